From an optimization exercise on the open Yosys and OpenROAD flow, aimed at small area; shortcuts taken in it are not production practice.
Only simulation tests tie the RTL to the original design; equivalence was not proved.
Order is by start time. A run may have started before the one above it ended, and the first run may already hold edits.
The series may have gaps, and a smaller design here may also do less where the tests do not look.
No driver is modelled on the clock port, so clocking that relies on it looks cheaper here than on a real chip.
Power is estimated from default activity; no workload was simulated.

$ cat run.sh
#!/bin/bash
# synth_recipe.tcl (not shown) runs the flow's synth.tcl, then flattens the netlist and writes it again
# the make line also repeats each setting of config.mk as NAME=value (left out here)
make -C /OpenROAD-flow-scripts/flow DESIGN_CONFIG=/design/flow/config.mk WORK_HOME=/design/flow/orfs CLKGATE_MAP_FILE= SYNTH_SCRIPT=/design/flow/synth_recipe.tcl finish
$ cat config.mk
export PLATFORM = sky130hd
export DESIGN_NAME = elevator_top
export DESIGN_NICKNAME = elevator_top
export VERILOG_FILES = /design/flow/design.v
export SDC_FILE = /design/flow/constraint.sdc
export NUM_CORES = 4
export LEC_CHECK = 0
export CAP_MARGIN = 20
export CORE_MARGIN = 2
export CORE_UTILIZATION = 40
export PLACE_DENSITY = 0.6
export SLEW_MARGIN = 20
$ cat constraint.sdc
create_clock -name core_clock -period 8.0 [get_ports {clks}]
set_input_delay 1.6000 -clock core_clock [delete_from_list [all_inputs] [get_ports {clks}]]
set_output_delay 1.6000 -clock core_clock [all_outputs]
set_load 0.01 [all_outputs]
$ cat design.v
module button_debouncer(clock, reset_n, key_in, enable_out);
    input                                           clock;
    input                                           reset_n;    
    input                                           key_in;
	output                                          enable_out;
	reg                     [1:0]                   key_current_state;
    reg                     [1:0]                   key_next_state;
	reg                                             enable_out;
	parameter UNPRESSED = 2'b00, 
              PRESSED = 2'b01, 
              RELEASED = 2'b10;
always@(posedge clock, negedge reset_n) begin
    if(reset_n == 1'b0)
        key_current_state <= UNPRESSED;
    else
        key_current_state <= key_next_state;
end 
always@(key_current_state, key_in) begin
    case(key_current_state)
        UNPRESSED: begin
            if(key_in == 1'b0)
                key_next_state = PRESSED;
            else
                key_next_state = UNPRESSED;
        end
        PRESSED: begin
            if(key_in == 1'b1)
                key_next_state = RELEASED;
            else
                key_next_state = PRESSED;
        end
        RELEASED: begin
            key_next_state = UNPRESSED;
        end
        default: key_next_state = 2'bxx;
    endcase
end 
always@(key_current_state) begin
    case(key_current_state)
        UNPRESSED: enable_out = 1'b0;
        PRESSED:   enable_out = 1'b0;
        RELEASED:  enable_out = 1'b1;
    default:       enable_out = 1'bx;
    endcase
end 
endmodule
module elevator_fsm(clock, reset_n, elevator_floor_selector, emergency_stop, activate_elevator, weight_sensor, power_switch, direction_selector, counter_state, control_output);
    input                                                     clock;     
	input                                                     reset_n; 
    input                       [3:0]                         elevator_floor_selector;  
    input                                                     emergency_stop;
    input                                                     activate_elevator;
    input                                                     weight_sensor;
    input                                                     power_switch;
    input                                                     direction_selector;  
	output                      [10:0]                        control_output;    
    output                      [4:0]                         counter_state;         
	reg                         [4:0]                         counter_state;
    reg                         [4:0]                         next_counter_state;
    reg                         [10:0]                        control_output;      
    parameter                   STOP_FL1                      = 5'h00,      
                                STOP_FL2                      = 5'h01,      
                                STOP_FL3                      = 5'h02,     
                                STOP_FL4                      = 5'h03,
                                STOP_FL5                      = 5'h04,
                                STOP_FL6                      = 5'h05,
                                STOP_FL7                      = 5'h06, 
                                STOP_FL8                      = 5'h07,
                                STOP_FL9                      = 5'h08,      
                                STOP_FL10                     = 5'h09,
                                STOP_FL11                     = 5'h0A, 
                                UP_F1_F2                      = 5'h0B,
                                UP_F2_F3                      = 5'h0C,
                                UP_F3_F4                      = 5'h0D,
                                UP_F4_F5                      = 5'h0E,
                                UP_F5_F6                      = 5'h0F,
                                UP_F6_F7                      = 5'h10,
                                UP_F7_F8                      = 5'h11,
                                UP_F8_F9                      = 5'h12,
                                UP_F9_F10                     = 5'h13,
                                UP_F10_F11                    = 5'h14,
                                DOWN_F11_F10                  = 5'h15,
                                DOWN_F10_F9                   = 5'h16,
                                DOWN_F9_F8                    = 5'h17,
                                DOWN_F8_F7                    = 5'h18,
                                DOWN_F7_F6                    = 5'h19,
                                DOWN_F6_F5                    = 5'h1A,
                                DOWN_F5_F4                    = 5'h1B,
                                DOWN_F4_F3                    = 5'h1C,
                                DOWN_F3_F2                    = 5'h1D,
                                DOWN_F2_F1                    = 5'h1E,
                                EMERGENCY                     = 5'h1F;
    parameter                   FLOOR_1                       = 4'h0,
                                FLOOR_2                       = 4'h1,
                                FLOOR_3                       = 4'h2,
                                FLOOR_4                       = 4'h3,
                                FLOOR_5                       = 4'h4,
                                FLOOR_6                       = 4'h5,
                                FLOOR_7                       = 4'h6,
                                FLOOR_8                       = 4'h7,
                                FLOOR_9                       = 4'h8,
                                FLOOR_10                      = 4'h9,
                                FLOOR_11                      = 4'hA;
    always @(posedge clock or negedge reset_n) begin
		if (!reset_n) begin
			counter_state <= STOP_FL1;  
        end
		else begin
            counter_state <= next_counter_state;  
        end
    end
    always @(*) begin
        case(counter_state)
            STOP_FL1:         next_counter_state = ((activate_elevator) & (power_switch) & (!emergency_stop) & (direction_selector) & (!weight_sensor) ) ? UP_F1_F2                                                                                                                           : (emergency_stop) ? EMERGENCY : STOP_FL1;
            UP_F1_F2:         next_counter_state = ((elevator_floor_selector == FLOOR_2) & (direction_selector)                                        ) ? STOP_FL2     : ((direction_selector)                                                                               ) ? UP_F2_F3    : (emergency_stop) ? EMERGENCY : UP_F1_F2;
            DOWN_F2_F1:       next_counter_state = ((elevator_floor_selector == FLOOR_1) & (!direction_selector)                                       ) ? STOP_FL1                                                                                                                           : (emergency_stop) ? EMERGENCY : DOWN_F2_F1;
            STOP_FL2:         next_counter_state = ((activate_elevator) & (power_switch) & (!emergency_stop) & (direction_selector) & (!weight_sensor) ) ? UP_F2_F3     : ((activate_elevator) & (power_switch) & (!emergency_stop) & (!direction_selector) & (!weight_sensor)) ? DOWN_F2_F1  : (emergency_stop) ? EMERGENCY : STOP_FL2;
            UP_F2_F3:         next_counter_state = ((elevator_floor_selector == FLOOR_3) & (direction_selector)                                        ) ? STOP_FL3     : ((direction_selector)                                                                               ) ? UP_F3_F4    : (emergency_stop) ? EMERGENCY : UP_F2_F3;
            DOWN_F3_F2:       next_counter_state = ((elevator_floor_selector == FLOOR_2) & (!direction_selector)                                       ) ? STOP_FL2     : ((!direction_selector)                                                                              ) ? DOWN_F2_F1  : (emergency_stop) ? EMERGENCY : DOWN_F3_F2;
            STOP_FL3:         next_counter_state = ((activate_elevator) & (power_switch) & (!emergency_stop) & (direction_selector) & (!weight_sensor) ) ? UP_F3_F4     : ((activate_elevator) & (power_switch) & (!emergency_stop) & (!direction_selector) & (!weight_sensor)) ? DOWN_F3_F2  : (emergency_stop) ? EMERGENCY : STOP_FL3;
            UP_F3_F4:         next_counter_state = ((elevator_floor_selector == FLOOR_4) & (direction_selector)                                        ) ? STOP_FL4     : ((direction_selector)                                                                               ) ? UP_F4_F5    : (emergency_stop) ? EMERGENCY : UP_F3_F4;
            DOWN_F4_F3:       next_counter_state = ((elevator_floor_selector == FLOOR_3) & (!direction_selector)                                       ) ? STOP_FL3     : ((!direction_selector)                                                                              ) ? DOWN_F3_F2  : (emergency_stop) ? EMERGENCY : DOWN_F4_F3;
            STOP_FL4:         next_counter_state = ((activate_elevator) & (power_switch) & (!emergency_stop) & (direction_selector) & (!weight_sensor) ) ? UP_F4_F5     : ((activate_elevator) & (power_switch) & (!emergency_stop) & (!direction_selector) & (!weight_sensor)) ? DOWN_F4_F3  : (emergency_stop) ? EMERGENCY : STOP_FL4;
            UP_F4_F5:         next_counter_state = ((elevator_floor_selector == FLOOR_5) & (direction_selector)                                        ) ? STOP_FL5     : ((direction_selector)                                                                               ) ? UP_F5_F6    : (emergency_stop) ? EMERGENCY : UP_F4_F5;
            DOWN_F5_F4:       next_counter_state = ((elevator_floor_selector == FLOOR_4) & (!direction_selector)                                       ) ? STOP_FL4     : ((!direction_selector)                                                                              ) ? DOWN_F4_F3  : (emergency_stop) ? EMERGENCY : DOWN_F5_F4;
            STOP_FL5:         next_counter_state = ((activate_elevator) & (power_switch) & (!emergency_stop) & (direction_selector) & (!weight_sensor) ) ? UP_F5_F6     : ((activate_elevator) & (power_switch) & (!emergency_stop) & (!direction_selector) & (!weight_sensor)) ? DOWN_F5_F4  : (emergency_stop) ? EMERGENCY : STOP_FL5;
            UP_F5_F6:         next_counter_state = ((elevator_floor_selector == FLOOR_6) & (direction_selector)                                        ) ? STOP_FL6     : ((direction_selector)                                                                               ) ? UP_F6_F7    : (emergency_stop) ? EMERGENCY : UP_F5_F6;
            DOWN_F6_F5:       next_counter_state = ((elevator_floor_selector == FLOOR_5) & (!direction_selector)                                       ) ? STOP_FL5     : ((!direction_selector)                                                                              ) ? DOWN_F5_F4  : (emergency_stop) ? EMERGENCY : DOWN_F6_F5;
            STOP_FL6:         next_counter_state = ((activate_elevator) & (power_switch) & (!emergency_stop) & (direction_selector) & (!weight_sensor) ) ? UP_F6_F7     : ((activate_elevator) & (power_switch) & (!emergency_stop) & (!direction_selector) & (!weight_sensor)) ? DOWN_F6_F5  : (emergency_stop) ? EMERGENCY : STOP_FL6;
            UP_F6_F7:         next_counter_state = ((elevator_floor_selector == FLOOR_7) & (direction_selector)                                        ) ? STOP_FL7     : ((direction_selector)                                                                               ) ? UP_F7_F8    : (emergency_stop) ? EMERGENCY : UP_F6_F7;
            DOWN_F7_F6:       next_counter_state = ((elevator_floor_selector == FLOOR_6) & (!direction_selector)                                       ) ? STOP_FL6     : ((!direction_selector)                                                                              ) ? DOWN_F6_F5  : (emergency_stop) ? EMERGENCY : DOWN_F7_F6;
            STOP_FL7:         next_counter_state = ((activate_elevator) & (power_switch) & (!emergency_stop) & (direction_selector) & (!weight_sensor) ) ? UP_F7_F8     : ((activate_elevator) & (power_switch) & (!emergency_stop) & (!direction_selector) & (!weight_sensor)) ? DOWN_F7_F6  : (emergency_stop) ? EMERGENCY : STOP_FL7;
            UP_F7_F8:         next_counter_state = ((elevator_floor_selector == FLOOR_8) & (direction_selector)                                        ) ? STOP_FL8     : ((direction_selector)                                                                               ) ? UP_F8_F9    : (emergency_stop) ? EMERGENCY : UP_F7_F8;
            DOWN_F8_F7:       next_counter_state = ((elevator_floor_selector == FLOOR_7) & (!direction_selector)                                       ) ? STOP_FL7     : ((!direction_selector)                                                                              ) ? DOWN_F7_F6  : (emergency_stop) ? EMERGENCY : DOWN_F8_F7;
            STOP_FL8:         next_counter_state = ((activate_elevator) & (power_switch) & (!emergency_stop) & (direction_selector) & (!weight_sensor) ) ? UP_F8_F9     : ((activate_elevator) & (power_switch) & (!emergency_stop) & (!direction_selector) & (!weight_sensor)) ? DOWN_F8_F7  : (emergency_stop) ? EMERGENCY : STOP_FL8;
            UP_F8_F9:         next_counter_state = ((elevator_floor_selector == FLOOR_9) & (direction_selector)                                        ) ? STOP_FL9     : ((direction_selector)                                                                               ) ? UP_F9_F10   : (emergency_stop) ? EMERGENCY : UP_F8_F9;
            DOWN_F9_F8:       next_counter_state = ((elevator_floor_selector == FLOOR_8) & (!direction_selector)                                       ) ? STOP_FL8     : ((!direction_selector)                                                                              ) ? DOWN_F8_F7  : (emergency_stop) ? EMERGENCY : DOWN_F9_F8;
            STOP_FL9:         next_counter_state = ((activate_elevator) & (power_switch) & (!emergency_stop) & (direction_selector) & (!weight_sensor) ) ? UP_F9_F10    : ((activate_elevator) & (power_switch) & (!emergency_stop) & (!direction_selector) & (!weight_sensor)) ? DOWN_F9_F8  : (emergency_stop) ? EMERGENCY : STOP_FL9;
            UP_F9_F10:        next_counter_state = ((elevator_floor_selector == FLOOR_10) & (direction_selector)                                       ) ? STOP_FL10    : ((direction_selector)                                                                               ) ? UP_F10_F11  : (emergency_stop) ? EMERGENCY : UP_F9_F10;
            DOWN_F10_F9:      next_counter_state = ((elevator_floor_selector == FLOOR_9) & (!direction_selector)                                       ) ? STOP_FL9     : ((!direction_selector)                                                                              ) ? DOWN_F9_F8  : (emergency_stop) ? EMERGENCY : DOWN_F10_F9;
            STOP_FL10:        next_counter_state = ((activate_elevator) & (power_switch) & (!emergency_stop) & (direction_selector) & (!weight_sensor) ) ? UP_F10_F11   : ((activate_elevator) & (power_switch) & (!emergency_stop) & (!direction_selector) & (!weight_sensor)) ? DOWN_F10_F9 : (emergency_stop) ? EMERGENCY : STOP_FL10;
            UP_F10_F11:       next_counter_state = ((elevator_floor_selector == FLOOR_11) & (direction_selector)                                       ) ? STOP_FL11    : ((direction_selector)                                                                               ) ? UP_F10_F11  : (emergency_stop) ? EMERGENCY : UP_F10_F11;
            DOWN_F11_F10:     next_counter_state = ((elevator_floor_selector == FLOOR_10) & (!direction_selector)                                      ) ? STOP_FL10    : ((!direction_selector)                                                                              ) ? DOWN_F10_F9 : (emergency_stop) ? EMERGENCY : DOWN_F11_F10;
            STOP_FL11:        next_counter_state = ((activate_elevator) & (power_switch) & (!emergency_stop) & (!direction_selector) & (!weight_sensor)) ? DOWN_F11_F10                                                                                                                       : (emergency_stop) ? EMERGENCY : STOP_FL11;
            EMERGENCY:        next_counter_state = ((!power_switch) & (!emergency_stop)                                                                ) ? STOP_FL1                                                                                                                           : (emergency_stop) ? EMERGENCY : EMERGENCY;  
            default:          next_counter_state = 5'hxx;  
        endcase     
    end
	always @(counter_state) begin
        case(counter_state)
            STOP_FL1:           control_output = 11'b00000010001;
            UP_F1_F2:           control_output = 11'b00010100110;
            DOWN_F2_F1:         control_output = 11'b00000101010;
            STOP_FL2:           control_output = 11'b00010010001;
            UP_F2_F3:           control_output = 11'b00100100110;
            DOWN_F3_F2:         control_output = 11'b00010101010;
            STOP_FL3:           control_output = 11'b00100010001;
            UP_F3_F4:           control_output = 11'b00110100110;
            DOWN_F4_F3:         control_output = 11'b00100101010;
            STOP_FL4:           control_output = 11'b00110010001;
            UP_F4_F5:           control_output = 11'b01000100110;
            DOWN_F5_F4:         control_output = 11'b00110101010;
            STOP_FL5:           control_output = 11'b01000010001;
            UP_F5_F6:           control_output = 11'b01010100110;
            DOWN_F6_F5:         control_output = 11'b01000101010;
            STOP_FL6:           control_output = 11'b01010010001;
            UP_F6_F7:           control_output = 11'b01100100110;
            DOWN_F7_F6:         control_output = 11'b01010101010;
            STOP_FL7:           control_output = 11'b01100010001;
            UP_F7_F8:           control_output = 11'b01110100110;
            DOWN_F8_F7:         control_output = 11'b01100101010;
            STOP_FL8:           control_output = 11'b01110010001;
            UP_F8_F9:           control_output = 11'b10000100110;
            DOWN_F9_F8:         control_output = 11'b01110101010;
            STOP_FL9:           control_output = 11'b10000010001;
            UP_F9_F10:          control_output = 11'b10010100110;
            DOWN_F10_F9:        control_output = 11'b10000101010;
            STOP_FL10:          control_output = 11'b10010010001;
            UP_F10_F11:         control_output = 11'b10100100110;
            DOWN_F11_F10:       control_output = 11'b10010101010;
            STOP_FL11:          control_output = 11'b10100010001;
            EMERGENCY:          control_output = 11'b11111010001;  
            default:            control_output = 11'bxxxxxxxxxxx;
        endcase
    end
endmodule
module floor_logic_control_unit(clock, reset_n, floor_call_buttons, panel_buttons, door_open_btn, door_close_btn, emergency_btn, power_switch, current_floor_state, elevator_state, elevator_moving, elevator_direction, elevator_floor_selector, direction_selector, activate_elevator, call_button_lights, panel_button_lights, door_open_allowed, door_close_allowed);
    input                                                       clock;
    input                                                       reset_n;
    input                       [10:0]                          floor_call_buttons;       
    input                       [10:0]                          panel_buttons;            
    input                                                       door_open_btn;
    input                                                       door_close_btn;
    input                                                       emergency_btn;
    input                                                       power_switch;                    
    input                       [3:0]                           current_floor_state;       
    input                       [4:0]                           elevator_state;            
    input                                                       elevator_moving;                 
    input                                                       elevator_direction;              
    output                      [3:0]                           elevator_floor_selector;
    output                                                      direction_selector;
    output                                                      activate_elevator;
    output                                                      door_open_allowed;
    output                                                      door_close_allowed;
    output                      [10:0]                          call_button_lights;
    output                      [10:0]                          panel_button_lights;
    reg                         [3:0]                           elevator_floor_selector;
    reg                                                         door_open_allowed;
    reg                                                         door_close_allowed;
    reg                                                         direction_selector;
    reg                                                         activate_elevator;
    reg                         [10:0]                          call_button_lights;
    reg                         [10:0]                          panel_button_lights;
    reg                         [3:0]                           next_floor;
    reg                         [3:0]                           floor_selector_held;
    reg                                                         direction_held;
    reg                                                         door_open_held;
    reg                                                         door_close_held;
    parameter                   FLOOR_1                       = 4'h0,
                                FLOOR_2                       = 4'h1,
                                FLOOR_3                       = 4'h2,
                                FLOOR_4                       = 4'h3,
                                FLOOR_5                       = 4'h4,
                                FLOOR_6                       = 4'h5,
                                FLOOR_7                       = 4'h6,
                                FLOOR_8                       = 4'h7,
                                FLOOR_9                       = 4'h8,
                                FLOOR_10                      = 4'h9,
                                FLOOR_11                      = 4'hA,
                                EMERGENCY_STATE               = 4'hF;                               
always @(posedge clock or negedge reset_n) begin
    if (!reset_n) begin
        call_button_lights = 11'b0;
        panel_button_lights = 11'b0;
    end
    else if (power_switch && !emergency_btn) begin   
        case (1'b1)
            panel_buttons[0] && current_floor_state != FLOOR_1 && !panel_button_lights[0]: panel_button_lights[0] = 1'b1;
            panel_buttons[1] && current_floor_state != FLOOR_2 && !panel_button_lights[1]: panel_button_lights[1] = 1'b1;
            panel_buttons[2] && current_floor_state != FLOOR_3 && !panel_button_lights[2]: panel_button_lights[2] = 1'b1;
            panel_buttons[3] && current_floor_state != FLOOR_4 && !panel_button_lights[3]: panel_button_lights[3] = 1'b1;
            panel_buttons[4] && current_floor_state != FLOOR_5 && !panel_button_lights[4]: panel_button_lights[4] = 1'b1;
            panel_buttons[5] && current_floor_state != FLOOR_6 && !panel_button_lights[5]: panel_button_lights[5] = 1'b1;
            panel_buttons[6] && current_floor_state != FLOOR_7 && !panel_button_lights[6]: panel_button_lights[6] = 1'b1;
            panel_buttons[7] && current_floor_state != FLOOR_8 && !panel_button_lights[7]: panel_button_lights[7] = 1'b1;
            panel_buttons[8] && current_floor_state != FLOOR_9 && !panel_button_lights[8]: panel_button_lights[8] = 1'b1;
            panel_buttons[9] && current_floor_state != FLOOR_10 && !panel_button_lights[9]: panel_button_lights[9] = 1'b1;
            panel_buttons[10] && current_floor_state != FLOOR_11 && !panel_button_lights[10]: panel_button_lights[10] = 1'b1;
        endcase
        case (1'b1)
            floor_call_buttons[0] && current_floor_state != FLOOR_1 && !call_button_lights[0]: call_button_lights[0] = 1'b1;
            floor_call_buttons[1] && current_floor_state != FLOOR_2 && !call_button_lights[1]: call_button_lights[1] = 1'b1;
            floor_call_buttons[2] && current_floor_state != FLOOR_3 && !call_button_lights[2]: call_button_lights[2] = 1'b1;
            floor_call_buttons[3] && current_floor_state != FLOOR_4 && !call_button_lights[3]: call_button_lights[3] = 1'b1;
            floor_call_buttons[4] && current_floor_state != FLOOR_5 && !call_button_lights[4]: call_button_lights[4] = 1'b1;
            floor_call_buttons[5] && current_floor_state != FLOOR_6 && !call_button_lights[5]: call_button_lights[5] = 1'b1;
            floor_call_buttons[6] && current_floor_state != FLOOR_7 && !call_button_lights[6]: call_button_lights[6] = 1'b1;
            floor_call_buttons[7] && current_floor_state != FLOOR_8 && !call_button_lights[7]: call_button_lights[7] = 1'b1;
            floor_call_buttons[8] && current_floor_state != FLOOR_9 && !call_button_lights[8]: call_button_lights[8] = 1'b1;
            floor_call_buttons[9] && current_floor_state != FLOOR_10 && !call_button_lights[9]: call_button_lights[9] = 1'b1;
            floor_call_buttons[10] && current_floor_state != FLOOR_11 && !call_button_lights[10]: call_button_lights[10] = 1'b1;
        endcase
        if (power_switch && !elevator_moving) begin
            case (1'b1)
                (activate_elevator) && current_floor_state == FLOOR_1: begin
                    panel_button_lights[0] = 1'b0;
                    call_button_lights[0] = 1'b0;
                end
                (activate_elevator) && current_floor_state == FLOOR_2: begin
                    panel_button_lights[1] = 1'b0;
                    call_button_lights[1] = 1'b0;
                end
                (activate_elevator) && current_floor_state == FLOOR_3: begin
                    panel_button_lights[2] = 1'b0;
                    call_button_lights[2] = 1'b0;
                end
                (activate_elevator) && current_floor_state == FLOOR_4: begin
                    panel_button_lights[3] = 1'b0;
                    call_button_lights[3] = 1'b0;
                end
                (activate_elevator) && current_floor_state == FLOOR_5: begin
                    panel_button_lights[4] = 1'b0;
                    call_button_lights[4] = 1'b0;
                end
                (activate_elevator) && current_floor_state == FLOOR_6: begin
                    panel_button_lights[5] = 1'b0;
                    call_button_lights[5] = 1'b0;
                end
                (activate_elevator) && current_floor_state == FLOOR_7: begin
                    panel_button_lights[6] = 1'b0;
                    call_button_lights[6] = 1'b0;
                end
                (activate_elevator) && current_floor_state == FLOOR_8: begin
                    panel_button_lights[7] = 1'b0;
                    call_button_lights[7] = 1'b0;
                end
                (activate_elevator) && current_floor_state == FLOOR_9: begin
                    panel_button_lights[8] = 1'b0;
                    call_button_lights[8] = 1'b0;
                end
                (activate_elevator) && current_floor_state == FLOOR_10: begin
                    panel_button_lights[9] = 1'b0;
                    call_button_lights[9] = 1'b0;
                end
                (activate_elevator) && current_floor_state == FLOOR_11: begin
                    panel_button_lights[10] = 1'b0;
                    call_button_lights[10] = 1'b0;
                end
            endcase
        end
    end
end
always @(posedge clock or negedge reset_n) begin
    if (!reset_n) begin
        floor_selector_held <= 4'b0;
        direction_held <= 1'b1;
        door_open_held <= 1'b0;
        door_close_held <= 1'b0;
    end
    else begin
        floor_selector_held <= elevator_floor_selector;
        direction_held <= direction_selector;
        door_open_held <= door_open_allowed;
        door_close_held <= door_close_allowed;
    end
end
always @(*) begin
    elevator_floor_selector = floor_selector_held;
    if (!reset_n) begin
        elevator_floor_selector = 4'b0;
    end
    else begin
        if (!elevator_moving && (floor_selector_held == current_floor_state)) begin
            if (elevator_direction) begin  
                case (1'b1)
                    (current_floor_state > FLOOR_1) && (call_button_lights[0] || panel_button_lights[0]): elevator_floor_selector = FLOOR_1;
                    (current_floor_state > FLOOR_2) && (call_button_lights[1] || panel_button_lights[1]): elevator_floor_selector = FLOOR_2;
                    (current_floor_state > FLOOR_3) && (call_button_lights[2] || panel_button_lights[2]): elevator_floor_selector = FLOOR_3;
                    (current_floor_state > FLOOR_4) && (call_button_lights[3] || panel_button_lights[3]): elevator_floor_selector = FLOOR_4;
                    (current_floor_state > FLOOR_5) && (call_button_lights[4] || panel_button_lights[4]): elevator_floor_selector = FLOOR_5;
                    (current_floor_state > FLOOR_6) && (call_button_lights[5] || panel_button_lights[5]): elevator_floor_selector = FLOOR_6;
                    (current_floor_state > FLOOR_7) && (call_button_lights[6] || panel_button_lights[6]): elevator_floor_selector = FLOOR_7;
                    (current_floor_state > FLOOR_8) && (call_button_lights[7] || panel_button_lights[7]): elevator_floor_selector = FLOOR_8;
                    (current_floor_state > FLOOR_9) && (call_button_lights[8] || panel_button_lights[8]): elevator_floor_selector = FLOOR_9;
                    (current_floor_state > FLOOR_10) && (call_button_lights[9] || panel_button_lights[9]): elevator_floor_selector = FLOOR_10;
                    (current_floor_state > FLOOR_11) && (call_button_lights[10] || panel_button_lights[10]): elevator_floor_selector = FLOOR_11;
                    default: begin
                        case (1'b1)
                            (call_button_lights[0] || panel_button_lights[0]): elevator_floor_selector = FLOOR_1;
                            (call_button_lights[1] || panel_button_lights[1]): elevator_floor_selector = FLOOR_2;
                            (call_button_lights[2] || panel_button_lights[2]): elevator_floor_selector = FLOOR_3;
                            (call_button_lights[3] || panel_button_lights[3]): elevator_floor_selector = FLOOR_4;
                            (call_button_lights[4] || panel_button_lights[4]): elevator_floor_selector = FLOOR_5;
                            (call_button_lights[5] || panel_button_lights[5]): elevator_floor_selector = FLOOR_6;
                            (call_button_lights[6] || panel_button_lights[6]): elevator_floor_selector = FLOOR_7;
                            (call_button_lights[7] || panel_button_lights[7]): elevator_floor_selector = FLOOR_8;
                            (call_button_lights[8] || panel_button_lights[8]): elevator_floor_selector = FLOOR_9;
                            (call_button_lights[9] || panel_button_lights[9]): elevator_floor_selector = FLOOR_10;
                            (call_button_lights[10] || panel_button_lights[10]): elevator_floor_selector = FLOOR_11;
                            default: elevator_floor_selector = current_floor_state;  
                        endcase
                    end
                endcase
            end
            else begin  
                case (1'b1)
                    (current_floor_state < FLOOR_1) && (call_button_lights[0] || panel_button_lights[0]): elevator_floor_selector = FLOOR_1;
                    (current_floor_state < FLOOR_2) && (call_button_lights[1] || panel_button_lights[1]): elevator_floor_selector = FLOOR_2;
                    (current_floor_state < FLOOR_3) && (call_button_lights[2] || panel_button_lights[2]): elevator_floor_selector = FLOOR_3;
                    (current_floor_state < FLOOR_4) && (call_button_lights[3] || panel_button_lights[3]): elevator_floor_selector = FLOOR_4;
                    (current_floor_state < FLOOR_5) && (call_button_lights[4] || panel_button_lights[4]): elevator_floor_selector = FLOOR_5;
                    (current_floor_state < FLOOR_6) && (call_button_lights[5] || panel_button_lights[5]): elevator_floor_selector = FLOOR_6;
                    (current_floor_state < FLOOR_7) && (call_button_lights[6] || panel_button_lights[6]): elevator_floor_selector = FLOOR_7;
                    (current_floor_state < FLOOR_8) && (call_button_lights[7] || panel_button_lights[7]): elevator_floor_selector = FLOOR_8;
                    (current_floor_state < FLOOR_9) && (call_button_lights[8] || panel_button_lights[8]): elevator_floor_selector = FLOOR_9;
                    (current_floor_state < FLOOR_10) && (call_button_lights[9] || panel_button_lights[9]): elevator_floor_selector = FLOOR_10;
                    (current_floor_state < FLOOR_11) && (call_button_lights[10] || panel_button_lights[10]): elevator_floor_selector = FLOOR_11;
                    default: begin
                        case (1'b1)
                            (call_button_lights[0] || panel_button_lights[0]): elevator_floor_selector = FLOOR_1;
                            (call_button_lights[1] || panel_button_lights[1]): elevator_floor_selector = FLOOR_2;
                            (call_button_lights[2] || panel_button_lights[2]): elevator_floor_selector = FLOOR_3;
                            (call_button_lights[3] || panel_button_lights[3]): elevator_floor_selector = FLOOR_4;
                            (call_button_lights[4] || panel_button_lights[4]): elevator_floor_selector = FLOOR_5;
                            (call_button_lights[5] || panel_button_lights[5]): elevator_floor_selector = FLOOR_6;
                            (call_button_lights[6] || panel_button_lights[6]): elevator_floor_selector = FLOOR_7;
                            (call_button_lights[7] || panel_button_lights[7]): elevator_floor_selector = FLOOR_8;
                            (call_button_lights[8] || panel_button_lights[8]): elevator_floor_selector = FLOOR_9;
                            (call_button_lights[9] || panel_button_lights[9]): elevator_floor_selector = FLOOR_10;
                            (call_button_lights[10] || panel_button_lights[10]): elevator_floor_selector = FLOOR_11;
                            default: elevator_floor_selector = current_floor_state;  
                        endcase
                    end
                endcase
            end
        end
    end
end
always @(*) begin
    direction_selector = direction_held;
    if (!reset_n) begin
        direction_selector = 1'b1;  
        activate_elevator = 1'b0;
    end
    else if (power_switch && !emergency_btn && !elevator_moving) begin
        if (elevator_floor_selector > current_floor_state) begin
            direction_selector = 1'b1;  
            if (elevator_floor_selector != current_floor_state)
                activate_elevator = 1'b1;
            else
                activate_elevator = 1'b0;
        end
        else if (elevator_floor_selector < current_floor_state) begin
            direction_selector = 1'b0;  
            if (elevator_floor_selector != current_floor_state)
                activate_elevator = 1'b1;
            else
                activate_elevator = 1'b0;
        end
        else begin
            activate_elevator = 1'b0;  
        end
    end
    else begin
        activate_elevator = 1'b0;  
    end
end
always @(*) begin
    door_open_allowed = door_open_held;
    door_close_allowed = door_close_held;
    if (!reset_n) begin
        door_open_allowed = 1'b0;
        door_close_allowed = 1'b0;
    end
    if ((!elevator_moving) && power_switch) begin
        door_open_allowed = door_open_btn;
        door_close_allowed = door_close_btn;
    end
end
endmodule
module elevator_top(clks, reset_n, raw_floor_call_buttons, raw_panel_buttons, raw_door_open_btn, raw_door_close_btn, raw_emergency_btn, raw_power_switch, weight_sensor, call_button_lights, panel_button_lights, door_open, elevator_control_output, safety_interlock, floor_indicator_lamps, elevator_upward_indicator_lamp, elevator_downward_indicator_lamp, alarm, weight_overload_lamp);
    input                                           reset_n;                     
    input                                           clks;
    input                   [10:0]                  raw_floor_call_buttons;   
    input                   [10:0]                  raw_panel_buttons;        
    input                                           raw_door_open_btn;
    input                                           raw_door_close_btn;
    input                                           raw_emergency_btn;
    input                                           raw_power_switch;
    input                                           weight_sensor;
    output                  [10:0]                  call_button_lights;       
    output                  [10:0]                  panel_button_lights;      
    output                                          door_open;
    output                  [10:0]                  elevator_control_output;  
    output                  [3:0]                   floor_indicator_lamps;       
    output                                          safety_interlock;
    output                                          elevator_upward_indicator_lamp;
    output                                          elevator_downward_indicator_lamp;
    output                                          weight_overload_lamp;
    output                                          alarm;
    wire                    [10:0]                  floor_call_buttons;
    wire                    [10:0]                  panel_buttons;
    wire                                            door_open_btn;
    wire                                            door_close_btn;
    wire                                            emergency_btn;
    wire                                            power_switch;
    wire                                            door_open_logic_check;
    wire                                            door_close_logic_check;
    wire                                            reset_n;
    wire                                            clks;
    wire                    [3:0]                   elevator_floor_selector;
    wire                                            direction_selector;
    wire                                            activate_elevator;
    wire                    [4:0]                   elevator_state;
    wire                                            elevator_moving;
    wire                                            elevator_direction;
    wire                    [3:0]                   current_floor_state;
    wire                                            elevator_movement;
    button_debouncer floor_call_debouncer0 (clks, reset_n, ~raw_floor_call_buttons[0], floor_call_buttons[0]);
    button_debouncer floor_call_debouncer1 (clks, reset_n, ~raw_floor_call_buttons[1], floor_call_buttons[1]);
    button_debouncer floor_call_debouncer2 (clks, reset_n, ~raw_floor_call_buttons[2], floor_call_buttons[2]);
    button_debouncer floor_call_debouncer3 (clks, reset_n, ~raw_floor_call_buttons[3], floor_call_buttons[3]);
    button_debouncer floor_call_debouncer4 (clks, reset_n, ~raw_floor_call_buttons[4], floor_call_buttons[4]);
    button_debouncer floor_call_debouncer5 (clks, reset_n, ~raw_floor_call_buttons[5], floor_call_buttons[5]);
    button_debouncer floor_call_debouncer6 (clks, reset_n, ~raw_floor_call_buttons[6], floor_call_buttons[6]);
    button_debouncer floor_call_debouncer7 (clks, reset_n, ~raw_floor_call_buttons[7], floor_call_buttons[7]);
    button_debouncer floor_call_debouncer8 (clks, reset_n, ~raw_floor_call_buttons[8], floor_call_buttons[8]);
    button_debouncer floor_call_debouncer9 (clks, reset_n, ~raw_floor_call_buttons[9], floor_call_buttons[9]);
    button_debouncer floor_call_debouncer10 (clks, reset_n, ~raw_floor_call_buttons[10], floor_call_buttons[10]);
    button_debouncer panel_debouncer0 (clks, reset_n, ~raw_panel_buttons[0], panel_buttons[0]);
    button_debouncer panel_debouncer1 (clks, reset_n, ~raw_panel_buttons[1], panel_buttons[1]);
    button_debouncer panel_debouncer2 (clks, reset_n, ~raw_panel_buttons[2], panel_buttons[2]);
    button_debouncer panel_debouncer3 (clks, reset_n, ~raw_panel_buttons[3], panel_buttons[3]);
    button_debouncer panel_debouncer4 (clks, reset_n, ~raw_panel_buttons[4], panel_buttons[4]);
    button_debouncer panel_debouncer5 (clks, reset_n, ~raw_panel_buttons[5], panel_buttons[5]);
    button_debouncer panel_debouncer6 (clks, reset_n, ~raw_panel_buttons[6], panel_buttons[6]);
    button_debouncer panel_debouncer7 (clks, reset_n, ~raw_panel_buttons[7], panel_buttons[7]);
    button_debouncer panel_debouncer8 (clks, reset_n, ~raw_panel_buttons[8], panel_buttons[8]);
    button_debouncer panel_debouncer9 (clks, reset_n, ~raw_panel_buttons[9], panel_buttons[9]);
    button_debouncer panel_debouncer10 (clks, reset_n, ~raw_panel_buttons[10], panel_buttons[10]);
    button_debouncer door_open_debouncer (clks, reset_n, ~raw_door_open_btn, door_open_btn);
    button_debouncer door_close_debouncer (clks, reset_n, ~raw_door_close_btn, door_close_btn);
    button_debouncer emergency_debouncer (clks, reset_n, ~raw_emergency_btn, emergency_btn);
    assign power_switch = raw_power_switch;  
    floor_logic_control_unit floor_logic_inst (clks, reset_n, floor_call_buttons, panel_buttons, door_open_btn, door_close_btn, emergency_btn, power_switch, floor_indicator_lamps, elevator_state, elevator_movement, elevator_direction, elevator_floor_selector, direction_selector, activate_elevator, call_button_lights, panel_button_lights, door_open_logic_check, door_close_logic_check);
    elevator_fsm elevator_fsm_inst (clks, reset_n, elevator_floor_selector, emergency_btn, activate_elevator, weight_sensor, power_switch, direction_selector, elevator_state, elevator_control_output);
    assign safety_interlock = elevator_control_output[0];
    assign elevator_movement = elevator_control_output[1];
    assign elevator_direction = elevator_control_output[2];
    assign elevator_upward_indicator_lamp = elevator_control_output[2];
    assign elevator_downward_indicator_lamp = elevator_control_output[3];
    assign door_open = door_open_logic_check ? 1'b1 : door_close_logic_check ? 1'b0 : elevator_control_output[4];
    assign alarm = elevator_control_output[6];
    assign weight_overload_lamp = weight_sensor;
    assign floor_indicator_lamps = elevator_control_output[10:7];
endmodule
==> results.json, run 1 <==
{
  "critPathCaptureType": "flip-flop",
  "track_usage_pct": 23.8,
  "fmax_mhz": 139,
  "io_buffers": 71,
  "diodes": 0,
  "core_sq_mm": 0.0173,
  "cts-root-buf": "clkbuf_16",
  "crit_end": "elevator_fsm_inst.counter_state[0]",
  "status": "no timing/DRC/antenna violations",
  "via_per_inst": 6.25,
  "drc_errors": 0,
  "busiest_layer": "met2",
  "antenna_found_initial": 0,
  "power_density_mw_per_mm2": 393,
  "max_stage_delay_ns": 0.87,
  "r2r-end": "elevator_fsm_inst.counter_state[0]",
  "drive_above_1_share_pct": 5.89,
  "hold_path_class": "reg -> reg",
  "internal_power_mw": 1.56,
  "die_x_um": 137,
  "drt-total-wl_um": 21600,
  "async_flop_share_pct": 100,
  "pwr-share-comb_pct": 65.1,
  "grtUsageMet1_pct": 33.9,
  "cts_resized": 0,
  "postRouteAntennaNets": 0,
  "synth_area_sq_mm": 0.00705,
  "timing.rr.start": "elevator_fsm_inst.counter_state[0]",
  "tightest_slew_ns": 1.09,
  "ys_dominant_reg_cell": "dfrtp_1",
  "synth_seq_area_share_pct": 29.8,
  "critPathArrivalTime_ns": 7.40,
  "wl_per_cell_um": 19.5,
  "vias": 6930,
  "p_leak_nw": 3.27,
  "irDropWorstVdd_v": 0.000184,
  "maxCapViolCount": 0,
  "grt_use_met2_pct": 34.7,
  "power.share.clock_pct": 13.5,
  "grt_remaining_overflow": 0,
  "h-tree-depth": 3,
  "cts_buffers": 9,
  "die-area_sq_mm": 0.0187,
  "clkSlewWorstSetupHoldPaths_ns": 0.07,
  "yosys_register_bits": 84,
  "die_y_um": 137,
  "max_slew_margin_pct": 27.1,
  "hold_violations": 0,
  "drv_slew": 0,
  "synth_edf_count": 0,
  "clkLatencyLatePin_ns": 0.35,
  "drtIter0Drc": 876,
  "start_kind": "flip-flop",
  "start_util_pct": 40.8,
  "dr.pass1.iters": 6,
  "rsz0062_at_grt": "no",
  "pwr-share-seq_pct": 21.4,
  "cts_buffer_depth": 2,
  "grt_max_degree": 52,
  "fin_setup_tns_ns": 0,
  "slowest_stage": "o21ai_1",
  "gp_congestion": 0.988,
  "cts_tree": "done",
  "synth.largest_area_cell": "dfrtp_1",
  "synth_area_leaders": "dfrtp_1, ha_1, nor2_1, nand2_1, inv_1",
  "fin_util_pct": 47.0,
  "synthTopCellsByCount": "dfrtp_1, nor2_1, nand2_1",
  "ys_warn_count": 3,
  "synth_area_per_cell_sq_um": 8.39,
  "synthCells": 841,
  "regToRegSetupSlack_ns": 0.80,
  "finalSetupViolCount": 0,
  "ctsHoldBuffers": 0,
  "p_sw_share_pct": 51.1,
  "holdCritStartpoint": "floor_logic_inst.door_open_held",
  "cts_sinks": 84,
  "grt_pass1_vias": 6393,
  "ys_types": 83,
  "cp-startpoint": "elevator_fsm_inst.counter_state[0]",
  "ioPinCount": 72,
  "synth_nets": 929,
  "required_ns": 8.20,
  "reg2reg_depth": 21,
  "worstSetupPathType": "reg -> reg",
  "grt_pass1_wl_um": 34800,
  "dp_hpwl_um": 16000,
  "grt.met3_usage_pct": 6.33,
  "p_sw_mw": 1.63,
  "skew_ns": 0.00569,
  "synth_most_common_cell": "dfrtp_1",
  "core.rowCount": 48,
  "period_minus_slack_ns": 7.20,
  "fin_crit_sh_pct": 90.0,
  "nets": 966,
  "worstPathCellList": "buf_4 > ha_1 > nor2b_1 > o22a_1 > nor2_8 > inv_2 > o311a_1 > nor3_1 > a211oi_1 > o21ai_1 > clkinv_1 > ha_1 > a41oi_1 > and4_1 > nor2b_1 > o22ai_1 > nor4_1 > o311ai_0 > nand4b_1 > nor4_1 > o2111ai_1",
  "cts_setup_buffers": 0,
  "area_growth_pct": 15.1,
  "cp_max_fo": 29,
  "synth.top_cell.area_share_pct": 29.4
}
==> critical path: cells and delay by family (launching register included) <==
| family | cells | cell delay (ns) |
|---|---|---|
| AND/OR/NAND/NOR | 8 | 2.33 |
| adder cells (fa/ha/maj) | 2 | 1.02 |
| flip-flops | 1 | 0.35 |
| buffers and inverters | 3 | 0.71 |
| AO/OA/AOI/OAI | 8 | 2.61 |
==> worst min path at each step <==
stage | end | slack [ns] | cells past startpoint
floorplan | floor_logic_inst.door_open_held | 0.47 | 2
global placement | floor_logic_inst.door_open_held | 0.49 | 2
detailed placement | floor_logic_inst.door_open_held | 0.50 | 2
CTS | floor_logic_inst.door_open_held | 0.51 | 2
global route | floor_logic_inst.door_open_held | 0.56 | 2
finish | floor_logic_inst.door_open_held | 0.51 | 2
==> final cells by class <==
| class | count | area, sq um |
|---|---|---|
| Clock buffer | 10 | 229 |
| Clock inverter | 6 | 68.8 |
| Fill cell | 1695 | 9180 |
| Inverter | 68 | 258 |
| Multi-Input combinational cell | 630 | 4370 |
| Sequential cell | 84 | 2100 |
| Tap cell | 225 | 282 |
| Timing Repair Buffer | 85 | 813 |
==> state kept, by name (all words and copies together) (netlist names), 4 cells and up <==
name / count
elevator_fsm_inst.counter_state: 5
floor_logic_inst.call_button_lights: 11
floor_logic_inst.floor_selector_held: 4
floor_logic_inst.panel_button_lights: 11
==> power groups by stage <==
stage          clock (mW)  sequential [mW]  combinational (mW)
5_1_grt             0.458            0.699                2.24
6_report            0.429            0.683                2.08
2_1_floorplan           0            0.654                1.43
3_3_place_gp            0            0.686                2.03
4_1_cts             0.440            0.680                2.03
3_5_place_dp            0            0.686                2.02
==> metrics by stage <==
step / area (sq um) / cells / total power [mW] / worst slack, ns / hold slack (ns)
final: 8120 / 1108 / 3.19 / 0.801 / 0.506
after global routing: 8120 / 1108 / 3.40 / 0.426 / 0.560
after CTS: 8120 / 1108 / 3.15 / 1.01 / 0.512
after detailed placement: 7820 / 1092 / 2.70 / 1.02 / 0.498
after global placement: 7820 / 1092 / 2.72 / 1.17 / 0.492
after floorplan: 7050 / 841 / 2.08 / 2.37 / 0.473
==> cell families (layout without fill, tap and decap cells) <==
kind of cell | after synthesis | in the layout | share of synthesized area, %
and+or+nand+nor | 324 | 324 | 24.8
AOI/OAI and AO/OA | 240 | 240 | 25.7
buffers and inverters | 127 | 169 | 8.27
DFF | 84 | 84 | 29.8
adders and majority gates | 59 | 59 | 10.5
muxes | 4 | 4 | 0.585
xor gates and xnor gates | 3 | 3 | 0.373
==> cells in the final DEF (no fill, tap or decap), types with 9 or more instances in the layout <==
cell	synthesis	final
nor3b_1	26	26
inv_1	61	61
o21a_1	30	30
clkbuf_16	0	9
nand2b_1	11	11
a21oi_1	28	28
buf_4	15	15
nand2_1	63	63
o41ai_1	11	11
nor2b_1	15	15
dfrtp_1	83	83
nand3_1	27	27
o311ai_0	9	9
o31ai_1	12	12
nor3_1	15	15
nand4_1	20	20
a211oi_1	12	12
nor2_1	75	75
nor4_1	16	16
clkdlybuf4s50_1	0	70
ha_1	59	59
a32o_1	9	9
o21ai_0	36	36
==> per-layer routing <==
metal | part of all wire, % | routed length (um)
met5 | 0 | 0
met4 | 3.1 | 674
met3 | 10 | 2210
met2 | 42 | 9090
met1 | 45 | 9610
==> run 2: changes to the inputs <==
==> design.v (replaced) <==
module elevator_top(clks, reset_n, raw_floor_call_buttons, raw_panel_buttons, raw_door_open_btn, raw_door_close_btn, raw_emergency_btn, raw_power_switch, weight_sensor, call_button_lights, panel_button_lights, door_open, elevator_control_output, safety_interlock, floor_indicator_lamps, elevator_upward_indicator_lamp, elevator_downward_indicator_lamp, alarm, weight_overload_lamp);
    input               clks;
    input               reset_n;
    input       [10:0]  raw_floor_call_buttons;
    input       [10:0]  raw_panel_buttons;
    input               raw_door_open_btn;
    input               raw_door_close_btn;
    input               raw_emergency_btn;
    input               raw_power_switch;
    input               weight_sensor;
    output      [10:0]  call_button_lights;
    output      [10:0]  panel_button_lights;
    output              door_open;
    output      [10:0]  elevator_control_output;
    output              safety_interlock;
    output      [3:0]   floor_indicator_lamps;
    output              elevator_upward_indicator_lamp;
    output              elevator_downward_indicator_lamp;
    output              alarm;
    output              weight_overload_lamp;
    wire [24:0] raw = {raw_emergency_btn, raw_door_close_btn, raw_door_open_btn, raw_panel_buttons, raw_floor_call_buttons};
    reg  [24:0] db_p, db_r;
    always @(posedge clks or negedge reset_n)
        if (!reset_n) begin
            db_p <= 25'b0;
            db_r <= 25'b0;
        end else begin
            db_p <= raw & ~db_r;
            db_r <= db_p & ~raw;
        end
    wire [10:0] call_pulse  = db_r[10:0];
    wire [10:0] panel_pulse = db_r[21:11];
    wire        open_pulse  = db_r[22];
    wire        close_pulse = db_r[23];
    wire        emerg_pulse = db_r[24];
    wire        power       = raw_power_switch;
    reg  [3:0]  cur;
    reg         mv, dir;
    reg  [3:0]  tgt;
    reg  [10:0] cl, pl;
    reg         open_h, close_h;
    wire        emer = cur[3] & cur[2];
    wire [10:0] lit = cl | pl;
    reg  [10:0] at, above, below;
    integer k;
    always @(*)
        for (k = 0; k < 11; k = k + 1) begin
            at[k]    = (cur == k);
            above[k] = (cur < k);
            below[k] = (cur > k) && !emer;
        end
    wire [10:0] lit_above = lit & above;
    wire        any_above = |lit_above;
    wire        any_below = |(lit & below);
    wire        any_lit   = |lit;
    wire        pick_mode = !mv && (tgt == cur);
    function [10:0] first;
        input [10:0] v;
        first = v & ~(v - 11'd1);
    endfunction
    function [3:0] enc;
        input [10:0] oh;
        integer j;
        begin
            enc = 4'd0;
            for (j = 0; j < 11; j = j + 1)
                if (oh[j]) enc = enc | j[3:0];
        end
    endfunction
    wire [3:0]  pick = enc(any_above ? first(lit_above) : first(lit));
    wire        run_ok = power && !emerg_pulse && !mv && !emer;
    wire        act    = run_ok && (pick_mode ? (any_above || any_below) : 1'b1);
    wire        go_dir = pick_mode ? any_above : dir;
    wire        go     = act && !weight_sensor;
    wire        arrive = (tgt == cur);
    always @(posedge clks or negedge reset_n)
        if (!reset_n) begin
            cur <= 4'd0;
            mv  <= 1'b0;
            dir <= 1'b0;
            tgt <= 4'd0;
        end else begin
            if (pick_mode && any_lit) begin
                tgt <= pick;
                dir <= any_above;
            end
            if (mv) begin
                if (arrive) mv <= 1'b0;
                else cur <= dir ? cur + 4'd1 : cur - 4'd1;
            end else if (emer) begin
                if (!power && !emerg_pulse) begin
                    cur <= 4'd0;
                    dir <= 1'b1;
                end
            end else if (go) begin
                mv  <= 1'b1;
                cur <= go_dir ? cur + 4'd1 : cur - 4'd1;
            end else if (emerg_pulse) begin
                cur <= 4'hF;
            end
        end
    wire        set_ok = power && !emerg_pulse;
    wire [10:0] clr    = (act ? at : 11'b0);
    wire [10:0] p_new  = set_ok ? first(panel_pulse & ~pl & ~at) : 11'b0;
    wire [10:0] c_new  = set_ok ? first(call_pulse & ~cl & ~at) : 11'b0;
    always @(posedge clks or negedge reset_n)
        if (!reset_n) begin
            cl <= 11'b0;
            pl <= 11'b0;
        end else begin
            pl <= (pl | p_new) & ~clr;
            cl <= (cl | c_new) & ~clr;
        end
    wire door_live = !mv && power;
    always @(posedge clks or negedge reset_n)
        if (!reset_n) begin
            open_h  <= 1'b0;
            close_h <= 1'b0;
        end else if (door_live) begin
            open_h  <= open_pulse;
            close_h <= close_pulse;
        end
    assign door_open = door_live ? (open_pulse || !close_pulse) : (open_h || (!close_h && !mv));
    assign elevator_control_output = {cur, emer, mv, !mv, mv && !dir, mv && dir, mv, !mv};
    assign call_button_lights = cl;
    assign panel_button_lights = pl;
    assign safety_interlock = !mv;
    assign floor_indicator_lamps = cur;
    assign elevator_upward_indicator_lamp = mv && dir;
    assign elevator_downward_indicator_lamp = mv && !dir;
    assign alarm = emer;
    assign weight_overload_lamp = weight_sensor;
endmodule
==> results.json, run 2 <==
{
  "status": "no timing/DRC/antenna violations",
  "h-tree-depth": 3,
  "grt_remaining_overflow": 0,
  "power.share.clock_pct": 17.4,
  "die_x_um": 109,
  "multiInputGateArea_sq_mm": 0.00210,
  "tightest_slew_ns": 0.794,
  "async_flop_share_pct": 100,
  "internal_power_mw": 1.10,
  "start_kind": "input port",
  "grt_pass1_vias": 3443,
  "die_y_um": 109,
  "pwr-share-comb_pct": 47.9,
  "synth_seq_area_share_pct": 47.7,
  "synthCells": 440,
  "antenna_found_initial": 0,
  "dp_hpwl_um": 7770,
  "drv_slew": 0,
  "ys_types": 58,
  "fin_util_pct": 49.6,
  "postRouteAntennaNets": 0,
  "drive_above_1_share_pct": 7.34,
  "rsz0062_at_grt": "no",
  "yosys_register_bits": 84,
  "hold_violations": 0,
  "critPathCaptureType": "output pin",
  "ys_dominant_reg_cell": "dfrtp_1",
  "ff_latch_area_sq_mm": 0.00210,
  "grt_max_degree": 85,
  "diodes": 0,
  "synth.top_cell.area_share_pct": 47.7,
  "fin_crit_sh_pct": 58.8,
  "p_sw_mw": 0.755,
  "pwr-share-seq_pct": 34.7,
  "synth_edf_count": 0,
  "irDropWorstVdd_v": 0.000182,
  "io_buffers": 71,
  "critPathArrivalTime_ns": 3.11,
  "synth_nets": 478,
  "fin_setup_tns_ns": 0,
  "via_per_inst": 5.47,
  "hold_path_class": "reg -> reg",
  "layout_commonest_cell": "dfrtp_1",
  "ys_warn_count": 1,
  "ctsHoldBuffers": 0,
  "synth_most_common_cell": "dfrtp_1",
  "synthTopCellsByCount": "dfrtp_1, nor2b_1, nand2_1",
  "core.rowCount": 38,
  "synth.largest_area_cell": "dfrtp_1",
  "synth_area_sq_mm": 0.00440,
  "track_usage_pct": 19.2,
  "synth_area_per_cell_sq_um": 10.0,
  "power_density_mw_per_mm2": 347,
  "cts-root-buf": "clkbuf_8",
  "core_sq_mm": 0.0108,
  "skew_ns": 0.0130,
  "finalSetupViolCount": 0,
  "drtIter0Drc": 185,
  "start_util_pct": 40.8,
  "required_ns": 6.40,
  "cts_setup_buffers": 0,
  "cts_buffer_depth": 2,
  "die-area_sq_mm": 0.0119,
  "cts_buffers": 9,
  "clkLatencyLatePin_ns": 0.37,
  "period_minus_slack_ns": 4.71,
  "vias": 3521,
  "drt-total-wl_um": 10700,
  "max_slew_margin_pct": 46.3,
  "fillers": 1027,
  "wl_per_cell_um": 16.6,
  "cts_tree": "done",
  "p_sw_share_pct": 40.6,
  "cts_sinks": 84,
  "grt_pass1_wl_um": 17400,
  "ioPinCount": 72,
  "gp_congestion": 0.932,
  "synth_area_leaders": "dfrtp_1, nor2b_1, nand2_1, nor2_1, ha_1",
  "drc_errors": 0,
  "p_leak_nw": 2.16,
  "clkSlewWorstSetupHoldPaths_ns": 0.07,
  "mostFrequentLayoutCells": "dfrtp_1, clkdlybuf4s50_1, nor2b_1",
  "area_growth_pct": 21.6,
  "nets": 538,
  "cp_max_fo": 6,
  "maxCapViolCount": 0,
  "dr.pass1.iters": 4,
  "fmax_mhz": 212,
  "worstSetupPathType": "in -> out",
  "cts_resized": 0
}
==> run 2: cell types whose count changed in the layout (fill, tap and decap cells not counted), sizes merged, moves of 22 or more <==
cell,previous run,this run
ha,59,9
inv,68,13
nand2,63,36
nand3,28,6
nor2,76,34
nor2b,15,56
nor3b,26,4
o21a,30,1
==> run 2: worst paths after layout <==
check	slack (ns)	startpoint	cells past startpoint	end
worst max-delay path	3.29	raw_power_switch	4	door_open
worst min-delay path	0.43	db_r[7]	1	db_p[7]
worst max register to register	4.02	cur[3]	9	pl[8]
worst min register to register	0.43	db_r[7]	1	db_p[7]
max in group asynchronous	6.23	reset_n	1	db_p[4]
min in group asynchronous	1.27	reset_n	1	db_p[20]
==> run 2: cells by family after synthesis <==
family	Yosys count	synth area share (%)
XOR/XNOR	8	1.59
AO/OA/AOI/OAI	103	17.3
adder cells (fa/ha/maj)	9	2.56
buffers and inverters	36	4.46
multiplexers	8	1.90
AND/OR/NAND/NOR	192	24.5
flip-flops	84	47.7
==> run 2: final cells by class <==
| class | instances | area share (%) |
|---|---|---|
| Clock inverter | 5 | 1.45 |
| Timing Repair Buffer | 72 | 13.4 |
| Tap cell | 140 | 3.27 |
| Inverter | 13 | 0.911 |
| Multi-Input combinational cell | 320 | 39.3 |
| Sequential cell | 84 | 39.3 |
| Clock buffer | 10 | 2.38 |
==> run 2: power by group through the flow <==
stage	clock, mW	combinational [mW]	sequential [mW]
after detailed placement	0	0.884	0.655
after global routing	0.351	0.973	0.665
after CTS	0.335	0.890	0.647
final	0.323	0.890	0.646
after floorplan	0	0.592	0.621
after global placement	0	0.875	0.653
==> run 2: metrics by stage <==
step	setup WS [ns]	area (sq um)	hold WS, ns	instances	power [mW]
floorplan	4.38	4400	0.395	440	1.21
global placement	3.32	5150	0.424	629	1.53
detailed placement	3.28	5150	0.416	629	1.54
CTS	3.28	5350	0.435	644	1.87
global route	3.22	5360	0.460	644	1.99
finish	3.29	5360	0.429	644	1.86
==> run 2: layer usage <==
layer / share of wire, % / vias to the layer above / wire, um / track usage (%)
li1: - / 1688 / - / -
met1: 46 / 1728 / 4970 / 26.9
met2: 46 / 86 / 4910 / 29.1
met3: 5.3 / 19 / 568 / 4.06
met4: 2.2 / 0 / 238 / 7.33
met5: 0 / - / 0 / 0
==> run 2: worst max-delay path, stage by stage <==
cell,delay [ns]
clkdlybuf4s50_1,0.57
nand2_1,0.14
o32a_1,0.32
clkdlybuf4s50_1,0.48
==> run 3: changes to the inputs <==
--- a/design.v
+++ b/design.v
@@ -47,7 +47,7 @@
         for (k = 0; k < 11; k = k + 1) begin
             at[k]    = (cur == k);
             above[k] = (cur < k);
-            below[k] = (cur > k) && !emer;
+            below[k] = (cur > k);
         end
     wire [10:0] lit_above = lit & above;
     wire        any_above = |lit_above;
@@ -56,7 +56,15 @@
     wire        pick_mode = !mv && (tgt == cur);
     function [10:0] first;
         input [10:0] v;
-        first = v & ~(v - 11'd1);
+        integer j;
+        reg seen;
+        begin
+            seen = 1'b0;
+            for (j = 0; j < 11; j = j + 1) begin
+                first[j] = v[j] & !seen;
+                seen = seen | v[j];
+            end
+        end
     endfunction
     function [3:0] enc;
         input [10:0] oh;
@@ -73,6 +81,17 @@
     wire        go_dir = pick_mode ? any_above : dir;
     wire        go     = act && !weight_sensor;
     wire        arrive = (tgt == cur);
+    wire        step_up = mv ? dir : go_dir;
+    reg  [3:0]  stepped;
+    reg         carry;
+    integer b;
+    always @(*) begin
+        carry = 1'b1;
+        for (b = 0; b < 4; b = b + 1) begin
+            stepped[b] = cur[b] ^ carry;
+            carry = carry & (cur[b] ~^ step_up);
+        end
+    end
     always @(posedge clks or negedge reset_n)
         if (!reset_n) begin
             cur <= 4'd0;
@@ -86,7 +105,7 @@
             end
             if (mv) begin
                 if (arrive) mv <= 1'b0;
-                else cur <= dir ? cur + 4'd1 : cur - 4'd1;
+                else cur <= stepped;
             end else if (emer) begin
                 if (!power && !emerg_pulse) begin
                     cur <= 4'd0;
@@ -94,7 +113,7 @@
                 end
             end else if (go) begin
                 mv  <= 1'b1;
-                cur <= go_dir ? cur + 4'd1 : cur - 4'd1;
+                cur <= stepped;
             end else if (emerg_pulse) begin
                 cur <= 4'hF;
             end
==> flow/run.sh (new file) <==
#!/bin/bash
# Standard ORFS layout with two changes: the port buffers are the smallest
# buffer (buf_1) instead of the default pick, and clock tree synthesis uses
# small clock buffers and no dummy loads.
set -euo pipefail
export BUFFER_PORTS_ARGS="-buffer_cell sky130_fd_sc_hd__buf_1"
export CTS_ARGS="-sink_clustering_enable -repair_clock_nets -dont_use_dummy_load -buf_list {sky130_fd_sc_hd__clkbuf_4 sky130_fd_sc_hd__clkbuf_8} -root_buf sky130_fd_sc_hd__clkbuf_8"
bash standard.sh > standard.log 2>&1
==> standard.sh (new file) <==
#!/bin/bash
# synth_recipe.tcl (not shown) runs the flow's synth.tcl, then flattens the netlist and writes it again
# the make line also repeats each setting of config.mk as NAME=value (left out here)
make -C /OpenROAD-flow-scripts/flow DESIGN_CONFIG=/design/flow/config.mk WORK_HOME=/design/flow/orfs CLKGATE_MAP_FILE= SYNTH_SCRIPT=/design/flow/synth_recipe.tcl "${@:-finish}"
removed: run.sh
==> results.json, run 3 <==
{
  "cp-startpoint": "raw_power_switch",
  "ioPinCount": 72,
  "synth.largest_area_cell": "dfrtp_1",
  "multiInputGateArea_sq_mm": 0.00186,
  "fin_crit_sh_pct": 49.4,
  "irDropWorstVdd_v": 0.000134,
  "async_flop_share_pct": 100,
  "start_kind": "input port",
  "min_path_cells": 1,
  "dr.pass1.iters": 4,
  "ys_types": 65,
  "drive_above_1_share_pct": 7.33,
  "start_util_pct": 40.6,
  "diodes": 0,
  "max_slew_margin_pct": 27.4,
  "finalNonFillerCells": 600,
  "worstHoldEndpoint": "db_p[20]",
  "cts-root-buf": "clkbuf_8",
  "skew_ns": 0.0226,
  "synth_area_leaders": "dfrtp_1, nor2b_1, nor2_1, buf_4, o21ai_0",
  "core.rowCount": 37,
  "clkSlewWorstSetupHoldPaths_ns": 0.08,
  "area_growth_pct": 10.5,
  "cts_buffers": 9,
  "finalHoldWorstSlack_ns": 0.416,
  "postRouteAntennaNets": 0,
  "die-area_sq_mm": 0.0112,
  "nets": 495,
  "synth_most_common_cell": "dfrtp_1",
  "synth_nets": 435,
  "ys_warn_count": 1,
  "final_area_sq_mm": 0.00457,
  "drtIter0Drc": 137,
  "timing.rr.start": "cur[1]",
  "required_ns": 6.40,
  "drt-total-wl_um": 9550,
  "cts_sinks": 84,
  "fmax_mhz": 253,
  "synth_edf_count": 0,
  "power_density_mw_per_mm2": 324,
  "dp_hpwl_um": 6860,
  "synth.top_cell.area_share_pct": 50.9,
  "hold_path_class": "reg -> reg",
  "fillers": 1031,
  "yosys_register_bits": 84,
  "gp_congestion": 0.915,
  "cts_buffer_depth": 2,
  "regToRegSetupSlack_ns": 4.52,
  "fin_setup_tns_ns": 0,
  "synth_seq_area_share_pct": 50.9,
  "period_minus_slack_ns": 3.95,
  "r2r-end": "cl[3]",
  "synth_area_per_cell_sq_um": 10.2,
  "reg2reg_depth": 8,
  "track_usage_pct": 18.6,
  "ys_dominant_reg_cell": "dfrtp_1",
  "io_buffers": 71,
  "ff_latch_area_sq_mm": 0.00210,
  "dp_cells": 591,
  "hold_violations": 0,
  "h-tree-depth": 3,
  "drv_slew": 0,
  "cts_tree": "done",
  "rsz0062_at_grt": "no",
  "layout_commonest_cell": "dfrtp_1",
  "die_y_um": 106,
  "core_sq_mm": 0.0102,
  "placed_area_sq_mm": 0.00444,
  "critPathArrivalTime_ns": 2.35,
  "die_x_um": 106,
  "via_per_inst": 5.35,
  "ctsHoldBuffers": 0,
  "antenna_found_initial": 0,
  "cts_setup_buffers": 0,
  "holdCritStartpoint": "db_r[20]",
  "cts_resized": 0,
  "grt_remaining_overflow": 0,
  "total_power_mw": 1.48,
  "tightest_slew_ns": 1.08,
  "critPathCaptureType": "output pin",
  "synthTopCellsByCount": "dfrtp_1, nor2b_1, nor2_1",
  "vias": 3212,
  "synth_area_sq_mm": 0.00413,
  "maxCapViolCount": 0,
  "finalSetupViolCount": 0,
  "p_leak_nw": 1.77,
  "mostFrequentLayoutCells": "dfrtp_1, buf_1, nor2b_1",
  "drc_errors": 0,
  "worstSetupPathType": "in -> out",
  "grt_pass1_wl_um": 16200,
  "wl_per_cell_um": 15.9,
  "grt_pass1_vias": 3224,
  "synthCells": 406,
  "grt_max_degree": 85,
  "status": "no timing/DRC/antenna violations",
  "cp_max_fo": 5,
  "clkLatencyLatePin_ns": 0.37
}
[run 3: cell count changes in the layout (fill, tap and decap cells not counted), moves of 6 or more]
cell and delta:
buf_1 +70, clkdlybuf4s50_1 -70, nand2_1 -14, a31oi_1 -11, ha_1 -9, inv_1 -8
o21ai_1 +6
[run 3: power by group]
part	switching (mW)	internal, mW	total, mW
registers	0.153	0.512	0.664
logic	0.333	0.250	0.583
clock network	0.133	0.101	0.233
total	0.618	0.863	1.48
[run 3: critical path, stage by stage]
cell,delay [ns]
buf_1,0.17
nand2_1,0.14
o32a_1,0.31
buf_1,0.13
[run 3: per-layer routing]
metal	vias up	share of wire [%]	GRT usage [%]
li1	1568	-	-
met1	1568	49	26.3
met2	65	45	27.4
met3	11	3.8	3.59
met4	0	1.9	8.93
met5	-	0	0
[run 3: cell families (layout without fill, tap and decap cells)]
group / count (synthesis) / in the layout / synth area share [%]
compound gates: 94 / 94 / 16.8
xor+xnor: 5 / 5 / 1.06
fa+ha+maj: 1 / 1 / 0.242
buf+inv: 31 / 89 / 4.21
flops: 84 / 84 / 50.9
mux: 4 / 4 / 1.15
simple gates: 187 / 187 / 25.7
[run 3: metrics by stage]
stage / util, % / worst slack (ns)
floorplan: - / 4.40
global placement: 43.6 / 4.08
detailed placement: 43.6 / 4.06
CTS: 44.8 / 4.06
global route: 44.8 / 3.99
finish: 44.8 / 4.05
[run 3: layout make-up]
cell class / instances / share of cell area, %
Clock buffer: 9 / 2.71
Timing Repair Buffer: 73 / 6.33
Tap cell: 136 / 3.73
Sequential cell: 84 / 46.0
Inverter: 7 / 0.575
Multi-Input combinational cell: 291 / 40.6
[run 3: worst max path at each step]
stage | to | cells after the start | slack [ns]
after floorplan | door_open | 2 | 4.40
after global placement | door_open | 4 | 4.08
after detailed placement | door_open | 4 | 4.06
after CTS | door_open | 4 | 4.06
after global routing | door_open | 4 | 3.99
final | door_open | 4 | 4.05
==> run 4: changes to the inputs <==
--- a/design.v
+++ b/design.v
@@ -41,19 +41,13 @@
     reg         open_h, close_h;
     wire        emer = cur[3] & cur[2];
     wire [10:0] lit = cl | pl;
-    reg  [10:0] at, above, below;
+    reg  [10:0] at, above;
     integer k;
     always @(*)
         for (k = 0; k < 11; k = k + 1) begin
             at[k]    = (cur == k);
             above[k] = (cur < k);
-            below[k] = (cur > k);
         end
-    wire [10:0] lit_above = lit & above;
-    wire        any_above = |lit_above;
-    wire        any_below = |(lit & below);
-    wire        any_lit   = |lit;
-    wire        pick_mode = !mv && (tgt == cur);
     function [10:0] first;
         input [10:0] v;
         integer j;
@@ -75,9 +69,12 @@
                 if (oh[j]) enc = enc | j[3:0];
         end
     endfunction
-    wire [3:0]  pick = enc(any_above ? first(lit_above) : first(lit));
+    wire        any_above = |(lit & above);
+    wire        any_other = |(lit & ~at);
+    wire        pick_mode = !mv && (tgt == cur);
+    wire [3:0]  pick = enc(first(lit & (above | {11{!any_above}})));
     wire        run_ok = power && !emerg_pulse && !mv && !emer;
-    wire        act    = run_ok && (pick_mode ? (any_above || any_below) : 1'b1);
+    wire        act    = run_ok && (pick_mode ? any_other : 1'b1);
     wire        go_dir = pick_mode ? any_above : dir;
     wire        go     = act && !weight_sensor;
     wire        arrive = (tgt == cur);
@@ -99,18 +96,18 @@
             dir <= 1'b0;
             tgt <= 4'd0;
         end else begin
-            if (pick_mode && any_lit) begin
+            if (pick_mode && any_other)
                 tgt <= pick;
+            if (pick_mode)
                 dir <= any_above;
-            end
+            else if (emer)
+                dir <= 1'b1;
             if (mv) begin
                 if (arrive) mv <= 1'b0;
                 else cur <= stepped;
             end else if (emer) begin
-                if (!power && !emerg_pulse) begin
+                if (!power && !emerg_pulse)
                     cur <= 4'd0;
-                    dir <= 1'b1;
-                end
             end else if (go) begin
                 mv  <= 1'b1;
                 cur <= stepped;
==> flow/run.sh (replaced) <==
#!/bin/bash
# The standard ORFS layout (standard.sh) with three changes:
#  - synthesis maps the logic with an area-oriented ABC script (flow/abc_area.script)
#    in place of ORFS's speed script; the rest of synthesis is unchanged;
#  - the port buffers are buf_1 instead of the default pick (clkdlybuf4s50_1);
#  - clock tree synthesis inserts no dummy loads.
set -euo pipefail
W=$(pwd)
# ORFS's scripts folder, with only the ABC speed script replaced
mkdir -p "$W/scripts"
for f in "$FLOW_HOME"/scripts/*; do ln -sf "$f" "$W/scripts/"; done
rm -f "$W/scripts/abc_speed.script"
cp "$W/flow/abc_area.script" "$W/scripts/abc_speed.script"
export SCRIPTS_DIR="$W/scripts"
export BUFFER_PORTS_ARGS="-buffer_cell sky130_fd_sc_hd__buf_1"
export CTS_ARGS="-sink_clustering_enable -repair_clock_nets -dont_use_dummy_load -buf_list sky130_fd_sc_hd__clkbuf_8 -root_buf sky130_fd_sc_hd__clkbuf_8"
bash standard.sh > standard.log 2>&1
==> flow/abc_area.script (new file) <==
strash
&get -n
&fraig -x
&deepsyn -T 30
&dch -f
&nf -p
&put
==> results.json, run 4 <==
{
  "status": "no timing/DRC/antenna violations",
  "synth_area_leaders": "dfrtp_1, nor2b_1, o21ai_0, nor2_1, nand2_1",
  "track_usage_pct": 16.8,
  "async_flop_share_pct": 100,
  "dp_slack_ns": 3.90,
  "critPathCaptureType": "output pin",
  "drt-total-wl_um": 8280,
  "pwr-share-seq_pct": 47.0,
  "ys_types": 43,
  "ctsHoldBuffers": 0,
  "synth_area_sq_mm": 0.00382,
  "rsz0062_at_grt": "no",
  "synthCells": 359,
  "worstPathCellList": "buf_1 > nand2_1 > mux2_1 > o21bai_1 > buf_1",
  "multiInputGateArea_sq_mm": 0.00162,
  "cts_buffers": 9,
  "period_minus_slack_ns": 4.07,
  "dr.pass1.iters": 4,
  "synth_area_per_cell_sq_um": 10.6,
  "synth_edf_count": 0,
  "finalHoldWorstSlack_ns": 0.417,
  "reg2reg_depth": 8,
  "h-tree-depth": 3,
  "cts_buffer_depth": 2,
  "hold_path_class": "reg -> reg",
  "cp.depth": 5,
  "postRouteAntennaNets": 0,
  "critPathArrivalTime_ns": 2.47,
  "diodes": 0,
  "gp_congestion": 0.834,
  "grt_pass1_vias": 2722,
  "cts_resized": 0,
  "fin_crit_sh_pct": 50.9,
  "slowest_stage": "mux2_1",
  "pwr-share-comb_pct": 36.5,
  "synth.top_cell.area_share_pct": 55.0,
  "clkLatencyLatePin_ns": 0.36,
  "drtIter0Drc": 112,
  "cts_setup_buffers": 0,
  "cpMostUsedCell": "buf_1",
  "skew_ns": 0.0244,
  "synth.largest_area_cell": "dfrtp_1",
  "fillers": 892,
  "antenna_found_initial": 0,
  "fin_setup_tns_ns": 0,
  "synth_seq_area_share_pct": 55.0,
  "start_kind": "input port",
  "internal_power_mw": 0.834,
  "path_buf_inv": 2,
  "ioPinCount": 72,
  "clkSlewWorstSetupHoldPaths_ns": 0.07,
  "grt_pass1_wl_um": 13400,
  "max_slew_margin_pct": 41.8,
  "grt_max_degree": 85,
  "tightest_slew_ns": 0.870,
  "maxCapViolCount": 0,
  "grt_remaining_overflow": 0,
  "die_y_um": 102,
  "placed_area_sq_mm": 0.00418,
  "mostFrequentLayoutCells": "dfrtp_1, buf_1, nor2b_1",
  "required_ns": 6.40,
  "fmax_mhz": 246,
  "ys_dominant_reg_cell": "dfrtp_1",
  "cts-root-buf": "clkbuf_8",
  "cp_top_family": "multiplexers",
  "layout_commonest_cell": "dfrtp_1",
  "drv_slew": 0,
  "start_util_pct": 41.3,
  "die-area_sq_mm": 0.0103,
  "yosys_register_bits": 84,
  "irDropWorstVdd_v": 0.000130,
  "io_buffers": 71,
  "finalSetupViolCount": 0,
  "dp_hpwl_um": 5820,
  "ff_latch_area_sq_mm": 0.00210,
  "die_x_um": 102,
  "power_density_mw_per_mm2": 327,
  "fin_util_pct": 46.7,
  "synth_nets": 388,
  "max_stage_delay_ns": 0.34,
  "core_sq_mm": 0.00924,
  "cts_sinks": 84,
  "final_area_sq_mm": 0.00431,
  "setup_ws_ns": 3.93,
  "cp_max_fo": 3,
  "total_power_mw": 1.41,
  "p_leak_nw": 1.65,
  "power.share.clock_pct": 16.4,
  "drive_above_1_share_pct": 3.03,
  "p_sw_mw": 0.577,
  "wl_per_cell_um": 14.8,
  "dp_cells": 549,
  "p_sw_share_pct": 40.9,
  "synthTopCellsByCount": "dfrtp_1, nor2b_1, o21ai_0",
  "nets": 460,
  "worstSetupPathType": "in -> out",
  "synth_most_common_cell": "dfrtp_1",
  "min_path_cells": 1,
  "hold_violations": 0,
  "drc_errors": 0,
  "ys_warn_count": 1,
  "via_per_inst": 5.21,
  "finalNonFillerCells": 558,
  "vias": 2906,
  "core.rowCount": 35,
  "area_growth_pct": 12.9,
  "cts_tree": "done"
}
==> run 4: cell types whose count changed after synthesis, moves of 6 or more <==
cell       change
buf_2          -7
nor2_1        -10
nor4_1         -7
o21ai_0       +16
o21ai_1        -6
o2bb2ai_1      -8
or2_0          +9
or2_2          -6
xnor2_1        +6
==> run 4: worst reg2reg max path, stage by stage, from the launching register on <==
cell and delay, ns:
dfrtp_1 0.90, nand4bb_1 0.36, a22o_1 0.38, a2111oi_1 0.78, o2111ai_1 0.33, a21oi_1 0.19, o21a_1 0.22, nand4b_1 0.12
xor2_1 0.15
==> run 4: area by class of cell <==
class,instances,area share (%)
multi-input cells,259,37.6
repair buffers,73,6.70
clock buffers,9,2.87
well taps,129,3.74
flip-flops and latches,84,48.8
inverters,4,0.348
==> run 4: cells by family (layout without fill, tap and decap cells) <==
group,after synthesis,after routing,share of synthesized area (%)
muxes,2,2,0.590
xor gates and xnor gates,8,8,1.83
AOI/OAI and AO/OA,82,82,14.5
DFF,84,84,55.0
buffers and inverters,16,86,2.75
and+or+nand+nor,167,167,25.3
==> run 4: power groups by stage <==
| stage | logic [mW] | registers (mW) | clock network, mW |
|---|---|---|---|
| 2_1_floorplan | 0.374 | 0.650 | 0 |
| 3_3_place_gp | 0.515 | 0.666 | 0 |
| 3_5_place_dp | 0.521 | 0.671 | 0 |
| 4_1_cts | 0.523 | 0.662 | 0.243 |
| 5_1_grt | 0.581 | 0.680 | 0.262 |
| 6_report | 0.515 | 0.663 | 0.232 |
==> run 4: routing by layer <==
metal  vias to the layer above  global-route usage [%]  part of all wire (%)
li1                       1411                       -                     -
met1                      1405                    23.0                    47
met2                        80                    25.4                    45
met3                        10                    5.04                   6.3
met4                         0                    5.93                   1.1
met5                         -                       0                     0
==> run 4: worst paths after layout <==
check | startpoint | end | slack, ns
worst max-delay path | raw_power_switch | door_open | 3.93
worst max register to register | cur[2] | cur[3] | 4.46
max in group asynchronous | reset_n | db_r[23] | 6.07
min in group asynchronous | reset_n | db_p[14] | 1.40
worst min register to register | db_r[23] | db_p[23] | 0.42
worst min-delay path | db_r[23] | db_p[23] | 0.42
==> run 5: changes to the inputs <==
--- a/design.v
+++ b/design.v
@@ -19,14 +19,14 @@
     output              alarm;
     output              weight_overload_lamp;
     wire [24:0] raw = {raw_emergency_btn, raw_door_close_btn, raw_door_open_btn, raw_panel_buttons, raw_floor_call_buttons};
-    reg  [24:0] db_p, db_r;
+    reg  [24:0] db_pn, db_r;
     always @(posedge clks or negedge reset_n)
         if (!reset_n) begin
-            db_p <= 25'b0;
-            db_r <= 25'b0;
+            db_pn <= {25{1'b1}};
+            db_r  <= 25'b0;
         end else begin
-            db_p <= raw & ~db_r;
-            db_r <= db_p & ~raw;
+            db_pn <= ~(raw & ~db_r);
+            db_r  <= ~(db_pn | raw);
         end
     wire [10:0] call_pulse  = db_r[10:0];
     wire [10:0] panel_pulse = db_r[21:11];
==> flow/abc_area.script (replaced) <==
strash
&get -n
&fraig -x
&deepsyn -T 30
&put
dch -f
amap
topo
==> results.json, run 5 <==
{
  "status": "no timing/DRC/antenna violations",
  "placed_area_sq_mm": 0.00392,
  "path_buf_inv": 4,
  "core_sq_mm": 0.00872,
  "crit_end": "door_open",
  "nets": 472,
  "vias": 2834,
  "grt_pass1_wl_um": 13000,
  "synth_most_common_cell": "nor2_1",
  "synthSimpleGateAreaFrac_pct": 18.8,
  "yosys_register_bits": 84,
  "synth_fa_ha_area_share_pct": 0,
  "drc_errors": 0,
  "io_buffers": 71,
  "synthTopCellsByCount": "nor2_1, dfrtp_1, clkinv_1",
  "clkLatencyLatePin_ns": 0.35,
  "start_kind": "input port",
  "die-area_sq_mm": 0.00976,
  "r2r-end": "cl[10]",
  "fin_crit_sh_pct": 53.0,
  "fillers": 834,
  "start_util_pct": 41.2,
  "synth_xor_area_share_pct": 0,
  "max_slew_margin_pct": 51.5,
  "synth_seq_area_share_pct": 59.4,
  "ys_types": 30,
  "dr.pass1.iters": 4,
  "synth_area_leaders": "dfrtp_1, dfstp_2, nor2_1, clkinv_1, o22ai_1",
  "critPathArrivalTime_ns": 2.64,
  "cp_top_family": "buffers and inverters",
  "synth_area_per_cell_sq_um": 9.66,
  "drv_slew": 0,
  "cts_setup_buffers": 0,
  "wl_per_cell_um": 13.8,
  "core.rowCount": 34,
  "grt_remaining_overflow": 0,
  "skew_ns": 0.0197,
  "final_area_sq_mm": 0.00404,
  "antenna_found_initial": 0,
  "ioPinCount": 72,
  "async_flop_share_pct": 100,
  "via_per_inst": 5.16,
  "irDropWorstVdd_v": 0.000111,
  "synth_top_family_by_area": "simple AND/OR/NAND/NOR gates",
  "grt_max_degree": 85,
  "fin_util_pct": 46.4,
  "tightest_slew_ns": 0.727,
  "die_x_um": 98.8,
  "p_leak_nw": 1.58,
  "cts_resized": 0,
  "mostFrequentLayoutCells": "nor2_1, buf_1, dfrtp_1",
  "diodes": 0,
  "grt_pass1_vias": 2789,
  "gp_congestion": 0.837,
  "cts_buffers": 9,
  "maxCapViolCount": 0,
  "synth.largest_area_cell": "dfrtp_1",
  "die_y_um": 98.8,
  "drt-total-wl_um": 7560,
  "period_minus_slack_ns": 4.24,
  "required_ns": 6.40,
  "track_usage_pct": 16.5,
  "fmax_mhz": 236,
  "finalSetupViolCount": 0,
  "layout_commonest_cell": "nor2_1",
  "timing.rr.start": "cur[2]",
  "cts_sinks": 84,
  "cts_tree": "done",
  "ys_warn_count": 1,
  "critPathCaptureType": "output pin",
  "synth_nets": 401,
  "cts_buffer_depth": 2,
  "area_growth_pct": 12.5,
  "worstSetupPathType": "in -> out",
  "postRouteAntennaNets": 0,
  "ys_dominant_reg_cell": "dfrtp_1",
  "drtIter0Drc": 125,
  "cts-root-buf": "clkbuf_8",
  "slowest_stage": "nor2_1",
  "reg2reg_depth": 17,
  "regToRegSetupSlack_ns": 3.92,
  "muxShareOfSynthArea_pct": 0,
  "power_density_mw_per_mm2": 337,
  "drive_above_1_share_pct": 8.16,
  "synthCells": 372,
  "cp-startpoint": "raw_power_switch",
  "synth_edf_count": 0,
  "total_power_mw": 1.36,
  "hold_path_class": "reg -> reg",
  "worstPathCellList": "buf_1 > clkinv_1 > nor2_1 > clkinv_1 > o22a_1 > o21ai_0 > buf_1",
  "synth_area_sq_mm": 0.00359,
  "synth_compound_area_share_pct": 14.9,
  "rsz0062_at_grt": "no",
  "synth.top_cell.area_share_pct": 41.1,
  "dp_hpwl_um": 5590,
  "fin_setup_tns_ns": 0,
  "max_stage_delay_ns": 0.24,
  "cp_max_fo": 4,
  "cp.depth": 7,
  "ctsHoldBuffers": 0,
  "hold_violations": 0,
  "h-tree-depth": 3,
  "clkSlewWorstSetupHoldPaths_ns": 0.06
}
==> run 5: changes by cell type after synthesis, moves of 6 or more <==
cell	delta
nor2_1	+42
nand2_1	+9
a31oi_1	+9
xnor2_1	-7
o21ai_0	-14
clkinv_1	+38
nor2b_1	-56
nand2b_1	+15
o21a_1	-6
o22ai_1	+20
dfstp_2	+25
dfrtp_1	-25
==> run 5: metal layers <==
metal	global-route usage, %	vias to the layer above	wire, um	part of all wire, %
met5	0	-	0	0
met4	6.95	0	53	0.70
met3	4.26	4	478	6.3
met2	24.5	92	3390	45
met1	23.2	1338	3650	48
li1	-	1400	-	-
==> run 5: how the worst min path moves through the flow <==
stage               from  cells past startpoint  slack [ns]   endpoint
2_1_floorplan   db_r[10]                      2        0.43  db_pn[10]
3_3_place_gp    db_pn[7]                      1        0.44    db_r[7]
3_5_place_dp    db_pn[7]                      1        0.45    db_r[7]
4_1_cts         db_pn[7]                      1        0.47    db_r[7]
5_1_grt        db_pn[15]                      1        0.47   db_r[15]
6_report        db_pn[7]                      1        0.46    db_r[7]
==> run 5: final cells by class <==
class / instances / area [sq um] / share of cell area [%]
clock buffers: 9 / 124 / 3.06
flip-flops and latches: 84 / 2130 / 52.8
multi-input cells: 234 / 1210 / 30.0
well taps: 108 / 135 / 3.34
repair buffers: 72 / 282 / 6.96
inverters: 42 / 158 / 3.90
==> run 5: per-stage QoR <==
step           std cells  hold WS (ns)  setup slack (ns)
6_report             549         0.462              3.76
5_1_grt              549         0.472              3.42
4_1_cts              549         0.466              3.74
3_5_place_dp         540         0.450              3.74
3_3_place_gp         540         0.445              3.79
2_1_floorplan        372         0.434              3.99
==> run 5: kinds of logic after synthesis <==
| logic type | Yosys count |
|---|---|
| buffers and inverters | 54 |
| and+or+nand+nor | 152 |
| DFF | 84 |
| AOI/OAI and AO/OA | 82 |
==> run 5: power by group <==
part,switching [mW],internal (mW),total (mW)
clock,0.126,0.101,0.226
combinational,0.340,0.180,0.520
sequential,0.0953,0.520,0.616
total,0.561,0.801,1.36
==> run 6: changes to the inputs <==
--- a/design.v
+++ b/design.v
@@ -72,7 +72,14 @@
     wire        any_above = |(lit & above);
     wire        any_other = |(lit & ~at);
     wire        pick_mode = !mv && (tgt == cur);
-    wire [3:0]  pick = enc(first(lit & (above | {11{!any_above}})));
+    reg  [3:0]  pick;
+    wire [10:0] pick_v = lit & (above | {11{!any_above}});
+    integer q;
+    always @(*) begin
+        pick = 4'd0;
+        for (q = 10; q >= 0; q = q - 1)
+            if (pick_v[q]) pick = q[3:0];
+    end
     wire        run_ok = power && !emerg_pulse && !mv && !emer;
     wire        act    = run_ok && (pick_mode ? any_other : 1'b1);
     wire        go_dir = pick_mode ? any_above : dir;
@@ -117,8 +124,19 @@
         end
     wire        set_ok = power && !emerg_pulse;
     wire [10:0] clr    = (act ? at : 11'b0);
-    wire [10:0] p_new  = set_ok ? first(panel_pulse & ~pl & ~at) : 11'b0;
-    wire [10:0] c_new  = set_ok ? first(call_pulse & ~cl & ~at) : 11'b0;
+    reg  [10:0] p_new, c_new;
+    reg         p_blk, c_blk;
+    integer m;
+    always @(*) begin
+        p_blk = !set_ok;
+        c_blk = !set_ok;
+        for (m = 0; m < 11; m = m + 1) begin
+            p_new[m] = panel_pulse[m] & !at[m] & !p_blk;
+            c_new[m] = call_pulse[m] & !at[m] & !c_blk;
+            p_blk = p_blk | (panel_pulse[m] & !pl[m] & !at[m]);
+            c_blk = c_blk | (call_pulse[m] & !cl[m] & !at[m]);
+        end
+    end
     always @(posedge clks or negedge reset_n)
         if (!reset_n) begin
             cl <= 11'b0;
==> flow/run.sh (replaced) <==
#!/bin/bash
# The standard ORFS layout (standard.sh) with these changes:
#  - synthesis maps the logic with an area-oriented ABC script (flow/abc_area.script)
#    in place of ORFS's speed script; the rest of synthesis is unchanged;
#  - the port buffers are buf_1 instead of the default pick (clkdlybuf4s50_1);
#  - clock tree synthesis builds the tree from clkbuf_4 without dummy loads, and
#    flow/post_cts.tcl then upsizes to clkbuf_8 each leaf buffer whose flip-flop
#    clock pins would see a slew over 105 ps.
set -euo pipefail
W=$(pwd)
# ORFS's scripts folder, with only the ABC speed script replaced
mkdir -p "$W/scripts"
for f in "$FLOW_HOME"/scripts/*; do ln -sf "$f" "$W/scripts/"; done
rm -f "$W/scripts/abc_speed.script"
cp "$W/flow/abc_area.script" "$W/scripts/abc_speed.script"
export SCRIPTS_DIR="$W/scripts"
export BUFFER_PORTS_ARGS="-buffer_cell sky130_fd_sc_hd__buf_1"
export CTS_ARGS="-sink_clustering_enable -repair_clock_nets -dont_use_dummy_load -buf_list sky130_fd_sc_hd__clkbuf_4 -root_buf sky130_fd_sc_hd__clkbuf_4"
export POST_CTS_TCL="$W/flow/post_cts.tcl"
export CLK_LEAF_SLEW_LIMIT=0.105
bash standard.sh > standard.log 2>&1
==> flow/post_cts.tcl (new file) <==
estimate_parasitics -placement
set upsized 0
foreach inst [get_cells *] {
  if {[get_property $inst ref_name] ne "sky130_fd_sc_hd__clkbuf_4"} { continue }
  set worst 0
  foreach out [get_pins -of_objects $inst -filter "direction == output"] {
    foreach p [get_pins -of_objects [get_nets -of_objects $out] -filter "direction == input"] {
      if {[get_property $p name] eq "CLK"} {
        set s [get_property $p slew_max]
        if {$s > $worst} { set worst $s }
      }
    }
  }
  puts "clock leaf [get_full_name $inst]: worst sink slew $worst"
  if {$worst > $::env(CLK_LEAF_SLEW_LIMIT)} {
    replace_cell $inst sky130_fd_sc_hd__clkbuf_8
    incr upsized
  }
}
puts "upsized $upsized clock buffers"
if {$upsized > 0} {
  detailed_placement
  check_placement -verbose
  estimate_parasitics -placement
}
==> results.json, run 6 <==
{
  "ys_dominant_reg_cell": "dfrtp_1",
  "cp_max_fo": 6,
  "die-area_sq_mm": 0.00988,
  "rsz0062_at_grt": "no",
  "area_growth_pct": 11.4,
  "grt_pass1_wl_um": 13600,
  "start_kind": "input port",
  "cts_sinks": 84,
  "grt_pass1_vias": 2799,
  "ys_warn_count": 1,
  "p_leak_nw": 1.57,
  "drc_errors": 0,
  "ioPinCount": 72,
  "die_x_um": 99.4,
  "irDropWorstVdd_v": 0.000104,
  "synth_area_leaders": "dfrtp_1, dfstp_2, nor2_1, clkinv_1, o22ai_1",
  "gp_congestion": 0.848,
  "grt_max_degree": 85,
  "synth.largest_area_cell": "dfrtp_1",
  "dp_hpwl_um": 5990,
  "mostFrequentLayoutCells": "buf_1, nor2_1, dfrtp_1",
  "critPathCaptureType": "output pin",
  "postRouteAntennaNets": 0,
  "async_flop_share_pct": 100,
  "core_sq_mm": 0.00876,
  "track_usage_pct": 17.3,
  "critPathArrivalTime_ns": 2.44,
  "clkLatencyLatePin_ns": 0.43,
  "synthTopCellsByCount": "nor2_1, dfrtp_1, clkinv_1",
  "synth_area_sq_mm": 0.00364,
  "worstSetupPathType": "in -> out",
  "synthCells": 378,
  "fin_crit_sh_pct": 50.5,
  "total_power_mw": 1.35,
  "cts_tree": "done",
  "synth_most_common_cell": "nor2_1",
  "drv_slew": 0,
  "clkSlewWorstSetupHoldPaths_ns": 0.09,
  "die_y_um": 99.4,
  "max_slew_margin_pct": 51.0,
  "power_density_mw_per_mm2": 333,
  "synth.top_cell.area_share_pct": 40.5,
  "start_util_pct": 41.5,
  "hold_violations": 0,
  "hold_path_class": "reg -> reg",
  "required_ns": 6.40,
  "dr.pass1.iters": 5,
  "status": "no timing/DRC/antenna violations",
  "core.rowCount": 34,
  "synth_seq_area_share_pct": 58.6,
  "drive_above_1_share_pct": 7.85,
  "synth_nets": 407,
  "tightest_slew_ns": 0.734,
  "io_buffers": 71,
  "nets": 477,
  "ys_types": 28,
  "yosys_register_bits": 84,
  "drtIter0Drc": 173,
  "drt-total-wl_um": 8190,
  "fin_setup_tns_ns": 0,
  "fmax_mhz": 247,
  "synth_area_per_cell_sq_um": 9.63,
  "vias": 2934,
  "finalSetupViolCount": 0,
  "grt_remaining_overflow": 0,
  "wl_per_cell_um": 14.8,
  "maxCapViolCount": 0,
  "period_minus_slack_ns": 4.04,
  "skew_ns": 0.0296,
  "synth_edf_count": 0,
  "antenna_found_initial": 1,
  "layout_commonest_cell": "buf_1",
  "via_per_inst": 5.29
}
-- run 6: cell count changes after synthesis, moves of 3 or more --
cell      before  now
clkinv_1      42   46
nand3_1        3    6
nor2_1        71   64
nor2b_1        0    3
o21a_1         1    5
o221ai_1       0    3
o22ai_1       23   27
or3_1          3    0
-- run 6: layout make-up --
| class | count | area [sq um] |
|---|---|---|
| Inverter | 46 | 173 |
| Clock buffer | 9 | 92.6 |
| Timing Repair Buffer | 71 | 274 |
| Tap cell | 108 | 135 |
| Sequential cell | 84 | 2130 |
| Fill cell | 861 | 4710 |
| Antenna cell | 1 | 2.50 |
| Multi-Input combinational cell | 236 | 1240 |
-- run 6: cells by family (layout without fill, tap and decap cells) --
logic type	count (synthesis)	in the layout	share of synthesized area [%]
and+or+nand+nor	147	147	18.3
AOI/OAI and AO/OA	89	89	15.9
DFF	84	84	58.6
buffers and inverters	58	126	7.22
other	0	1	0
-- run 6: through the flow --
| stage | instances | hold slack (ns) | area (sq um) | utilization [%] | worst slack, ns |
|---|---|---|---|---|---|
| after floorplan | 378 | 0.427 | 3640 | - | 4.31 |
| after global placement | 545 | 0.441 | 3960 | 45.1 | 3.95 |
| after detailed placement | 545 | 0.452 | 3960 | 45.1 | 3.87 |
| final | 555 | 0.442 | 4060 | 46.3 | 3.96 |
| after global routing | 555 | 0.474 | 4060 | 46.3 | 3.75 |
-- run 6: metal layers --
layer,GRT usage [%],up-vias,wire length [um]
met1,23.6,1413,3850
met4,5.69,0,114
li1,-,1428,-
met2,26.5,86,3740
met5,0,-,0
met3,5.41,7,490
-- run 6: worst max-delay path, cell delays in order --
cell     delay [ns]
buf_1          0.21
nand2_1        0.12
nand2_1        0.08
o21ai_0        0.09
o21ai_0        0.17
buf_1          0.17
-- run 6: path summary, 6_finish.rpt --
check / slack [ns] / end / startpoint / depth (start not counted)
min in group asynchronous: 1.20 / db_r[21] / reset_n / 1
worst max register to register: 4.16 / pl[10] / cur[2] / 18
worst min register to register: 0.44 / db_r[0] / db_pn[0] / 1
max in group asynchronous: 6.26 / cl[0] / reset_n / 1
worst min-delay path: 0.44 / db_r[0] / db_pn[0] / 1
worst max-delay path: 3.96 / door_open / raw_power_switch / 6
-- run 6: power by group --
part | total [mW] | internal (mW) | switching, mW
logic | 0.539 | 0.188 | 0.351
registers | 0.613 | 0.515 | 0.0978
clock network | 0.198 | 0.0734 | 0.125
==> run 7: changes to the inputs <==
==> flow/run.sh (replaced) <==
#!/bin/bash
# The standard ORFS layout (standard.sh) with these changes:
#  - synthesis maps the logic with an area-oriented ABC script
#    (flow/abc_area.script.in: deepsyn, then area mapping) in place of ORFS's
#    speed script; the rest of synthesis is unchanged. Synthesis runs four
#    times, with deepsyn seeds 1-4, and the layout continues from the run with
#    the smallest cell area;
#  - the port buffers are buf_1 instead of the default pick (clkdlybuf4s50_1);
#  - clock tree synthesis builds the tree from clkbuf_4 without dummy loads, and
#    flow/post_cts.tcl then upsizes to clkbuf_8 each leaf buffer whose flip-flop
#    clock pins would see a slew over 105 ps.
set -euo pipefail
W=$(pwd)
export BUFFER_PORTS_ARGS="-buffer_cell sky130_fd_sc_hd__buf_1"
export CTS_ARGS="-sink_clustering_enable -repair_clock_nets -dont_use_dummy_load -buf_list sky130_fd_sc_hd__clkbuf_4 -root_buf sky130_fd_sc_hd__clkbuf_4"
export POST_CTS_TCL="$W/flow/post_cts.tcl"
export CLK_LEAF_SLEW_LIMIT=0.105

# one ORFS scripts folder per seed, with only the ABC speed script replaced
for s in 1 2 3 4; do
  mkdir -p "$W/scripts_$s"
  for f in "$FLOW_HOME"/scripts/*; do ln -sf "$f" "$W/scripts_$s/"; done
  rm -f "$W/scripts_$s/abc_speed.script"
  sed "s/SEED/$s/" "$W/flow/abc_area.script.in" > "$W/scripts_$s/abc_speed.script"
  sed "s#WORK_HOME=$W/orfs #WORK_HOME=$W/orfs_s$s #" standard.sh > "$W/standard_s$s.sh"
  grep -q "WORK_HOME=$W/orfs_s$s " "$W/standard_s$s.sh"
done
pids=()
for s in 1 2 3 4; do
  SCRIPTS_DIR="$W/scripts_$s" bash "$W/standard_s$s.sh" synth > "$W/synth_s$s.log" 2>&1 &
  pids+=($!)
done
for p in "${pids[@]}"; do wait "$p"; done

best=""; best_area=""
for s in 1 2 3 4; do
  a=$(grep "Chip area" "$W/orfs_s$s/reports/sky130hd/elevator_top/base/synth_stat.txt" | awk '{print $NF}')
  echo "seed $s: synthesis cell area $a" | tee -a "$W/synth_pick.log"
  if [[ -z "$best" ]] || awk -v a="$a" -v b="$best_area" 'BEGIN{exit !(a<b)}'; then best=$s; best_area=$a; fi
done
echo "using seed $best" | tee -a "$W/synth_pick.log"
mv "$W/orfs_s$best" "$W/orfs"
export SCRIPTS_DIR="$W/scripts_$best"
bash standard.sh > standard.log 2>&1
==> flow/abc_area.script.in (new file) <==
strash
&get -n
&fraig -x
&deepsyn -T 30 -S SEED
&put
dch -f
amap
topo
removed: flow/abc_area.script
==> results.json, run 7 <==
{
  "status": "no timing/DRC/antenna violations",
  "max_slew_margin_pct": 51.8,
  "finalNonFillerCells": 556,
  "final_area_sq_mm": 0.00403,
  "finalSetupViolCount": 0,
  "track_usage_pct": 16.5,
  "total_power_mw": 1.33,
  "p_leak_nw": 1.57,
  "clkLatencyLatePin_ns": 0.43,
  "reg2reg_depth": 17,
  "grt_max_degree": 85,
  "via_per_inst": 5.10,
  "synth.top_cell.area_share_pct": 40.8,
  "synth_area_per_cell_sq_um": 9.54,
  "critPathCaptureType": "output pin",
  "yosys_register_bits": 84,
  "worstPathCellList": "buf_1 > clkinv_1 > nor2_1 > nor2_1 > a21oi_1 > o21bai_1 > buf_1",
  "core_sq_mm": 0.00876,
  "power_density_mw_per_mm2": 330,
  "placed_area_sq_mm": 0.00394,
  "ys_dominant_reg_cell": "dfrtp_1",
  "cp_max_fo": 4,
  "dr.pass1.iters": 5,
  "synthCells": 379,
  "synthTopCellsByCount": "nor2_1, dfrtp_1, clkinv_1",
  "grt_pass1_vias": 2772,
  "drv_slew": 0,
  "worstSetupPathType": "in -> out",
  "grt_remaining_overflow": 0,
  "maxCapViolCount": 0,
  "die-area_sq_mm": 0.00981,
  "die_x_um": 99.1,
  "mostFrequentLayoutCells": "nor2_1, buf_1, dfrtp_1",
  "synth_nets": 408,
  "cts_sinks": 84,
  "critPathArrivalTime_ns": 2.46,
  "hold_violations": 0,
  "synth_edf_count": 0,
  "synth_seq_area_share_pct": 59.0,
  "tightest_slew_ns": 0.723,
  "dp_hpwl_um": 5650,
  "synth_area_leaders": "dfrtp_1, dfstp_2, nor2_1, clkinv_1, o22ai_1",
  "clkSlewWorstSetupHoldPaths_ns": 0.10,
  "start_util_pct": 41.2,
  "drt-total-wl_um": 7630,
  "path_buf_inv": 3,
  "skew_ns": 0.0292,
  "min_path_cells": 2,
  "ys_warn_count": 1,
  "ys_types": 28,
  "synth.largest_area_cell": "dfrtp_1",
  "cp.depth": 7,
  "antenna_found_initial": 0,
  "wl_per_cell_um": 13.7,
  "area_growth_pct": 11.6,
  "io_buffers": 71,
  "fillers": 861,
  "rsz0062_at_grt": "no",
  "layout_commonest_cell": "nor2_1",
  "synth_area_sq_mm": 0.00361,
  "required_ns": 6.40,
  "synth_most_common_cell": "nor2_1",
  "start_kind": "input port",
  "async_flop_share_pct": 100,
  "drtIter0Drc": 134,
  "fin_setup_tns_ns": 0,
  "irDropWorstVdd_v": 0.0000924,
  "vias": 2834,
  "max_stage_delay_ns": 0.20,
  "period_minus_slack_ns": 4.06,
  "fmax_mhz": 246,
  "fin_crit_sh_pct": 50.8,
  "dp_cells": 547,
  "drc_errors": 0,
  "cp_top_family": "buffers and inverters",
  "grt_pass1_wl_um": 12800,
  "die_y_um": 99.1,
  "hold_path_class": "reg -> reg",
  "nets": 479,
  "drive_above_1_share_pct": 8.04,
  "slowest_stage": "nor2_1",
  "core.rowCount": 34,
  "ioPinCount": 72,
  "gp_congestion": 0.896,
  "cts_tree": "done",
  "diodes": 0,
  "postRouteAntennaNets": 0
}
## run 7: kinds of logic (layout without fill, tap and decap cells)
kind of cell | Yosys count | after routing | synth area share (%)
compound gates | 83 | 83 | 14.8
simple gates | 154 | 154 | 18.9
flops | 84 | 84 | 59.0
buf+inv | 58 | 127 | 7.27
## run 7: worst paths after layout
| kind | startpoint | endpoint | slack, ns |
|---|---|---|---|
| worst max-delay path | raw_power_switch | door_open | 3.94 |
| worst max register to register | cur[3] | cl[10] | 4.23 |
| worst min-delay path | db_r[21] | db_pn[21] | 0.45 |
| min in group asynchronous | reset_n | cur[3] | 1.20 |
| max in group asynchronous | reset_n | db_r[5] | 6.29 |
| worst min register to register | db_r[21] | db_pn[21] | 0.45 |
## run 7: power breakdown
| group | switching [mW] | internal (mW) |
|---|---|---|
| sequential | 0.0987 | 0.520 |
| combinational | 0.332 | 0.182 |
| clock | 0.126 | 0.0734 |
## run 7: layout make-up
type | instances | area (sq um) | area share (%)
Timing Repair Buffer | 72 | 282 | 6.98
Inverter | 46 | 173 | 4.28
Sequential cell | 84 | 2130 | 52.9
Multi-Input combinational cell | 237 | 1220 | 30.2
Tap cell | 108 | 135 | 3.35
Clock buffer | 9 | 92.6 | 2.30
## run 7: per-stage QoR
stage          setup slack (ns)  hold slack [ns]  util, %
2_1_floorplan              4.23            0.434        -
3_3_place_gp               3.91            0.446     44.9
3_5_place_dp               3.86            0.451     44.9
5_1_grt                    3.60            0.477     46.0
6_report                   3.94            0.449     46.0
## run 7: metal layers
layer / wire length, um / global-route usage (%)
met3: 424 / 4.40
met5: 0 / 0
met4: 128 / 6.95
met1: 3540 / 22.3
met2: 3530 / 25.2
## run 7: worst min-delay path, stage by stage, from the launching register on
cell and delay (ns):
dfrtp_1 0.38, clkinv_1 0.06, nand2_1 0.05
==> run 8: changes to the inputs <==
--- a/flow/run.sh
+++ b/flow/run.sh
@@ -3,7 +3,7 @@
 #  - synthesis maps the logic with an area-oriented ABC script
 #    (flow/abc_area.script.in: deepsyn, then area mapping) in place of ORFS's
 #    speed script; the rest of synthesis is unchanged. Synthesis runs four
-#    times, with deepsyn seeds 1-4, and the layout continues from the run with
+#    times, with deepsyn seeds 1-8 (four at a time), and the layout continues from the run with
 #    the smallest cell area;
 #  - the port buffers are buf_1 instead of the default pick (clkdlybuf4s50_1);
 #  - clock tree synthesis builds the tree from clkbuf_4 without dummy loads, and
@@ -17,7 +17,7 @@
 export CLK_LEAF_SLEW_LIMIT=0.105
 
 # one ORFS scripts folder per seed, with only the ABC speed script replaced
-for s in 1 2 3 4; do
+for s in 1 2 3 4 5 6 7 8; do
   mkdir -p "$W/scripts_$s"
   for f in "$FLOW_HOME"/scripts/*; do ln -sf "$f" "$W/scripts_$s/"; done
   rm -f "$W/scripts_$s/abc_speed.script"
@@ -25,15 +25,17 @@
   sed "s#WORK_HOME=$W/orfs #WORK_HOME=$W/orfs_s$s #" standard.sh > "$W/standard_s$s.sh"
   grep -q "WORK_HOME=$W/orfs_s$s " "$W/standard_s$s.sh"
 done
-pids=()
-for s in 1 2 3 4; do
-  SCRIPTS_DIR="$W/scripts_$s" bash "$W/standard_s$s.sh" synth > "$W/synth_s$s.log" 2>&1 &
-  pids+=($!)
+for wave in "1 2 3 4" "5 6 7 8"; do
+  pids=()
+  for s in $wave; do
+    SCRIPTS_DIR="$W/scripts_$s" bash "$W/standard_s$s.sh" synth > "$W/synth_s$s.log" 2>&1 &
+    pids+=($!)
+  done
+  for p in "${pids[@]}"; do wait "$p"; done
 done
-for p in "${pids[@]}"; do wait "$p"; done
 
 best=""; best_area=""
-for s in 1 2 3 4; do
+for s in 1 2 3 4 5 6 7 8; do
   a=$(grep "Chip area" "$W/orfs_s$s/reports/sky130hd/elevator_top/base/synth_stat.txt" | awk '{print $NF}')
   echo "seed $s: synthesis cell area $a" | tee -a "$W/synth_pick.log"
   if [[ -z "$best" ]] || awk -v a="$a" -v b="$best_area" 'BEGIN{exit !(a<b)}'; then best=$s; best_area=$a; fi
==> results.json, run 8 <==
{
  "synth.largest_area_cell": "dfrtp_1",
  "hold_violations": 0,
  "synth_seq_area_share_pct": 59.3,
  "wl_met2_um": 3540,
  "holdCritStartpoint": "db_pn[1]",
  "drc_errors": 0,
  "wl_met3_um": 486,
  "final_area_sq_mm": 0.00403,
  "start_kind": "input port",
  "ys_types": 28,
  "fmax_mhz": 245,
  "die_y_um": 98.9,
  "antenna_found_initial": 0,
  "wl_met1_um": 3750,
  "p_leak_nw": 1.56,
  "core.rowCount": 34,
  "dp_hpwl_um": 5950,
  "p_sw_mw": 0.540,
  "maxCapViolCount": 0,
  "synth_area_per_cell_sq_um": 9.60,
  "internal_power_mw": 0.763,
  "grt_max_degree": 85,
  "synth_area_sq_mm": 0.00360,
  "ys_warn_count": 1,
  "period_minus_slack_ns": 4.09,
  "worstSetupPathType": "in -> out",
  "timing.rr.start": "cur[1]",
  "nets": 475,
  "fin_crit_sh_pct": 51.1,
  "area_growth_pct": 11.8,
  "die_x_um": 98.9,
  "dr.pass1.iters": 5,
  "gp_congestion": 0.860,
  "synth_area_leaders": "dfrtp_1, dfstp_2, nor2_1, clkinv_1, nand2b_1",
  "die-area_sq_mm": 0.00977,
  "finalSetupViolCount": 0,
  "async_flop_share_pct": 100,
  "hold_path_class": "reg -> reg",
  "regToRegSetupSlack_ns": 3.97,
  "critPathArrivalTime_ns": 2.49,
  "synth.top_cell.area_share_pct": 41.0,
  "cp_max_fo": 5,
  "mostFrequentLayoutCells": "nor2_1, buf_1, dfrtp_1",
  "skew_ns": 0.0318,
  "min_path_cells": 1,
  "synthCells": 375,
  "finalHoldWorstSlack_ns": 0.461,
  "cts_tree": "done",
  "clkSlewWorstSetupHoldPaths_ns": 0.10,
  "layout_commonest_cell": "nor2_1",
  "vias": 2895,
  "synthTopCellsByCount": "nor2_1, dfrtp_1, clkinv_1",
  "io_buffers": 71,
  "r2r-end": "cur[2]",
  "wl_per_cell_um": 14.5,
  "ys_dominant_reg_cell": "dfrtp_1",
  "top_layer_used": "met4",
  "track_usage_pct": 17.2,
  "drv_slew": 0,
  "diodes": 0,
  "drt-total-wl_um": 7990,
  "rsz0062_at_grt": "no",
  "via_per_inst": 5.24,
  "placed_area_sq_mm": 0.00392,
  "fillers": 869,
  "cts_sinks": 84,
  "grt_pass1_vias": 2813,
  "postRouteAntennaNets": 0,
  "synth_edf_count": 0,
  "core_sq_mm": 0.00872,
  "power_density_mw_per_mm2": 324,
  "required_ns": 6.40,
  "critPathCaptureType": "output pin",
  "clkLatencyLatePin_ns": 0.44,
  "reg2reg_depth": 15,
  "pwr-share-comb_pct": 37.9,
  "pwr-share-seq_pct": 46.2,
  "status": "no timing/DRC/antenna violations",
  "power.share.clock_pct": 15.9,
  "yosys_register_bits": 84,
  "ioPinCount": 72,
  "max_slew_margin_pct": 49.7,
  "drtIter0Drc": 169,
  "start_util_pct": 41.3,
  "fin_setup_tns_ns": 0,
  "p_sw_share_pct": 41.4,
  "tightest_slew_ns": 0.754,
  "worstHoldEndpoint": "db_r[1]",
  "synth_most_common_cell": "nor2_1",
  "drive_above_1_share_pct": 8.11,
  "irDropWorstVdd_v": 0.000110,
  "grt_pass1_wl_um": 13400,
  "synth_nets": 404,
  "grt_remaining_overflow": 0
}
-- run 8: cell types whose count changed after synthesis, sizes merged, moves of 4 or more --
| cell | previous run | this run |
|---|---|---|
| clkinv | 46 | 41 |
| a211oi | 0 | 4 |
| a31oi | 12 | 8 |
| nor2 | 74 | 78 |
| o22ai | 25 | 21 |
-- run 8: stage by stage --
step	worst slack (ns)	total power [mW]	instances	utilization, %
6_report	3.91	1.30	552	46.2
5_1_grt	3.34	1.41	552	46.2
3_5_place_dp	3.76	1.10	543	45.0
3_3_place_gp	3.92	1.10	543	45.0
2_1_floorplan	4.16	0.961	375	-
-- run 8: cells by family after synthesis --
group                  after synthesis  synth area share (%)
AO/OA/AOI/OAI                       80                  14.8
AND/OR/NAND/NOR                    158                  19.2
flip-flops                          84                  59.3
buffers and inverters               53                  6.78
-- run 8: layout make-up --
class	count	area, sq um	area share [%]
Timing Repair Buffer	72	282	6.99
Inverter	41	154	3.82
Multi-Input combinational cell	238	1220	30.4
Clock buffer	9	98.8	2.46
Sequential cell	84	2130	53.0
Tap cell	108	135	3.36
-- run 8: worst max-delay path, cell delays in order --
cell and delay, ns:
buf_1 0.15, nand2_1 0.14, clkinv_1 0.09, o22a_1 0.20
o21ai_0 0.14, buf_1 0.17
-- run 8: worst max-delay path by stage --
| stage | startpoint | to | slack, ns | cells past startpoint |
|---|---|---|---|---|
| floorplan | raw_power_switch | door_open | 4.16 | 4 |
| global placement | raw_power_switch | door_open | 3.92 | 6 |
| detailed placement | raw_power_switch | cl[10] | 3.76 | 12 |
| global route | cur[0] | cur[2] | 3.34 | 15 |
| finish | raw_power_switch | door_open | 3.91 | 6 |
-- run 8: power groups by stage --
stage          logic (mW)  clock network (mW)  registers [mW]
5_1_grt             0.560               0.237           0.617
2_1_floorplan       0.351                   0           0.610
3_3_place_gp        0.490                   0           0.606
6_report            0.494               0.207           0.602
3_5_place_dp        0.491                   0           0.610
-- run 8: per-layer routing --
layer	vias up	track usage, %
met5	-	0
met4	0	8.64
met3	22	5.25
met2	99	25.5
met1	1369	22.8
li1	1405	-

## separate check: timing with driven ports
The flow's constraints put no driver on any port. The routed layouts listed below were extracted and timed again, unchanged, in two steps.
Step 1 sets driving cells, clkbuf_16 on the clock port and buf_2 on the other inputs (assumed; they add their load-dependent delay and slew).
Step 2 times the ports against the registers' clock, not the clock port: input delays grow and output delays shrink by t, the midpoint of the rising clock arrivals with the driver on.
Slacks: ideal ports / drivers / drivers and shift; pairs: ideal ports / drivers.
| run | t (ns) | slack for setup (ns) | clock arrival spread, ns | slew at the worst register clock pin (ns) | worst data-port slew with drivers (ns) |
|---|---|---|---|---|---|
| run 1 | 0.387 | 0.801 / 0.801 / 0.801 | 0.007 / 0.007 | 0.07 / 0.07 | 0.03 |
| run 2 | 0.400 | 3.294 / 3.268 / 3.268 | 0.014 / 0.013 | 0.09 / 0.09 | 0.04 |
| run 3 | 0.389 | 4.048 / 4.026 / 4.026 | 0.023 / 0.023 | 0.09 / 0.09 | 0.03 |
| run 4 | 0.379 | 3.928 / 3.902 / 3.876 | 0.025 / 0.025 | 0.09 / 0.09 | 0.03 |
| run 5 | 0.367 | 3.757 / 3.733 / 3.733 | 0.019 / 0.020 | 0.08 / 0.08 | 0.03 |
| run 6 | 0.448 | 3.958 / 3.929 / 3.810 | 0.029 / 0.029 | 0.10 / 0.10 | 0.04 |
| run 7 | 0.450 | 3.936 / 3.905 / 3.854 | 0.029 / 0.029 | 0.10 / 0.10 | 0.04 |
| run 8 | 0.452 | 3.913 / 3.890 / 3.683 | 0.031 / 0.032 | 0.10 / 0.10 | 0.03 |
After both steps every run listed still meets setup and hold. The setup slack of run 8, which loses most, moves by -0.023 ns with the drivers and by -0.230 ns with both steps.
